This design comes from an exercise in tuning for small area on the open sky130 flow, not from production work.
Where RTL was checked, it was by simulation tests only, not by an equivalence proof against the original.
Runs are listed by start time; runs that overlapped did not see each other's results, and the first one shown may already differ from the original design.
The series may have gaps, and a smaller design here may also do less where the tests do not look.
No functional check of the RTL was part of run 3.
In runs 9 to 11 the design's own scripts or RTL, not TritonCTS, make the clock network.
The clock port is modelled as an ideal driver, which makes a skipped or thinned clock tree look cheaper than it is; a real chip needs a root buffer or a tree.

**design/flow/run.sh**
```bash
#!/bin/bash
# synth_recipe.tcl (not shown) runs the flow's synth.tcl, then flattens the netlist and writes it again
# the make line also repeats each setting of config.mk as NAME=value (left out here)
make -C /OpenROAD-flow-scripts/flow DESIGN_CONFIG=/design/flow/config.mk WORK_HOME=/design/flow/orfs CLKGATE_MAP_FILE= SYNTH_SCRIPT=/design/flow/synth_recipe.tcl finish
```
**design/flow/config.mk**
```make
export PLATFORM = sky130hd
export DESIGN_NAME = top
export DESIGN_NICKNAME = top
export VERILOG_FILES = /design/flow/design.v
export SDC_FILE = /design/flow/constraint.sdc
export NUM_CORES = 4
export LEC_CHECK = 0
export CAP_MARGIN = 20
export CORE_MARGIN = 2
export CORE_UTILIZATION = 40
export SLEW_MARGIN = 20
```
**design/flow/constraint.sdc**
```tcl
create_clock -name core_clock -period 10.0 [get_ports {opb_clk}]
set_input_delay 2.0000 -clock core_clock [delete_from_list [all_inputs] [get_ports {opb_clk}]]
set_output_delay 2.0000 -clock core_clock [all_outputs]
set_load 0.01 [all_outputs]
```
**design/flow/design.v**
```verilog
`timescale 1ns / 1ps
module serialclockdvdr(write,m_ss_bar,reset,clock,m_sclk,address,opb_datain,opb_dataout,read,cs,MOSI_2);
input reset,clock,write,read,cs;
input [15:0] address;
input [31:0]opb_datain;
output [31:0] opb_dataout;
reg[0:7] spcr;
reg[0:7] temp;
reg[0:7] temp1;
reg [31:0]opb_dataout;
output m_sclk,m_ss_bar,MOSI_2;
reg m_sclk,m_ss_bar,MOSI_2;
integer count1,count2,count3,count4;
reg[15:0] n_clk_cycles,clk_hightime,clk_lowtime;
parameter idle=3'b000,delay=3'b001,sclk1=3'b010,sclk0=3'b011,sclkhigh=3'b100;
reg [2:0]nst;
integer cntr_tx ;
always @(posedge clock or posedge reset)
  begin 
	if (reset ==1)
	 begin
	  n_clk_cycles<=16'b0000000000000000;
	  clk_hightime<=16'b0000000000000000;
	  clk_lowtime<=16'b0000000000000000;
	  spcr<=8'b00000000;
	  temp1<=8'b00000000;
	 end
	 else if(write==1 && cs ==1)
     begin
	   if(address == 16'b0000000000000000)
	      begin
			n_clk_cycles<=opb_datain[15:0];
		   end
		else if(address ==16'b0000000000010000)
		temp1<=opb_datain[7:0];
		else if(address ==16'b0000000000000100)
         clk_hightime<=opb_datain[15:0];
      else if(address ==16'b0000000000001000)
	       clk_lowtime<=opb_datain[15:0];
		else if(address ==16'b0000000000001100)
	       begin
			 spcr<=opb_datain[7:0];
			 end
	  end
  end
always @(posedge clock or posedge reset)
 begin
 if (reset ==1)
	 begin
	  opb_dataout<=32'h00000000;
	 end
  else if(read==1 && cs==1)
   begin
    if(address==16'b0000000000000000)
	  opb_dataout<=n_clk_cycles;
    else if(address==16'b0000000000000100)
	  opb_dataout<=clk_hightime;
    else if(address==16'b0000000000001000)
	  opb_dataout<=clk_lowtime;
    else if (address==16'b000000000001100)
	  opb_dataout<=spcr;
	end
end
wire sclk_rise = (m_sclk==0) && ((nst==sclk1 && count2<=n_clk_cycles && count3<=clk_hightime) || nst==sclkhigh);
always @(posedge clock or posedge reset)
 begin
	if (reset==1)
	begin
	MOSI_2<=0;
	cntr_tx<=0;
	end
	else if (sclk_rise)
	begin
	if (cntr_tx<7)
	begin
   MOSI_2<=temp1[cntr_tx];  
	cntr_tx <= cntr_tx +1;
	end
	else 
	begin
	MOSI_2<=temp1[cntr_tx];  
	cntr_tx <= 0;
	end
	end
end  
always @(posedge clock or posedge reset)
 begin
 if(reset==1 )
                 begin 
	               m_ss_bar<=1;count1<=0;count2<=0;count3<=0;count4<=0;
	                nst<=idle;
					    m_sclk<=0;
					  end
  else 
  case(nst)
         idle:begin
			       if (write==1 &&  spcr==8'b01001010)
                 begin
                  m_ss_bar<=0;
                  nst<=delay;
                 end	
					  end
			delay:begin 
			       if(count1<=1)
                 begin
					   count1<=count1+1;
						nst<=delay;
					  end
					 else
                 begin 
						count1<=0;
                  nst<=sclk1;
                 end
               end
 			sclk1: begin
			          if(count2<=n_clk_cycles)
                    begin
                     if(count3<=clk_hightime)
                      begin
                       m_sclk<=1;
							  count3<=count3+1;
							  nst<=sclk1;
                      end
                     else
                      begin
                       count2<=count2+1;
							  count3<=0;
                       nst<=sclk0;
                      end
							end
						 else
						  begin
                     nst<=sclkhigh;
                    end
                  end
       sclk0:begin
                if(count2<=n_clk_cycles)
                 begin
                  if(count4<=clk_lowtime)
                   begin
                    count4<=count4+1;						 
						  m_sclk<=0;
                    nst<=sclk0;
                   end
                  else
                   begin 
						 count2<=count2+1;
						  count4<=0;						
                    nst<=sclk1;
                   end
                 	end
						else
                   begin
                    nst<=sclkhigh;
						 end
					end
     sclkhigh:begin
	          count2<=0;
				 m_sclk<=1;
				 m_ss_bar<=1;
				 nst<=idle;
				 end
	 default:begin
				nst<=idle;
            end	
	endcase
	end
endmodule
`timescale 1ns / 1ps
module slavebusint(opb_dbus,reset,opb_abus,opb_select,opb_rnw,o_sl_dbus,o_sl_xferack,o_sl_fullack,rd,wr,cs,opb_clk,opb_addrs,data_in,data_out);
    input [31:0] opb_dbus;
    input [15:0]opb_abus;
	 input [31:0]data_out;
	 input opb_clk,reset;
	 input opb_select;
    input opb_rnw;
    output [31:0] o_sl_dbus,data_in;
    output o_sl_xferack;
    output o_sl_fullack;
    output rd;
    output wr;
    output cs;
    output[15:0]  opb_addrs;
    reg o_sl_xferack,o_sl_fullack,rd,wr,cs;
	 reg[15:0] opb_addrs;
	 reg [31:0] o_sl_dbus,data_in;
    reg[2:0] nst;
	 integer readcount;
	 parameter idle=3'b000,write=3'b001,read=3'b010,readwait=3'b011,done=3'b100;
	 always @(posedge opb_clk or posedge reset )
	  begin 
	  if (reset==1)
				 begin
				  rd<=0;
				  wr<=0;
				  o_sl_xferack<=1'b0;
				  o_sl_fullack<=1'b0;
				  cs<=0;
				  opb_addrs<=16'h0000;
				  data_in<=32'h00000000;
				  o_sl_dbus<=32'h00000000;
				  nst<=idle;
				  readcount<=0;
				  end
			else
		case(nst)
		idle:begin				 
				 begin
				 if(opb_select==1) 
              begin
               cs<=1;
               opb_addrs<=opb_abus;	
               if(opb_rnw==0)
                 begin
					  wr<=1;
					  nst<=write;
					  end 
					else
                 nst<=read;
               end 					  
	          else
              begin
				  wr<=0;
				  rd<=0;
				  o_sl_xferack<=1'b0;
              o_sl_fullack<=1'b0;
				  nst<=idle;
              end                
	          end				 
				end 				  
       write:begin
		       wr<=1;
				 data_in<=opb_dbus;
				 o_sl_xferack<=1;
				 o_sl_fullack<=1;
				 nst<=done;
				 end
		 readwait:begin
		           if (readcount<2)
		            begin
                   readcount<=readcount+1;
                   nst<=readwait;
                  end
                 else
                  begin 					  
                   readcount<=0;
					   nst<=idle;
                  end					 
                end   
		 read:begin
		       rd<=1;
				 o_sl_dbus<=data_out;
				 o_sl_xferack<=1;
				 o_sl_fullack<=1;
				 nst<=readwait;
				end 
		 done:begin
		       cs<=0;
				 wr<=0;
				 rd<=0;
				 o_sl_xferack<=1;
				 nst<=idle;
				end
       default:
		         nst<=idle;
	endcase
 end	
endmodule
`timescale 1ns / 1ps
module top(m_ss_bar,reset,m_sclk,MOSI_2,opb_abus,opb_dbus,opb_select,opb_rnw,opb_clk,opb_dataout); 
	 input [31:0] opb_dbus;
    input [15:0]opb_abus;
	 input opb_clk,reset;
	 input opb_select;
    input opb_rnw;
	 wire read,cs,rd,wr;
	 wire [31:0]data_in;
	 wire [15:0]opb_addrs;
	 output [31:0] opb_dataout;
	 output m_sclk,m_ss_bar,MOSI_2;
	 wire m_sclk,m_ss_bar,MOSI_2;
	 wire [15:0]address;
	 wire [31:0] opb_datain;
	 wire [31:0] data_in_opb,data_out_m;
    wire [31:0] o_sl_dbus;
    wire o_sl_xferack;
    wire o_sl_fullack;
serialclockdvdr m1 (
    .write(wr), 
    .m_ss_bar(m_ss_bar), 
    .reset(reset), 
    .clock(opb_clk), 
    .m_sclk(m_sclk), 
    .address(address), 
    .opb_datain(data_in), 
    .opb_dataout(data_out_m), 
    .read(rd), 
    .cs(cs), 
    .MOSI_2(MOSI_2)
    );
slavebusint m3(
    .opb_dbus(opb_dbus), 
    .reset(reset), 
    .opb_abus(opb_abus), 
    .opb_select(opb_select), 
    .opb_rnw(opb_rnw), 
    .rd(rd),
    .wr(wr), 
    .cs(cs), 
    .opb_clk(opb_clk), 
    .opb_addrs(address),  
    .data_in(data_in), 
    .data_out(data_in_opb),
	 .o_sl_dbus (o_sl_dbus),
    .o_sl_xferack (o_sl_xferack),
    .o_sl_fullack (o_sl_fullack)
	 );
assign data_in_opb = data_out_m;
assign opb_dataout = o_sl_dbus;
endmodule
```
==> results of run 1 <==
per-stage QoR:
stage                     cell area [um2]  hold slack [ns]
final                               19100            0.475
after global routing                19100            0.512
after CTS                           19000            0.481
after detailed placement            17800            0.468
after global placement              17800            0.458
after floorplan                     16800            0.444
worst register-to-register path, cell delays in order, from the launching register on:
cell and delay (ns):
sky130_fd_sc_hd__dfrtp_1 0.37, sky130_fd_sc_hd__nor4_1 0.33, sky130_fd_sc_hd__nand4_1 0.39, sky130_fd_sc_hd__or3_1 0.53, sky130_fd_sc_hd__o31ai_4 0.52, sky130_fd_sc_hd__a41oi_4 0.49
sky130_fd_sc_hd__or2_1 0.65, sky130_fd_sc_hd__o41ai_2 0.40
registers in the layout (all words and copies together), names as in the netlist, 3 cells and up:
name             cells
m1.clk_hightime     16
m1.count1           32
m3.o_sl_dbus        16
m3.nst               3
m1.n_clk_cycles     16
m1.opb_dataout      16
m1.count4           32
m1.temp1             8
m3.data_in          16
m1.clk_lowtime      16
m1.count2           32
m3.readcount        32
m3.opb_addrs        16
m1.count3           32
m1.cntr_tx          32
m1.nst               3
m1.spcr              8
logic make-up (layout without fill, tap and decap cells):
group | Yosys count | after routing | synth area share [%]
XOR/XNOR | 49 | 49 | 2.56
adder cells (fa/ha/maj) | 58 | 58 | 4.33
AO/OA/AOI/OAI | 316 | 316 | 12.1
buffers and inverters | 157 | 214 | 4.03
AND/OR/NAND/NOR | 616 | 616 | 19.5
flip-flops | 332 | 332 | 49.6
multiplexers | 117 | 117 | 7.86
other | 1 | 16 | 0.0224
layout make-up:
class	count	area, um2	share of cell area (%)
Clock buffer	53	1120	5.86
Multi-Input combinational cell	1172	7860	41.2
Timing Repair Buffer	73	716	3.75
Clock inverter	12	120	0.630
Sequential cell	332	8310	43.5
Inverter	76	289	1.51
Tap cell	532	666	3.49
worst min-delay path by stage:
stage                          to  slack, ns  depth (start not counted)
6_report       m1.opb_dataout[11]       0.47                          2
2_1_floorplan   m1.opb_dataout[0]       0.44                          2
3_5_place_dp   m1.opb_dataout[11]       0.47                          2
5_1_grt             m1.count2[21]       0.51                          1
3_3_place_gp   m1.opb_dataout[13]       0.46                          2
4_1_cts        m1.opb_dataout[11]       0.48                          2
metal layers:
metal	track usage (%)	up-vias	part of all wire, %
met4	5.91	0	2.7
met5	0	-	0
met2	28.0	156	45
met1	25.6	6098	49
met3	3.07	69	3.3
li1	-	5989	-
cell usage after synthesis, types with 3 or more instances:
| library cell | n | share of area [%] |
|---|---|---|
| sky130_fd_sc_hd__dfrtp_1 | 331 | 49 |
| sky130_fd_sc_hd__o21ai_0 | 137 | 4.1 |
| sky130_fd_sc_hd__nand2_1 | 127 | 2.8 |
| sky130_fd_sc_hd__nor2_1 | 127 | 2.8 |
| sky130_fd_sc_hd__mux2_2 | 97 | 6.5 |
| sky130_fd_sc_hd__inv_1 | 76 | 1.7 |
| sky130_fd_sc_hd__nand3_1 | 60 | 1.8 |
| sky130_fd_sc_hd__ha_1 | 58 | 4.3 |
| sky130_fd_sc_hd__a21oi_1 | 56 | 1.7 |
| sky130_fd_sc_hd__clkbuf_1 | 51 | 1.1 |
| sky130_fd_sc_hd__nor4_1 | 48 | 1.8 |
| sky130_fd_sc_hd__and2_1 | 46 | 1.7 |
| sky130_fd_sc_hd__o31ai_1 | 44 | 2.0 |
| sky130_fd_sc_hd__nand4_1 | 41 | 1.5 |
| sky130_fd_sc_hd__and3_1 | 36 | 1.3 |
| sky130_fd_sc_hd__xor2_1 | 29 | 1.5 |
| sky130_fd_sc_hd__nor2b_1 | 21 | 0.78 |
| sky130_fd_sc_hd__nand2b_1 | 20 | 0.75 |
| sky130_fd_sc_hd__or4_1 | 20 | 0.90 |
| sky130_fd_sc_hd__xnor2_1 | 20 | 1.0 |
| sky130_fd_sc_hd__mux2i_1 | 18 | 1.1 |
| sky130_fd_sc_hd__buf_4 | 17 | 0.76 |
| sky130_fd_sc_hd__nor3_1 | 17 | 0.51 |
| sky130_fd_sc_hd__and4_1 | 13 | 0.68 |
| sky130_fd_sc_hd__a31oi_1 | 10 | 0.37 |
| sky130_fd_sc_hd__and2b_1 | 10 | 0.45 |
| sky130_fd_sc_hd__a222oi_1 | 8 | 0.48 |
| sky130_fd_sc_hd__o21a_1 | 8 | 0.36 |
| sky130_fd_sc_hd__or3_1 | 8 | 0.30 |
| sky130_fd_sc_hd__a21o_1 | 5 | 0.22 |
| sky130_fd_sc_hd__a41oi_1 | 5 | 0.26 |
| sky130_fd_sc_hd__buf_1 | 5 | 0.11 |
| sky130_fd_sc_hd__buf_2 | 5 | 0.15 |
| sky130_fd_sc_hd__o211ai_1 | 5 | 0.22 |
| sky130_fd_sc_hd__a211oi_1 | 3 | 0.13 |
| sky130_fd_sc_hd__a2bb2oi_1 | 3 | 0.16 |
| sky130_fd_sc_hd__o22a_1 | 3 | 0.16 |
| sky130_fd_sc_hd__o22ai_1 | 3 | 0.11 |
| sky130_fd_sc_hd__o31a_1 | 3 | 0.16 |
| sky130_fd_sc_hd__o41ai_2 | 3 | 0.29 |
==> flow_metrics.tcl, run 1 <==
set metrics [dict create \
    cts-htree-levels 2 \
    worst-endpoint-required_ns 10.44 \
    drt_first_pass_iters 5 \
    numClockSinks 332 \
    timing.critical_path.slowest_cell_delay_ns 0.64 \
    chip_height_um 209 \
    postRouteWirelength_um 38500 \
    outcome "complete, no violations" \
    critical_path_arrival_ns 4.23 \
    critical_path_depth 7 \
    cts.repair.resized 0 \
    synth_seq_cells 332 \
    synth_async_sr_flop_share_pct 100 \
    chipWidth_um 209 \
    crit_end "m1.cntr_tx[9]" \
    flow.area_growth_from_synthesis_pct 13.9 \
    finalWeightedCongestion 0.781 \
    slowest_stage "sky130_fd_sc_hd__or2_1" \
    synth-seq-area-share_pct 49.6 \
    cts_tree "done" \
    worst_r2r_startpoint "m1.count2[27]" \
    number_of_antenna_violations_at_the_first_check_in_global_routing 1 \
    synthesis.yosys.warnings 2 \
    crit_reg_reg_endpoint "m1.cntr_tx[9]" \
    fin_util_pct 46.4 \
    design.die.area_um2 43500 \
    post_synth_inst_count 1646 \
    drt-initial-drc-count 791 \
    worstPathMaxFanout 26 \
    numCtsBuffers 38 \
    crit_path_end_kind "flop" \
    layout.cells.most_common "sky130_fd_sc_hd__dfrtp_1" \
    post-route-period-util_pct 37.9 \
    routed_wire_length_per_instance_um 17.1 \
    ioPinCount 87 \
    grt_pass1_vias 12200 \
    ff2ff_setup_slack_ns 6.21 \
    clk_root_buffer_cell "sky130_fd_sc_hd__clkbuf_16" \
    post_route_drc 0 \
    maximum_count_of_clock_buffers_along_a_single_path 3 \
    placement.io_buffers 54 \
    finalSetupViolations 0 \
    worstSetupStartpoint "m1.count2[27]" \
    rsz0062_at_grt "false" \
    cp_num_buf_inv 0 \
    placed_cells_incl_taps 2184 \
    grt_pass1_wl_um 64400 \
    path_clk_slew_ns 0.06 \
    ant_nets 0 \
    hp_start "m1.opb_dataout[11]" \
    layout-drive-gt1-share_pct 12.1 \
    globalRouteOverflowTotal 0 \
    tns_ns 0 \
    dr_total_vias 12300 \
    worst_slack_ns 6.21 \
    antenna-diode-count 0 \
    synth_flop_cell "sky130_fd_sc_hd__dfrtp_1" \
    initial_utilization_pct 40.8 \
    fillerInstances 3842 \
    drv_cap 0 \
    crit_chain "nor4_1 > nand4_1 > or3_1 > o31ai_4 > a41oi_4 > or2_1 > o41ai_2" \
    grt_max_degree 184 \
    final_cell_count_no_fill 2250 \
    cts.repair_timing.setup_buffer_count 0 \
    drt-vias-per-instance 5.47 \
    maxSlewViolCount 0 \
    tightest_pin_transition_ns 1.02 \
    hold_viol 0 \
    synth.cell_area_um2 16800 \
    slew-limit-headroom_pct 32.1 \
    synth_edf_count 0 \
    fin_nets 1803 \
    pre_cts_ws_ns 5.37 \
    clock-skew-final_ns 0.0170 \
    grt.total_usage_pct 18.0 \
    maximum_clock_frequency_ghz 0.264 \
    fp.coreArea_um2 41100 \
    ctsHoldBuffers 0 \
    critPathTopFamily "simple AND/OR/NAND/NOR gates" \
    yosys.cell_types.count 79 \
    dp.final_hpwl_um 26200 \
    reg2regPathDepth 7 \
    layout.cells.most_common_list "sky130_fd_sc_hd__dfrtp_1, sky130_fd_sc_hd__o21ai_0, sky130_fd_sc_hd__nor2_1, sky130_fd_sc_hd__nand2_1, sky130_fd_sc_hd__mux2_2" \
    timing.final.crit_period_ns 3.79 \
    rows 74 \
    timing.hold.worst.class "flop to flop" \
    critical_path_class "flop to flop" \
    timing.critical_path.from_type "flop" \
    synth_area_per_cell_um2 10.2 \
    worst_skew_pair.late_latency_ns 0.55 \
]
Power of run 1 is not shown: the default activity estimate is doubtful for this run.
==> inputs of run 2 (changes only) <==
==> design/flow/design.v (replaced) <==
module serialclockdvdr(clock, reset, write, read, asel, opb_datain, opb_dataout,
                       m_ss_bar, m_sclk, MOSI_2);
  input         clock, reset;
  input         write, read;
  input  [2:0]  asel;
  input  [15:0] opb_datain;
  output [15:0] opb_dataout;
  output        m_ss_bar, m_sclk, MOSI_2;
  reg [15:0] n_clk_cycles, clk_hightime, clk_lowtime;
  reg [7:0]  spcr, txbyte;
  reg [15:0] opb_dataout;
  reg        m_sclk, MOSI_2;
  reg [2:0]  cntr_tx;
  reg [2:0]  st;
  reg [15:0] count2;
  reg [16:0] count3, count4;
  localparam IDLE = 3'd0, D0 = 3'd1, D1 = 3'd2, D2 = 3'd3,
             S1 = 3'd4, S0 = 3'd5, SH = 3'd6, OVF = 3'd7;
  assign m_ss_bar = (st == IDLE);
  always @(posedge clock or posedge reset) begin
    if (reset) begin
      n_clk_cycles <= 16'h0000;
      clk_hightime <= 16'h0000;
      clk_lowtime <= 16'h0000;
      spcr <= 8'h00;
      txbyte <= 8'h00;
    end else if (write) begin
      case (asel)
        3'd0: n_clk_cycles <= opb_datain;
        3'd1: clk_hightime <= opb_datain;
        3'd2: clk_lowtime <= opb_datain;
        3'd3: spcr <= opb_datain[7:0];
        3'd4: txbyte <= opb_datain[7:0];
        default: ;
      endcase
    end
  end
  always @(posedge clock or posedge reset) begin
    if (reset)
      opb_dataout <= 16'h0000;
    else if (read && !asel[2]) begin
      case (asel[1:0])
        2'd0: opb_dataout <= n_clk_cycles;
        2'd1: opb_dataout <= clk_hightime;
        2'd2: opb_dataout <= clk_lowtime;
        default: opb_dataout <= {8'h00, spcr};
      endcase
    end
  end
  wire c2_le = count2 <= n_clk_cycles;
  wire c3_le = count3 <= {1'b0, clk_hightime};
  wire c4_le = count4 <= {1'b0, clk_lowtime};
  wire sclk_rise = !m_sclk && ((st == S1 && c2_le && c3_le) || st == SH);
  always @(posedge clock or posedge reset) begin
    if (reset) begin
      MOSI_2 <= 1'b0;
      cntr_tx <= 3'd0;
    end else if (sclk_rise) begin
      MOSI_2 <= txbyte[3'd7 - cntr_tx];
      cntr_tx <= cntr_tx + 3'd1;
    end
  end
  always @(posedge clock or posedge reset) begin
    if (reset) begin
      st <= IDLE;
      m_sclk <= 1'b0;
      count2 <= 16'h0000;
      count3 <= 17'h00000;
      count4 <= 17'h00000;
    end else begin
      case (st)
        IDLE: if (write && spcr == 8'h4a) st <= D0;
        D0: st <= D1;
        D1: st <= D2;
        D2: st <= S1;
        S1: begin
          if (c2_le) begin
            if (c3_le) begin
              m_sclk <= 1'b1;
              count3 <= count3 + 17'd1;
            end else begin
              count2 <= count2 + 16'd1;
              count3 <= 17'h00000;
              st <= (count2 == 16'hffff) ? OVF : S0;
            end
          end else
            st <= SH;
        end
        S0: begin
          if (c2_le) begin
            if (c4_le) begin
              m_sclk <= 1'b0;
              count4 <= count4 + 17'd1;
            end else begin
              count2 <= count2 + 16'd1;
              count4 <= 17'h00000;
              st <= (count2 == 16'hffff) ? OVF : S1;
            end
          end else
            st <= SH;
        end
        SH: begin
          count2 <= 16'h0000;
          m_sclk <= 1'b1;
          st <= IDLE;
        end
        default: st <= SH;
      endcase
    end
  end
endmodule
module slavebusint(opb_clk, reset, opb_select, opb_rnw, opb_abus, opb_dbus,
                   rd, wr, asel, data_in, data_out, o_sl_dbus);
  input         opb_clk, reset;
  input         opb_select, opb_rnw;
  input  [15:0] opb_abus;
  input  [31:0] opb_dbus;
  input  [15:0] data_out;
  output        rd, wr;
  output [2:0]  asel;
  output [15:0] data_in;
  output [15:0] o_sl_dbus;
  reg        rd;
  reg [2:0]  asel;
  reg [15:0] data_in;
  reg [15:0] o_sl_dbus;
  reg [2:0]  st;
  localparam IDLE = 3'd0, WRITE = 3'd1, DONE = 3'd2, READ = 3'd4,
             RW0 = 3'd5, RW1 = 3'd6, RW2 = 3'd7;
  assign wr = (st == WRITE) || (st == DONE);
  wire avalid = (opb_abus[15:5] == 11'd0) && (opb_abus[1:0] == 2'd0) &&
                !(opb_abus[4] && (opb_abus[3] || opb_abus[2]));
  always @(posedge opb_clk or posedge reset) begin
    if (reset) begin
      rd <= 1'b0;
      asel <= 3'd0;
      data_in <= 16'h0000;
      o_sl_dbus <= 16'h0000;
      st <= IDLE;
    end else begin
      case (st)
        IDLE: begin
          if (opb_select) begin
            asel <= avalid ? opb_abus[4:2] : 3'd7;
            st <= opb_rnw ? READ : WRITE;
          end else
            rd <= 1'b0;
        end
        WRITE: begin
          data_in <= opb_dbus[15:0];
          st <= DONE;
        end
        DONE: begin
          rd <= 1'b0;
          st <= IDLE;
        end
        READ: begin
          rd <= 1'b1;
          o_sl_dbus <= data_out;
          st <= RW0;
        end
        RW0: st <= RW1;
        RW1: st <= RW2;
        RW2: st <= IDLE;
        default: st <= IDLE;
      endcase
    end
  end
endmodule
module top(m_ss_bar,reset,m_sclk,MOSI_2,opb_abus,opb_dbus,opb_select,opb_rnw,opb_clk,opb_dataout);
  input  [31:0] opb_dbus;
  input  [15:0] opb_abus;
  input         opb_clk, reset;
  input         opb_select;
  input         opb_rnw;
  output [31:0] opb_dataout;
  output        m_sclk, m_ss_bar, MOSI_2;
  wire        rd, wr;
  wire [2:0]  asel;
  wire [15:0] wdata;
  wire [15:0] rback;
  wire [15:0] dout;
  slavebusint m3 (
    .opb_clk(opb_clk), .reset(reset),
    .opb_select(opb_select), .opb_rnw(opb_rnw), .opb_abus(opb_abus), .opb_dbus(opb_dbus),
    .rd(rd), .wr(wr), .asel(asel), .data_in(wdata), .data_out(rback), .o_sl_dbus(dout));
  serialclockdvdr m1 (
    .clock(opb_clk), .reset(reset),
    .write(wr), .read(rd), .asel(asel), .opb_datain(wdata), .opb_dataout(rback),
    .m_ss_bar(m_ss_bar), .m_sclk(m_sclk), .MOSI_2(MOSI_2));
  assign opb_dataout = {16'h0000, dout};
endmodule
==> flow_metrics.tcl, run 2 <==
set metrics [dict create \
    synth_seq_cells 177 \
    postPlaceCellArea_um2 10300 \
    tightest_pin_transition_ns 0.989 \
    clk_root_buffer_cell "sky130_fd_sc_hd__clkbuf_16" \
    chipWidth_um 158 \
    clock-skew-final_ns 0.0115 \
    ctsHoldBuffers 0 \
    worst-endpoint-required_ns 8.00 \
    timing.final.crit_period_ns 3.99 \
    fin_nets 1108 \
    post-synth-top-count-cell "sky130_fd_sc_hd__dfrtp_1" \
    number_of_antenna_violations_at_the_first_check_in_global_routing 0 \
    worstPathMaxFanout 26 \
    synth_flop_cell "sky130_fd_sc_hd__dfrtp_1" \
    rows 56 \
    timing.hold.worst.class "flop to flop" \
    stdcell_area_um2 11000 \
    grt_max_degree 107 \
    flow.area_growth_from_synthesis_pct 15.7 \
    tns_ns 0 \
    layout.cells.most_common_list "sky130_fd_sc_hd__dfrtp_1, sky130_fd_sc_hd__nand2_1, sky130_fd_sc_hd__o21ai_0" \
    timing.critical_path.from_type "flop" \
    fp.coreArea_um2 23400 \
    placed_cells_incl_taps 1303 \
    slowest_stage "sky130_fd_sc_hd__dfrtp_1" \
    maximum_count_of_clock_buffers_along_a_single_path 2 \
    drt-vias-per-instance 5.35 \
    rsz0062_at_grt "false" \
    design.die.area_um2 25000 \
    post_synth_inst_count 956 \
    layout.cells.most_common "sky130_fd_sc_hd__dfrtp_1" \
    hold_viol 0 \
    post_synth_main_area_contributors "sky130_fd_sc_hd__dfrtp_1, sky130_fd_sc_hd__mux2_2, sky130_fd_sc_hd__ha_1, sky130_fd_sc_hd__o21ai_0, sky130_fd_sc_hd__nand2_1" \
    post_route_drc 0 \
    critical_path_class "flop to output pin" \
    netlist.area_leader.share_pct 46.7 \
    synth_area_per_cell_um2 9.93 \
    synth_edf_count 0 \
    grt.total_usage_pct 19.5 \
    ant_nets 0 \
    routed_wire_length_per_instance_um 17.2 \
    maximum_clock_frequency_ghz 0.251 \
    dr_total_vias 7144 \
    cts-htree-levels 4 \
    ff2ff_setup_slack_ns 6.54 \
    ioPinCount 87 \
    critical_path_arrival_ns 1.99 \
    biggestRegsByFlops "m1.count3 (17), m1.count4 (17)" \
    worst_skew_pair.late_latency_ns 0.44 \
    timing.critical_path.slowest_cell_delay_ns 0.69 \
    drt_first_pass_iters 4 \
    maxSlewViolCount 0 \
    crit_chain "nor3_1 > clkdlybuf4s50_1" \
    synth.largest_area_cell "sky130_fd_sc_hd__dfrtp_1" \
    final_cell_count_no_fill 1336 \
    initial_utilization_pct 40.6 \
    post-route-period-util_pct 39.9 \
    synthesis.yosys.warnings 2 \
    path_clk_slew_ns 0.08 \
    antenna-diode-count 0 \
    cts.repair_timing.setup_buffer_count 0 \
    postRouteWirelength_um 23000 \
    final.hold.worst_slack_ns 0.491 \
    placement.io_buffers 54 \
    numCtsBuffers 17 \
    grt_pass1_wl_um 37100 \
    outcome "complete, no violations" \
    finalSetupViolations 0 \
    yosys.cell_types.count 64 \
    dp.final_hpwl_um 16500 \
    numClockSinks 177 \
    layout-drive-gt1-share_pct 13.4 \
    synth-seq-area-share_pct 46.7 \
    synth.cell_area_um2 9490 \
    cts_tree "done" \
    grt_pass1_vias 6825 \
    cts.repair.resized 0 \
    chip_height_um 158 \
    synth_commonest_cells "sky130_fd_sc_hd__dfrtp_1, sky130_fd_sc_hd__nand2_1, sky130_fd_sc_hd__o21ai_0, sky130_fd_sc_hd__nor2_1, sky130_fd_sc_hd__mux2_2" \
    finalWeightedCongestion 0.822 \
    synth_async_sr_flop_share_pct 100 \
    crit_path_end_kind "output pin" \
    globalRouteOverflowTotal 0 \
    drt-initial-drc-count 463 \
    slew-limit-headroom_pct 33.9 \
    drv_cap 0 \
]
run 2: metrics by stage:
stage	setup WS (ns)	utilization, %
5_1_grt	5.86	46.9
6_report	6.01	46.9
2_1_floorplan	3.20	-
3_3_place_gp	5.74	44.1
4_1_cts	5.96	46.8
3_5_place_dp	5.76	44.1
run 2: path summary, 6_finish.rpt:
path	startpoint	endpoint	depth (start not counted)
worst max-delay path	flop	m_ss_bar	2
worst min-delay path	m1.cntr_tx[2]	m1.cntr_tx[2]	1
worst max register to register	m1.count2[13]	m1.count3[11]	8
worst min register to register	m1.cntr_tx[2]	m1.cntr_tx[2]	1
max in group asynchronous	reset	m1.count4[2]	4
min in group asynchronous	reset	m1.count2[7]	2
run 2: layout make-up:
cell class	instances	area, um2
Tap cell	319	399
Multi-Input combinational cell	682	4640
Clock buffer	17	425
Inverter	60	230
Clock inverter	15	209
Sequential cell	177	4430
Timing Repair Buffer	66	651
Fill cell	2228	12400
run 2: metal layers:
metal / part of all wire (%) / up-vias / track usage [%]
met4: 0.76 / 0 / 5.36
li1: - / 3490 / -
met2: 47 / 137 / 30.5
met1: 48 / 3506 / 27.5
met5: 0 / - / 0
met3: 4.1 / 11 / 3.75
run 2: cell families after synthesis:
family | synth area share [%]
buf+inv | 5.17
simple gates | 16.4
xor+xnor | 0.185
flops | 46.7
fa+ha+maj | 6.85
compound gates | 14.0
mux | 10.7
other cells | 0.0395
run 2: critical path, delay by kind of cell (launching register included):
| family | cells | cell delay, ns |
|---|---|---|
| flip-flops | 1 | 0.69 |
| AND/OR/NAND/NOR | 1 | 0.29 |
| buffers and inverters | 1 | 0.57 |
Power of run 2 is not shown: the default activity estimate is doubtful for this run.
==> inputs of run 3 (changes only) <==
--- a/design/flow/design.v
+++ b/design/flow/design.v
@@ -8,3 +8,4 @@
   output        m_ss_bar, m_sclk, MOSI_2;
-  reg [15:0] n_clk_cycles, clk_hightime, clk_lowtime;
+  localparam W = 16;    
+  reg [W-1:0] n_clk_cycles, clk_hightime, clk_lowtime;
   reg [7:0]  spcr, txbyte;
@@ -14,4 +15,5 @@
   reg [2:0]  st;
-  reg [15:0] count2;
-  reg [16:0] count3, count4;
+  reg [W-1:1] c2hi;
+  wire [W-1:0] count2 = {c2hi, st == S0};
+  reg [W:0]   count3, count4;
   localparam IDLE = 3'd0, D0 = 3'd1, D1 = 3'd2, D2 = 3'd3,
@@ -21,5 +23,5 @@
     if (reset) begin
-      n_clk_cycles <= 16'h0000;
-      clk_hightime <= 16'h0000;
-      clk_lowtime <= 16'h0000;
+      n_clk_cycles <= 0;
+      clk_hightime <= 0;
+      clk_lowtime <= 0;
       spcr <= 8'h00;
@@ -28,5 +30,5 @@
       case (asel)
-        3'd0: n_clk_cycles <= opb_datain;
-        3'd1: clk_hightime <= opb_datain;
-        3'd2: clk_lowtime <= opb_datain;
+        3'd0: n_clk_cycles <= opb_datain[W-1:0];
+        3'd1: clk_hightime <= opb_datain[W-1:0];
+        3'd2: clk_lowtime <= opb_datain[W-1:0];
         3'd3: spcr <= opb_datain[7:0];
@@ -66,5 +68,5 @@
       m_sclk <= 1'b0;
-      count2 <= 16'h0000;
-      count3 <= 17'h00000;
-      count4 <= 17'h00000;
+      c2hi <= 0;
+      count3 <= 0;
+      count4 <= 0;
     end else begin
@@ -79,7 +81,6 @@
               m_sclk <= 1'b1;
-              count3 <= count3 + 17'd1;
+              count3 <= count3 + 1'b1;
             end else begin
-              count2 <= count2 + 16'd1;
-              count3 <= 17'h00000;
-              st <= (count2 == 16'hffff) ? OVF : S0;
+              count3 <= 0;
+              st <= S0;
             end
@@ -92,7 +93,7 @@
               m_sclk <= 1'b0;
-              count4 <= count4 + 17'd1;
+              count4 <= count4 + 1'b1;
             end else begin
-              count2 <= count2 + 16'd1;
-              count4 <= 17'h00000;
-              st <= (count2 == 16'hffff) ? OVF : S1;
+              c2hi <= c2hi + 1'b1;
+              count4 <= 0;
+              st <= (&c2hi) ? OVF : S1;
             end
@@ -102,3 +103,3 @@
         SH: begin
-          count2 <= 16'h0000;
+          c2hi <= 0;
           m_sclk <= 1'b1;
--- a/design/flow/config.mk
+++ b/design/flow/config.mk
@@ -10,2 +10,3 @@
 export CORE_UTILIZATION = 40
+export CTS_BUF_LIST = sky130_fd_sc_hd__clkbuf_8
 export SLEW_MARGIN = 20
==> flow_metrics.tcl, run 3 <==
set metrics [dict create \
    outcome "complete, no violations" \
    dr_total_vias 6496 \
    design.die.area_um2 24500 \
    maximum_count_of_clock_buffers_along_a_single_path 2 \
    stdcell_area_um2 10500 \
    ioPinCount 87 \
    slowest_stage "sky130_fd_sc_hd__clkdlybuf4s50_1" \
    netlist.area_leader.share_pct 47.4 \
    drt_first_pass_iters 4 \
    synth.cell_area_um2 9290 \
    synth_flop_cell "sky130_fd_sc_hd__dfrtp_1" \
    synth-seq-area-share_pct 47.4 \
    timing.critical_path.slowest_cell_delay_ns 0.65 \
    cts-htree-levels 4 \
    placed_cells_incl_taps 1174 \
    postPlaceCellArea_um2 10000 \
    synth_edf_count 0 \
    grt_pass1_wl_um 34200 \
    synth_seq_cells 176 \
    drt-vias-per-instance 5.39 \
    grt_max_degree 65 \
    crit_chain "nor3_1 > clkdlybuf4s50_1" \
    chipWidth_um 156 \
    post-synth-top-count-cell "sky130_fd_sc_hd__dfrtp_1" \
    crit_path_end_kind "output pin" \
    critical_path_arrival_ns 2.18 \
    synthesis.yosys.warnings 2 \
    fillerInstances 2076 \
    grt_pass1_vias 6340 \
    rows 55 \
    layout.cells.most_common "sky130_fd_sc_hd__dfrtp_1" \
    grt.total_usage_pct 18.1 \
    synth_area_per_cell_um2 10.8 \
    biggestRegsByFlops "m1.count3 (17), m1.count4 (17)" \
    worstPathMaxFanout 11 \
    ctsHoldBuffers 0 \
    worst_skew_pair.late_latency_ns 0.48 \
    drv_cap 0 \
    tightest_pin_transition_ns 0.938 \
    critical_path_class "flop to output pin" \
    drt-initial-drc-count 334 \
    antenna-diode-count 0 \
    worst-endpoint-required_ns 8.00 \
    finalWeightedCongestion 0.801 \
    flow.area_growth_from_synthesis_pct 12.6 \
    numCtsBuffers 17 \
    number_of_antenna_violations_at_the_first_check_in_global_routing 0 \
    synth.largest_area_cell "sky130_fd_sc_hd__dfrtp_1" \
    yosys.cell_types.count 58 \
    clock-skew-final_ns 0.0216 \
    rsz0062_at_grt "false" \
    ant_nets 0 \
    numClockSinks 176 \
    post_synth_inst_count 862 \
    timing.final.crit_period_ns 4.18 \
    timing.hold.worst.class "flop to flop" \
    postRouteWirelength_um 21000 \
    tns_ns 0 \
    layout.cells.most_common_list "sky130_fd_sc_hd__dfrtp_1, sky130_fd_sc_hd__mux2_2, sky130_fd_sc_hd__inv_1, sky130_fd_sc_hd__nor2_1, sky130_fd_sc_hd__o21ai_0" \
    chip_height_um 156 \
    post_synth_main_area_contributors "sky130_fd_sc_hd__dfrtp_1, sky130_fd_sc_hd__mux2_2, sky130_fd_sc_hd__ha_1, sky130_fd_sc_hd__o21ai_0, sky130_fd_sc_hd__a21oi_1" \
    path_clk_slew_ns 0.10 \
    synth_async_sr_flop_share_pct 100 \
    hold_viol 0 \
    fin_util_pct 46.0 \
    initial_utilization_pct 40.9 \
    routed_wire_length_per_instance_um 17.4 \
    layout-drive-gt1-share_pct 17.7 \
    globalRouteOverflowTotal 0 \
    timing.critical_path.from_type "flop" \
    synth_commonest_cells "sky130_fd_sc_hd__dfrtp_1, sky130_fd_sc_hd__mux2_2, sky130_fd_sc_hd__inv_1, sky130_fd_sc_hd__nor2_1, sky130_fd_sc_hd__o21ai_0" \
    slew-limit-headroom_pct 37.3 \
    clk_root_buffer_cell "sky130_fd_sc_hd__clkbuf_8" \
    post_route_drc 0 \
    dp.final_hpwl_um 15400 \
    fin_nets 1012 \
    maximum_clock_frequency_ghz 0.239 \
    cts_tree "done" \
    final_cell_count_no_fill 1206 \
    maxSlewViolCount 0 \
    cts.repair_timing.setup_buffer_count 0 \
    ff2ff_setup_slack_ns 6.66 \
    placement.io_buffers 54 \
    post-route-period-util_pct 41.8 \
    cts.repair.resized 0 \
    fp.coreArea_um2 22700 \
    finalSetupViolations 0 \
]
run 3: cell types whose count changed in the layout (fill, tap and decap cells not counted), sizes merged, moves of 5 or more:
| cell | delta |
|---|---|
| nor4 | -11 |
| buf | -6 |
| o21a | +5 |
| nor2b | -7 |
| nand3b | +5 |
| mux2 | +46 |
| a21o | -6 |
| nor3 | -11 |
| o31ai | +5 |
| nand2b | -9 |
| o21ai | -34 |
| a31oi | -5 |
| nand2 | -58 |
run 3: worst paths after layout:
path / from / endpoint / cells past startpoint
max reg2reg: flop / m1.count4[14] / 8
min in group asynchronous: reset / m1.c2hi[11] / 2
max in group asynchronous: reset / m3.data_in[6] / 4
min: m1.cntr_tx[2] / m1.cntr_tx[2] / 1
max: m1.st[0] / m_ss_bar / 2
min reg2reg: m1.cntr_tx[2] / m1.cntr_tx[2] / 1
run 3: worst max-delay path, delay by kind of cell (launching register included):
kind                   cells  cell delay, ns
buffers and inverters      1            0.65
AND/OR/NAND/NOR            1            0.55
flip-flops                 1            0.51
run 3: layout make-up:
class	count	area [um2]	share of cell area [%]
clock buffers	17	234	2.24
clock inverters	15	186	1.78
inverters	60	230	2.20
multi-input cells	593	4460	42.6
flip-flops and latches	176	4410	42.1
well taps	285	357	3.41
repair buffers	60	586	5.60
run 3: metal layers:
layer,track usage (%),wire (um)
met2,28.9,10100
met4,4.41,218
met1,25.4,9960
met3,3.49,698
met5,0,0
run 3: per-stage QoR:
step	hold WS (ns)	worst slack (ns)
floorplan	0.455	3.23
CTS	0.495	5.80
global placement	0.477	5.51
finish	0.487	5.82
global route	0.521	5.72
detailed placement	0.471	5.54
run 3: kinds of logic after synthesis:
logic type	after synthesis	synth area share, %
AND/OR/NAND/NOR	228	12.3
flip-flops	176	47.4
AO/OA/AOI/OAI	167	11.3
multiplexers	127	16.5
buffers and inverters	108	5.16
adder cells (fa/ha/maj)	52	7.01
XOR/XNOR	3	0.283
other	1	0.0404
Power of run 3 is not shown: the default activity estimate is doubtful for this run.
==> inputs of run 4 (changes only) <==
--- a/design/flow/design.v
+++ b/design/flow/design.v
@@ -51,5 +51,15 @@
   end
-  wire c2_le = count2 <= n_clk_cycles;
-  wire c3_le = count3 <= {1'b0, clk_hightime};
-  wire c4_le = count4 <= {1'b0, clk_lowtime};
+  function automatic le(input [W-1:0] a, input [W-1:0] b);
+    integer i;
+    reg c;
+    begin
+      c = 1'b1;
+      for (i = 0; i < W; i = i + 1)
+        c = (~a[i] & b[i]) | (~a[i] & c) | (b[i] & c);
+      le = c;
+    end
+  endfunction
+  wire c2_le = le(count2, n_clk_cycles);
+  wire c3_le = !count3[W] && le(count3[W-1:0], clk_hightime);
+  wire c4_le = !count4[W] && le(count4[W-1:0], clk_lowtime);
   wire sclk_rise = !m_sclk && ((st == S1 && c2_le && c3_le) || st == SH);
@@ -64,2 +74,31 @@
   end
+  function automatic [W:0] incr(input [W:0] a, input cin);
+    integer i;
+    reg c;
+    begin
+      c = cin;
+      for (i = 0; i <= W; i = i + 1) begin
+        incr[i] = a[i] ^ c;
+        c = a[i] & c;
+      end
+    end
+  endfunction
+  wire in_s1 = (st == S1);
+  wire in_s0 = (st == S0);
+  wire en3 = in_s1 && c2_le;
+  wire en4 = in_s0 && c2_le;
+  wire [W:0] count3_inc = incr(count3, en3 && c3_le);
+  wire [W:0] count4_inc = incr(count4, en4 && c4_le);
+  wire [W:0] c2hi_inc = incr({2'b00, c2hi}, en4 && !c4_le);
+  always @(posedge clock or posedge reset) begin
+    if (reset) begin
+      count3 <= 0;
+      count4 <= 0;
+      c2hi <= 0;
+    end else begin
+      count3 <= (en3 && !c3_le) ? {(W+1){1'b0}} : count3_inc;
+      count4 <= (en4 && !c4_le) ? {(W+1){1'b0}} : count4_inc;
+      c2hi <= (st == SH) ? {(W-1){1'b0}} : c2hi_inc[W-2:0];
+    end
+  end
   always @(posedge clock or posedge reset) begin
@@ -68,5 +107,2 @@
       m_sclk <= 1'b0;
-      c2hi <= 0;
-      count3 <= 0;
-      count4 <= 0;
     end else begin
@@ -79,9 +115,4 @@
           if (c2_le) begin
-            if (c3_le) begin
-              m_sclk <= 1'b1;
-              count3 <= count3 + 1'b1;
-            end else begin
-              count3 <= 0;
-              st <= S0;
-            end
+            if (c3_le) m_sclk <= 1'b1;
+            else st <= S0;
           end else
@@ -91,10 +122,4 @@
           if (c2_le) begin
-            if (c4_le) begin
-              m_sclk <= 1'b0;
-              count4 <= count4 + 1'b1;
-            end else begin
-              c2hi <= c2hi + 1'b1;
-              count4 <= 0;
-              st <= (&c2hi) ? OVF : S1;
-            end
+            if (c4_le) m_sclk <= 1'b0;
+            else st <= (&c2hi) ? OVF : S1;
           end else
@@ -103,3 +128,2 @@
         SH: begin
-          c2hi <= 0;
           m_sclk <= 1'b1;
==> design/flow/flow/run.sh (new file) <==
#!/bin/bash
# Own layout flow: the standard ORFS flow (standard.sh) with three changes that only
# affect how the layout is built:
#  - synthesis runs synth_recipe.tcl unchanged except that ABC maps the logic with an
#    area-oriented script (area.abc) instead of ORFS's speed script; registers are mapped
#    by the same dfflibmap step, so their names and cells are the standard ones;
#  - every input and output port still gets a buffer, but a 1x one (buf_1);
#  - the clock tree uses clkbuf_8 and no dummy loads.
# Each tool's output goes to its own log in this folder (and ORFS's logs under orfs/logs).
set -euo pipefail
W=$(pwd)
sed "s#synth_recipe\.tcl#flow/synth_area.tcl#" standard.sh > run_standard.sh
export MY_ABC_SCRIPT="$W/flow/area.abc"
bash run_standard.sh \
  "BUFFER_PORTS_ARGS=-buffer_cell sky130_fd_sc_hd__buf_1" \
  "CTS_ARGS=-sink_clustering_enable -repair_clock_nets -buf_list sky130_fd_sc_hd__clkbuf_8 -dont_use_dummy_load" \
  finish > "$W/flow_make.log" 2>&1
for f in orfs/logs/*/*/*/*.log; do cp "$f" "$W/log_$(basename "$f")"; done
==> design/flow/flow/area.abc (new file) <==
strash
dc2
dch -f
amap
topo
==> design/flow/flow/synth_area.tcl (new file) <==
# synth_recipe.tcl with one change: ABC's script is $::env(MY_ABC_SCRIPT).
proc synth {args} { yosys synth -nofsm -noshare {*}$args }
proc abc {args} {
  set i [lsearch -exact $args -script]
  if {$i >= 0} { lset args [expr {$i + 1}] $::env(MY_ABC_SCRIPT) }
  yosys abc {*}$args
}
source $::env(SCRIPTS_DIR)/synth.tcl
# left out here: clear keep_hierarchy, flatten, clean up, hide names made inside functions, write 1_2_yosys.v
==> design/flow/standard.sh (new file) <==
#!/bin/bash
# synth_recipe.tcl (not shown) runs the flow's synth.tcl, then flattens the netlist and writes it again
# the make line also repeats each setting of config.mk as NAME=value (left out here)
make -C /OpenROAD-flow-scripts/flow DESIGN_CONFIG=/design/flow/config.mk WORK_HOME=/design/flow/orfs CLKGATE_MAP_FILE= SYNTH_SCRIPT=/design/flow/synth_recipe.tcl "${@:-finish}"
removed: design/flow/run.sh
==> flow_metrics.tcl, run 4 <==
set metrics [dict create \
    placement.io_buffers 54 \
    slew-limit-headroom_pct 31.2 \
    hold_viol 0 \
    finalSetupViolations 0 \
    worst-endpoint-required_ns 10.31 \
    timing.critical_path.slowest_cell_delay_ns 0.52 \
    number_of_antenna_violations_at_the_first_check_in_global_routing 0 \
    post_synth_main_area_contributors "sky130_fd_sc_hd__dfrtp_1, sky130_fd_sc_hd__ha_1, sky130_fd_sc_hd__o22ai_1, sky130_fd_sc_hd__clkinv_1, sky130_fd_sc_hd__nor2b_1" \
    clock-skew-final_ns 0.0176 \
    layout-drive-gt1-share_pct 3.57 \
    biggestRegsByFlops "m1.count3 (17), m1.count4 (17)" \
    maximum_clock_frequency_ghz 0.149 \
    critical_path_arrival_ns 7.03 \
    tightest_pin_transition_ns 1.03 \
    critical_path_class "flop to flop" \
    synth_top_family_by_area "compound AO/OA/AOI/OAI gates" \
    drt_first_pass_iters 7 \
    dr_total_vias 5770 \
    cts.repair.resized 0 \
    netlist.area_leader.share_pct 56.0 \
    tns_ns 0 \
    initial_utilization_pct 40.6 \
    worst_skew_pair.late_latency_ns 0.46 \
    numClockSinks 176 \
    timing.final.crit_period_ns 6.72 \
    synth-seq-area-share_pct 56.0 \
    post-synth-top-count-cell "sky130_fd_sc_hd__dfrtp_1" \
    synth-compound-area-share_pct 18.2 \
    yosys.area_share.adder_pct 7.48 \
    synth_flop_cell "sky130_fd_sc_hd__dfrtp_1" \
    outcome "complete, no violations" \
    synthesis.yosys.warnings 2 \
    fp.coreArea_um2 19400 \
    ioPinCount 87 \
    post-route-period-util_pct 67.2 \
    routed_wire_length_per_instance_um 15.4 \
    clk_root_buffer_cell "sky130_fd_sc_hd__clkbuf_8" \
    dp.final_hpwl_um 12100 \
    crit_path_end_kind "flop" \
    ctsHoldBuffers 0 \
    postRouteWirelength_um 17000 \
    cts-htree-levels 4 \
    post_route_drc 0 \
    chip_height_um 144 \
    grt.total_usage_pct 17.4 \
    rows 51 \
    synth_commonest_cells "sky130_fd_sc_hd__dfrtp_1, sky130_fd_sc_hd__clkinv_1, sky130_fd_sc_hd__o22ai_1, sky130_fd_sc_hd__nor2_1, sky130_fd_sc_hd__o21ai_0" \
    layout.cells.most_common "sky130_fd_sc_hd__dfrtp_1" \
    flow.area_growth_from_synthesis_pct 10.0 \
    most_common_cell_type_on_the_critical_path "sky130_fd_sc_hd__ha_1" \
    multiplexer_fraction_of_the_synthesized_cell_area_pct 0 \
    cts_tree "done" \
    synth_area_per_cell_um2 10.3 \
    layout.cells.most_common_list "sky130_fd_sc_hd__dfrtp_1, sky130_fd_sc_hd__clkinv_1, sky130_fd_sc_hd__o22ai_1" \
    timing.hold.worst.class "flop to flop" \
    path_clk_slew_ns 0.08 \
    drt-vias-per-instance 5.22 \
    synth_edf_count 0 \
    cp_num_buf_inv 2 \
    synth_simple_gate_area_share_pct 11.1 \
    maxSlewViolCount 0 \
    synth_seq_cells 176 \
    globalRouteOverflowTotal 0 \
    maximum_count_of_clock_buffers_along_a_single_path 2 \
    cts.repair_timing.setup_buffer_count 0 \
    synth.largest_area_cell "sky130_fd_sc_hd__dfrtp_1" \
    design.die.area_um2 20800 \
    worstPathMaxFanout 7 \
    antenna-diode-count 0 \
    rsz0062_at_grt "false" \
    post_synth_inst_count 762 \
    slowest_stage "sky130_fd_sc_hd__nor3b_1" \
    drv_cap 0 \
    synth_async_sr_flop_share_pct 100 \
    chipWidth_um 144 \
    critPathTopFamily "adder cells" \
    numCtsBuffers 17 \
    ant_nets 0 \
    timing.critical_path.from_type "flop" \
    synthXorXnorAreaFrac_pct 0 \
    synth.cell_area_um2 7870 \
    fin_nets 941 \
    finalWeightedCongestion 0.805 \
    grt_max_degree 108 \
    yosys.cell_types.count 34 \
    grt_pass1_vias 5388 \
    drt-initial-drc-count 466 \
    grt_pass1_wl_um 28000 \
]
-- run 4: cell type report --
| class | count | area, um2 |
|---|---|---|
| fill | 1910 | 10700 |
| sequential | 176 | 4400 |
| multi-input combinational | 466 | 2970 |
| inverter | 119 | 452 |
| tap | 265 | 332 |
| timing repair buffer | 62 | 263 |
| clock buffer | 17 | 234 |
-- run 4: worst reg2reg max path, delay by kind of cell, from the launching register on --
kind,cells,cell delay [ns]
adder cells (fa/ha/maj),16,3.27
AND/OR/NAND/NOR,9,1.52
AO/OA/AOI/OAI,10,1.06
flip-flops,1,0.46
buffers and inverters,2,0.27
-- run 4: per-layer routing --
layer  part of all wire, %  global-route usage [%]  vias to the layer above
met2                    45                    26.4                      124
met1                    49                    25.4                     2790
met5                     0                       0                        -
met3                   3.9                    3.28                       19
li1                      -                       -                     2837
met4                   1.5                    5.16                        0
-- run 4: final timing paths --
kind	from	endpoint	slack (ns)	cells past startpoint
worst min register to register	m1.count4[16]	m1.count4[16]	0.48	1
max in group asynchronous	reset	m1.clk_hightime[2]	6.79	3
worst max-delay path	flop	m1.count3[15]	3.28	37
min in group asynchronous	reset	m3.o_sl_dbus[6]	1.77	2
worst max register to register	flop	m1.count3[15]	3.28	37
worst min-delay path	m1.count4[16]	m1.count4[16]	0.48	1
-- run 4: cell families (layout without fill, tap and decap cells) --
| kind of cell | Yosys count | in the layout |
|---|---|---|
| adder cells (fa/ha/maj) | 47 | 47 |
| AND/OR/NAND/NOR | 188 | 188 |
| AO/OA/AOI/OAI | 215 | 215 |
| flip-flops | 176 | 176 |
| other | 1 | 16 |
| buffers and inverters | 135 | 198 |
-- run 4: metrics by stage --
| step | worst slack [ns] | cells | area [um2] | utilization (%) | hold WS, ns |
|---|---|---|---|---|---|
| finish | 3.28 | 1105 | 8650 | 44.6 | 0.482 |
| global route | 2.61 | 1105 | 8650 | 44.6 | 0.508 |
| CTS | 3.20 | 1105 | 8640 | 44.6 | 0.487 |
| detailed placement | 3.23 | 1088 | 8410 | 43.4 | 0.471 |
| global placement | 3.32 | 1088 | 8410 | 43.4 | 0.463 |
| floorplan | 4.08 | 777 | 7920 | - | 0.448 |
Power of run 4 is not shown: the default activity estimate is doubtful for this run.
==> inputs of run 5 (changes only) <==
==> design/flow/run.sh (new file) <==
#!/bin/bash
# synth_recipe.tcl (not shown) runs the flow's synth.tcl, then flattens the netlist and writes it again
# the make line also repeats each setting of config.mk as NAME=value (left out here)
make -C /OpenROAD-flow-scripts/flow DESIGN_CONFIG=/design/flow/config.mk WORK_HOME=/design/flow/orfs CLKGATE_MAP_FILE= SYNTH_SCRIPT=/design/flow/synth_recipe.tcl finish
removed: design/flow/flow/run.sh
removed: design/flow/flow/area.abc
removed: design/flow/flow/synth_area.tcl
removed: design/flow/standard.sh
==> flow_metrics.tcl, run 5 <==
set metrics [dict create \
    outcome "complete, no violations" \
    chip_height_um 151 \
    placement.io_buffers 54 \
    drt_first_pass_iters 4 \
    synth-seq-area-share_pct 51.3 \
    rows 53 \
    number_of_antenna_violations_at_the_first_check_in_global_routing 0 \
    drt-vias-per-instance 5.21 \
    routed_wire_length_per_instance_um 17.0 \
    cts.repair_timing.setup_buffer_count 0 \
    clk_root_buffer_cell "sky130_fd_sc_hd__clkbuf_8" \
    initial_utilization_pct 40.8 \
    finalWeightedCongestion 0.839 \
    postRouteWirelength_um 17900 \
    fin_util_pct 46.4 \
    biggestRegsByFlops "m1.count3 (17), m1.count4 (17)" \
    stdcell_area_um2 9750 \
    timing.critical_path.from_type "flop" \
    post-synth-top-count-cell "sky130_fd_sc_hd__dfrtp_1" \
    timing.hold.worst.class "flop to flop" \
    flow.area_growth_from_synthesis_pct 13.6 \
    grt_use_met1_pct 22.7 \
    dp.final_hpwl_um 13300 \
    maxSlewViolCount 0 \
    chipWidth_um 151 \
    crit_end "m1.count3[15]" \
    layout.cells.most_common_list "sky130_fd_sc_hd__dfrtp_1, sky130_fd_sc_hd__mux2_2, sky130_fd_sc_hd__clkdlybuf4s50_1" \
    ant_nets 0 \
    timing.final.crit_period_ns 5.64 \
    synth_seq_cells 176 \
    fp.coreArea_um2 21000 \
    drt-initial-drc-count 285 \
    critical_path_arrival_ns 5.95 \
    rsz0062_at_grt "false" \
    synth.cell_area_um2 8590 \
    placed_cells_incl_taps 1020 \
    yosys.cell_types.count 62 \
    synthesis.yosys.warnings 2 \
    grt.total_usage_pct 17.0 \
    dr_total_vias 5481 \
    numClockSinks 176 \
    netlist.area_leader.share_pct 51.3 \
    tns_ns 0 \
    synth_edf_count 0 \
    globalRouteOverflowTotal 0 \
    synth_area_per_cell_um2 12.1 \
    synth_flop_cell "sky130_fd_sc_hd__dfrtp_1" \
    hold_viol 0 \
    crit_reg_reg_endpoint "m1.count3[15]" \
    worst_r2r_startpoint "m1.st[1]" \
    synth_commonest_cells "sky130_fd_sc_hd__dfrtp_1, sky130_fd_sc_hd__mux2_2, sky130_fd_sc_hd__ha_1, sky130_fd_sc_hd__inv_1, sky130_fd_sc_hd__and2_1" \
    cts-htree-levels 4 \
    grt_max_degree 115 \
    slew-limit-headroom_pct 26.4 \
    post_synth_inst_count 712 \
    synth.largest_area_cell "sky130_fd_sc_hd__dfrtp_1" \
    clock-skew-final_ns 0.0137 \
    antenna-diode-count 0 \
    tightest_pin_transition_ns 1.10 \
    globalRouteMet3Util_pct 3.12 \
    critical_path_class "flop to flop" \
    finalSetupViolations 0 \
    grt_pass1_wl_um 29200 \
    groute.layer.met2.usage_pct 27.5 \
    ff2ff_setup_slack_ns 4.36 \
    post_route_drc 0 \
    design.die.area_um2 22700 \
    crit_path_end_kind "flop" \
    ioPinCount 87 \
    worst_skew_pair.late_latency_ns 0.47 \
    cts_tree "done" \
    synth_async_sr_flop_share_pct 100 \
    layout-drive-gt1-share_pct 20.3 \
    maximum_clock_frequency_ghz 0.177 \
    layout.cells.most_common "sky130_fd_sc_hd__dfrtp_1" \
    maximum_count_of_clock_buffers_along_a_single_path 2 \
    worstSetupStartpoint "m1.st[1]" \
    drv_cap 0 \
    grt_most_used_layer "met2" \
    worst-endpoint-required_ns 10.31 \
    fin_nets 863 \
    reg2regPathDepth 24 \
    cts.repair.resized 0 \
    post-route-period-util_pct 56.4 \
    grt_pass1_vias 5620 \
    worstPathMaxFanout 10 \
    numCtsBuffers 17 \
    postPlaceCellArea_um2 9330 \
    path_clk_slew_ns 0.10 \
    final_cell_count_no_fill 1052 \
    ctsHoldBuffers 0 \
    post_synth_main_area_contributors "sky130_fd_sc_hd__dfrtp_1, sky130_fd_sc_hd__mux2_2, sky130_fd_sc_hd__ha_1, sky130_fd_sc_hd__mux4_2, sky130_fd_sc_hd__and2_1" \
]
==> run 5: cell types whose count changed after synthesis, sizes merged, moves of 19 or more <==
cell    before  now
clkinv     119    0
inv          0   46
a222oi      19    0
mux2         0   97
nor2        66   26
o21ai       49   30
o22ai       72    9
and2         0   34
==> run 5: worst min-delay path by stage <==
stage	to	slack [ns]	cells after the start	from
after floorplan	m1.opb_dataout[10]	0.44	2	m1.opb_dataout[10]
after global placement	m1.opb_dataout[9]	0.46	2	m1.opb_dataout[9]
final	m1.opb_dataout[11]	0.49	2	m1.opb_dataout[11]
after global routing	m1.opb_dataout[8]	0.52	2	m1.opb_dataout[8]
after detailed placement	m1.opb_dataout[14]	0.48	2	m1.opb_dataout[14]
after CTS	m1.opb_dataout[14]	0.50	2	m1.opb_dataout[14]
==> run 5: kinds of logic (layout without fill, tap and decap cells) <==
family                   after synthesis  in the layout  share of synthesized area [%]
flip-flops                           176            176                           51.3
AND/OR/NAND/NOR                      176            176                           11.6
multiplexers                         115            115                           16.3
AO/OA/AOI/OAI                         96             96                           7.51
buffers and inverters                 86            136                           4.72
adder cells (fa/ha/maj)               56             56                           7.91
XOR/XNOR                               6              6                          0.612
other                                  1             16                         0.0437
==> run 5: layout make-up <==
type / count / area (um2)
Clock buffer: 17 / 234
Multi-Input combinational cell: 465 / 3830
Inverter: 46 / 180
Sequential cell: 176 / 4400
Clock inverter: 15 / 185
Timing Repair Buffer: 58 / 571
Tap cell: 275 / 344
Fill cell: 1892 / 11300
==> run 5: worst max-delay path, cell delays in order, from the launching register on <==
cell	delay, ns
sky130_fd_sc_hd__dfrtp_1	0.53
sky130_fd_sc_hd__nand3b_1	0.27
sky130_fd_sc_hd__a211oi_1	0.25
sky130_fd_sc_hd__nor3_1	0.08
sky130_fd_sc_hd__o21ai_0	0.36
sky130_fd_sc_hd__a31oi_4	0.19
sky130_fd_sc_hd__nand2_2	0.15
sky130_fd_sc_hd__nor3_1	0.12
sky130_fd_sc_hd__ha_1	0.25
sky130_fd_sc_hd__ha_1	0.20
sky130_fd_sc_hd__ha_1	0.19
sky130_fd_sc_hd__ha_1	0.20
sky130_fd_sc_hd__ha_1	0.20
sky130_fd_sc_hd__ha_1	0.21
sky130_fd_sc_hd__ha_1	0.21
sky130_fd_sc_hd__ha_1	0.20
sky130_fd_sc_hd__ha_1	0.20
sky130_fd_sc_hd__ha_1	0.20
sky130_fd_sc_hd__ha_1	0.22
sky130_fd_sc_hd__ha_1	0.20
sky130_fd_sc_hd__ha_1	0.21
sky130_fd_sc_hd__ha_1	0.21
sky130_fd_sc_hd__ha_1	0.21
sky130_fd_sc_hd__ha_1	0.28
sky130_fd_sc_hd__nor2b_1	0.13
==> run 5: per-stage QoR <==
step                      hold WS, ns  setup slack (ns)
after detailed placement        0.476              4.32
after floorplan                 0.444              3.23
after global routing            0.523              4.06
after CTS                       0.498              4.29
final                           0.489              4.36
after global placement          0.459              4.41
==> run 5: metal layers <==
metal	share of wire [%]	vias to the layer above
li1	-	2583
met1	46	2755
met2	48	117
met3	4.5	26
met4	2.1	0
met5	0	-
Power of run 5 is not shown: the default activity estimate is doubtful for this run.
==> inputs of run 6 (changes only) <==
--- a/design/flow/design.v
+++ b/design/flow/design.v
@@ -14,3 +14,6 @@
   reg [2:0]  cntr_tx;
-  reg [2:0]  st;
+  reg        st2, st1, st0;
+  wire [2:0] st = {st2, st1, st0};
+  reg [2:0]  st_nx;
+  reg        sclk_nx;
   reg [W-1:1] c2hi;
@@ -18,4 +21,4 @@
   reg [W:0]   count3, count4;
-  localparam IDLE = 3'd0, D0 = 3'd1, D1 = 3'd2, D2 = 3'd3,
-             S1 = 3'd4, S0 = 3'd5, SH = 3'd6, OVF = 3'd7;
+  localparam IDLE = 3'd0, D0 = 3'd1, D1 = 3'd3, D2 = 3'd7,
+             S1 = 3'd6, S0 = 3'd4, SH = 3'd2, OVF = 3'd5;
   assign m_ss_bar = (st == IDLE);
@@ -103,32 +106,42 @@
   end
-  always @(posedge clock or posedge reset) begin
-    if (reset) begin
-      st <= IDLE;
+  always @* begin
+    st_nx = st;
+    sclk_nx = m_sclk;
+    case (st)
+      IDLE: if (write && spcr == 8'h4a) st_nx = D0;
+      D0: st_nx = D1;
+      D1: st_nx = D2;
+      D2: st_nx = S1;
+      S1: begin
+        if (c2_le) begin
+          if (c3_le) sclk_nx = 1'b1;
+          else st_nx = S0;
+        end else
+          st_nx = SH;
+      end
+      S0: begin
+        if (c2_le) begin
+          if (c4_le) sclk_nx = 1'b0;
+          else st_nx = (&c2hi) ? OVF : S1;
+        end else
+          st_nx = SH;
+      end
+      SH: begin
+        sclk_nx = 1'b1;
+        st_nx = IDLE;
+      end
+      default: st_nx = SH;
+    endcase
+  end
+  always @(posedge clock or posedge reset) begin
+    if (reset) begin
+      st2 <= 1'b0;
+      st1 <= 1'b0;
+      st0 <= 1'b0;
       m_sclk <= 1'b0;
     end else begin
-      case (st)
-        IDLE: if (write && spcr == 8'h4a) st <= D0;
-        D0: st <= D1;
-        D1: st <= D2;
-        D2: st <= S1;
-        S1: begin
-          if (c2_le) begin
-            if (c3_le) m_sclk <= 1'b1;
-            else st <= S0;
-          end else
-            st <= SH;
-        end
-        S0: begin
-          if (c2_le) begin
-            if (c4_le) m_sclk <= 1'b0;
-            else st <= (&c2hi) ? OVF : S1;
-          end else
-            st <= SH;
-        end
-        SH: begin
-          m_sclk <= 1'b1;
-          st <= IDLE;
-        end
-        default: st <= SH;
-      endcase
+      st2 <= st_nx[2];
+      st1 <= st_nx[1];
+      st0 <= st_nx[0];
+      m_sclk <= sclk_nx;
     end
==> design/flow/flow/run.sh (new file) <==
#!/bin/bash
# Own layout flow: the standard ORFS flow (standard.sh) with three changes that only
# affect how the layout is built:
#  - synthesis runs synth_recipe.tcl unchanged except that ABC maps the logic with an
#    area-oriented script (area.abc) instead of ORFS's speed script; registers are mapped
#    by the same dfflibmap step, so their names and cells are the standard ones;
#    ORFS's half/full-adder extraction is also skipped so that ABC maps adders too;
#  - every input and output port still gets a buffer, but a 1x one (buf_1);
#  - the clock tree uses clkbuf_8 and no dummy loads.
# Each tool's output goes to its own log in this folder (and ORFS's logs under orfs/logs).
set -euo pipefail
W=$(pwd)
sed "s#synth_recipe\.tcl#flow/synth_area.tcl#" standard.sh > run_standard.sh
export MY_ABC_SCRIPT="$W/flow/area.abc"
bash run_standard.sh \
  ADDER_MAP_FILE= \
  "BUFFER_PORTS_ARGS=-buffer_cell sky130_fd_sc_hd__buf_1" \
  "CTS_ARGS=-sink_clustering_enable -repair_clock_nets -buf_list sky130_fd_sc_hd__clkbuf_8 -dont_use_dummy_load" \
  finish > "$W/flow_make.log" 2>&1
for f in orfs/logs/*/*/*/*.log; do cp "$f" "$W/log_$(basename "$f")"; done
==> design/flow/flow/area.abc (new file) <==
strash
dc2
dch -f
amap -m
topo
==> design/flow/flow/synth_area.tcl (new file) <==
# synth_recipe.tcl with one change: ABC's script is $::env(MY_ABC_SCRIPT).
proc synth {args} { yosys synth -nofsm -noshare {*}$args }
proc abc {args} {
  set i [lsearch -exact $args -script]
  if {$i >= 0} { lset args [expr {$i + 1}] $::env(MY_ABC_SCRIPT) }
  yosys abc {*}$args
}
source $::env(SCRIPTS_DIR)/synth.tcl
# left out here: clear keep_hierarchy, flatten, clean up, hide names made inside functions, write 1_2_yosys.v
==> design/flow/standard.sh (new file) <==
#!/bin/bash
# synth_recipe.tcl (not shown) runs the flow's synth.tcl, then flattens the netlist and writes it again
# the make line also repeats each setting of config.mk as NAME=value (left out here)
make -C /OpenROAD-flow-scripts/flow DESIGN_CONFIG=/design/flow/config.mk WORK_HOME=/design/flow/orfs CLKGATE_MAP_FILE= SYNTH_SCRIPT=/design/flow/synth_recipe.tcl "${@:-finish}"
removed: design/flow/run.sh
==> flow_metrics.tcl, run 6 <==
set metrics [dict create \
    synth-seq-area-share_pct 57.8 \
    crit_path_end_kind "flop" \
    synth_commonest_cells "sky130_fd_sc_hd__dfrtp_1, sky130_fd_sc_hd__clkinv_1, sky130_fd_sc_hd__nor2_1, sky130_fd_sc_hd__nand2_1, sky130_fd_sc_hd__o21ai_0" \
    drv_cap 0 \
    ctsHoldBuffers 0 \
    slowest_stage "sky130_fd_sc_hd__nor3_1" \
    grt.total_usage_pct 18.3 \
    synth_top_family_by_area "compound AO/OA/AOI/OAI gates" \
    post-route-period-util_pct 56.4 \
    maxSlewViolCount 0 \
    post_synth_main_area_contributors "sky130_fd_sc_hd__dfrtp_1, sky130_fd_sc_hd__clkinv_1, sky130_fd_sc_hd__o21ai_0, sky130_fd_sc_hd__nor2_1, sky130_fd_sc_hd__o22ai_1" \
    worstPathMaxFanout 5 \
    post_synth_inst_count 809 \
    critical_path_arrival_ns 5.94 \
    placement.io_buffers 54 \
    grt_pass1_wl_um 28700 \
    yosys.cell_types.count 34 \
    layout.cells.most_common_list "sky130_fd_sc_hd__dfrtp_1, sky130_fd_sc_hd__clkinv_1, sky130_fd_sc_hd__nor2_1" \
    tightest_pin_transition_ns 1.08 \
    grt_pass1_vias 5502 \
    synth_seq_cells 176 \
    drt_first_pass_iters 5 \
    synth.cell_area_um2 7620 \
    cts_tree "done" \
    critical_path_class "flop to flop" \
    fp.coreArea_um2 18700 \
    routed_wire_length_per_instance_um 15.3 \
    worst_r2r_startpoint "m1.n_clk_cycles[2]" \
    design.die.area_um2 20200 \
    layout.cells.most_common "sky130_fd_sc_hd__dfrtp_1" \
    reg2regPathDepth 32 \
    numCtsBuffers 17 \
    drt-vias-per-instance 5.29 \
    hold_viol 0 \
    globalRouteOverflowTotal 0 \
    synth_simple_gate_area_share_pct 13.9 \
    crit_reg_reg_endpoint "m1.count3[15]" \
    postRouteWirelength_um 17100 \
    chip_height_um 142 \
    ff2ff_setup_slack_ns 4.36 \
    antenna-diode-count 0 \
    post-synth-top-count-cell "sky130_fd_sc_hd__dfrtp_1" \
    tns_ns 0 \
    synthXorXnorAreaFrac_pct 0 \
    timing.critical_path.slowest_cell_delay_ns 0.50 \
    synth_flop_cell "sky130_fd_sc_hd__dfrtp_1" \
    synth_area_per_cell_um2 9.41 \
    numClockSinks 176 \
    rows 50 \
    netlist.area_leader.share_pct 57.8 \
    fin_util_pct 44.6 \
    synth_edf_count 0 \
    dp.final_hpwl_um 12300 \
    rsz0062_at_grt "false" \
    ant_nets 0 \
    most_common_cell_type_on_the_critical_path "sky130_fd_sc_hd__nand2_1" \
    finalWeightedCongestion 0.822 \
    dr_total_vias 5929 \
    synthesis.yosys.warnings 2 \
    cts-htree-levels 4 \
    yosys.area_share.adder_pct 0 \
    slew-limit-headroom_pct 27.9 \
    flow.area_growth_from_synthesis_pct 9.59 \
    layout-drive-gt1-share_pct 3.05 \
    drt-initial-drc-count 488 \
    outcome "complete, no violations" \
    path_clk_slew_ns 0.07 \
    worst_skew_pair.late_latency_ns 0.46 \
    clk_root_buffer_cell "sky130_fd_sc_hd__clkbuf_8" \
    worstSetupStartpoint "m1.n_clk_cycles[2]" \
    timing.critical_path.from_type "flop" \
    finalSetupViolations 0 \
    fin_nets 940 \
    synth.largest_area_cell "sky130_fd_sc_hd__dfrtp_1" \
    worst-endpoint-required_ns 10.30 \
    final.hold.worst_slack_ns 0.474 \
    chipWidth_um 142 \
    cts.repair.resized 0 \
    synth_async_sr_flop_share_pct 100 \
    grt_max_degree 99 \
    timing.hold.worst.class "flop to flop" \
    ioPinCount 87 \
    multiplexer_fraction_of_the_synthesized_cell_area_pct 0 \
    cts.repair_timing.setup_buffer_count 0 \
    maximum_count_of_clock_buffers_along_a_single_path 2 \
    synth-compound-area-share_pct 20.4 \
    crit_end "m1.count3[15]" \
    post_route_drc 0 \
    timing.final.crit_period_ns 5.64 \
    number_of_antenna_violations_at_the_first_check_in_global_routing 0 \
    initial_utilization_pct 40.7 \
    clock-skew-final_ns 0.0197 \
    maximum_clock_frequency_ghz 0.177 \
    biggestRegsByFlops "m1.count3 (17), m1.count4 (17)" \
]
run 6: worst max-delay path: cells and delay by family, from the launching register on:
kind / cells / cell delay, ns
compound gates: 12 / 1.72
buf+inv: 2 / 0.27
flops: 1 / 0.39
simple gates: 18 / 3.10
run 6: final cells by class:
type	count	area, um2
fillers	1840	10400
flip-flops and latches	176	4400
inverters	127	482
repair buffers	61	259
multi-input cells	505	2680
clock buffers	17	234
well taps	234	293
run 6: through the flow:
stage | setup WS (ns) | cells | instance area [um2]
2_1_floorplan | 4.84 | 824 | 7670
3_3_place_gp | 4.38 | 1103 | 8110
3_5_place_dp | 4.28 | 1103 | 8110
4_1_cts | 4.26 | 1120 | 8340
5_1_grt | 3.45 | 1120 | 8350
6_report | 4.36 | 1120 | 8350
run 6: per-layer routing:
metal	global-route usage (%)	wire [um]	vias to the layer above
li1	-	-	2989
met1	26.6	8490	2803
met2	27.9	7680	118
met3	3.70	685	19
met4	5.26	259	0
met5	0	0	-
run 6: logic make-up (layout without fill, tap and decap cells):
kind of cell,count (synthesis),count (layout)
compound gates,238,238
simple gates,251,251
other cells,1,16
buf+inv,143,205
flops,176,176
run 6: worst min path at each step:
stage	slack [ns]	cells after the start	from	to
floorplan	0.45	2	m1.txbyte[3]	m1.txbyte[3]
global placement	0.46	2	m3.o_sl_dbus[5]	m3.o_sl_dbus[5]
detailed placement	0.47	2	m3.o_sl_dbus[7]	m3.o_sl_dbus[7]
CTS	0.48	2	m3.o_sl_dbus[1]	m3.o_sl_dbus[1]
global route	0.50	2	m3.o_sl_dbus[6]	m3.o_sl_dbus[6]
finish	0.47	2	m3.o_sl_dbus[1]	m3.o_sl_dbus[1]
Power of run 6 is not shown: the default activity estimate is doubtful for this run.
==> inputs of run 7 (changes only) <==
--- a/design/flow/flow/run.sh
+++ b/design/flow/flow/run.sh
@@ -15,3 +15,3 @@
 bash run_standard.sh \
-  ADDER_MAP_FILE= \
+  ADDER_MAP_FILE= SKIP_REPAIR_TIE_FANOUT=1 \
   "BUFFER_PORTS_ARGS=-buffer_cell sky130_fd_sc_hd__buf_1" \
--- a/design/flow/config.mk
+++ b/design/flow/config.mk
@@ -9,3 +9,3 @@
 export CORE_MARGIN = 2
-export CORE_UTILIZATION = 40
+export CORE_UTILIZATION = 70
 export CTS_BUF_LIST = sky130_fd_sc_hd__clkbuf_8
==> flow_metrics.tcl, run 7 <==
set metrics [dict create \
    maxUsedRoutingLayer "met4" \
    maxSlewViolCount 0 \
    maximum_count_of_clock_buffers_along_a_single_path 2 \
    flow.area_growth_from_synthesis_pct 7.13 \
    layout.cells.most_common_list "sky130_fd_sc_hd__dfrtp_1, sky130_fd_sc_hd__clkinv_1, sky130_fd_sc_hd__nor2_1" \
    path_clk_slew_ns 0.09 \
    slew-limit-headroom_pct 31.9 \
    critPathTopFamily "simple AND/OR/NAND/NOR gates" \
    timing.critical_path.slowest_cell_delay_ns 0.55 \
    worst_r2r_startpoint "m1.st2" \
    drt-initial-drc-count 611 \
    worstSetupStartpoint "m1.st2" \
    grt.total_usage_pct 32.1 \
    fp.coreArea_um2 10700 \
    cts.repair_timing.setup_buffer_count 0 \
    pre_cts_ws_ns 4.28 \
    fillerInstances 802 \
    post_route_drc 0 \
    synth_seq_cells 176 \
    synth_area_per_cell_um2 9.41 \
    worst_slack_ns 4.17 \
    outcome "complete, no violations" \
    ff2ff_setup_slack_ns 4.17 \
    clock-skew-final_ns 0.0281 \
    slowest_stage "sky130_fd_sc_hd__nor3_1" \
    dp.final_hpwl_um 12400 \
    biggestRegsByFlops "m1.count3 (17), m1.count4 (17)" \
    met3_length_um 1370 \
    post_synth_inst_count 809 \
    number_of_antenna_violations_at_the_first_check_in_global_routing 0 \
    synth_commonest_cells "sky130_fd_sc_hd__dfrtp_1, sky130_fd_sc_hd__clkinv_1, sky130_fd_sc_hd__nor2_1, sky130_fd_sc_hd__nand2_1, sky130_fd_sc_hd__o21ai_0" \
    crit_path_end_kind "flop" \
    post_synth_main_area_contributors "sky130_fd_sc_hd__dfrtp_1, sky130_fd_sc_hd__clkinv_1, sky130_fd_sc_hd__o21ai_0, sky130_fd_sc_hd__nor2_1, sky130_fd_sc_hd__o22ai_1" \
    drt_first_pass_iters 6 \
    rows 38 \
    grt_pass1_vias 5789 \
    chipWidth_um 108 \
    clk_root_buffer_cell "sky130_fd_sc_hd__clkbuf_8" \
    most_common_cell_type_on_the_critical_path "sky130_fd_sc_hd__nand2_1" \
    rsz0062_at_grt "false" \
    total_length_of_routed_met2_wires_um 8510 \
    netlist.area_leader.share_pct 57.8 \
    ioPinCount 87 \
    critical_path_class "flop to flop" \
    register_area_um2 4400 \
    synthXorXnorAreaFrac_pct 0 \
    post-synth-top-count-cell "sky130_fd_sc_hd__dfrtp_1" \
    timing.hold.worst.class "flop to flop" \
    cp_num_buf_inv 2 \
    worst-endpoint-required_ns 10.32 \
    dr_total_vias 6279 \
    worst_skew_pair.late_latency_ns 0.46 \
    synth-compound-area-share_pct 20.4 \
    critical_path_arrival_ns 6.15 \
    synth_simple_gate_area_share_pct 13.9 \
    antenna-diode-count 0 \
    drt-vias-per-instance 6.22 \
    cts-htree-levels 4 \
    post-route-period-util_pct 58.3 \
    grt_max_degree 101 \
    reg2regPathDepth 33 \
    synth-seq-area-share_pct 57.8 \
    routed_wire_length_per_instance_um 17.5 \
    final_cell_count_no_fill 1009 \
    crit_reg_reg_endpoint "m1.count3[15]" \
    cts_tree "done" \
    synthesis.yosys.warnings 2 \
    critical_path_depth 33 \
    globalRouteOverflowTotal 0 \
    placement.io_buffers 54 \
    multi_input_comb_area_um2 2620 \
    chip_height_um 108 \
    numCtsBuffers 17 \
    postRouteWirelength_um 17700 \
    stdcell_area_um2 8160 \
    design.die.area_um2 11700 \
    met1Wirelength_um 7550 \
    worstPathMaxFanout 5 \
    drv_cap 0 \
    layout-drive-gt1-share_pct 3.11 \
    hold_viol 0 \
    ctsHoldBuffers 0 \
    yosys.area_share.adder_pct 0 \
    tightest_pin_transition_ns 1.02 \
    synth.largest_area_cell "sky130_fd_sc_hd__dfrtp_1" \
    layout.cells.most_common "sky130_fd_sc_hd__dfrtp_1" \
    yosys.cell_types.count 34 \
    grt_pass1_wl_um 28400 \
    timing.critical_path.from_type "flop" \
    multiplexer_fraction_of_the_synthesized_cell_area_pct 0 \
    hold_path_depth 2 \
    crit_end "m1.count3[15]" \
    synth_top_family_by_area "compound AO/OA/AOI/OAI gates" \
    cts.repair.resized 0 \
    tns_ns 0 \
    synth_flop_cell "sky130_fd_sc_hd__dfrtp_1" \
    numClockSinks 176 \
    synth_edf_count 0 \
    fin_nets 923 \
    synth.cell_area_um2 7620 \
    synth_async_sr_flop_share_pct 100 \
    ant_nets 0 \
    initial_utilization_pct 70.9 \
    timing.final.crit_period_ns 5.83 \
    finalWeightedCongestion 0.880 \
    placed_cells_incl_taps 992 \
    finalSetupViolations 0 \
    maximum_clock_frequency_ghz 0.172 \
    postPlaceCellArea_um2 7920 \
]
==> run 7: cells by family (layout without fill, tap and decap cells) <==
family	after synthesis	in the layout
simple gates	251	251
buf+inv	143	203
flops	176	176
compound gates	238	238
other cells	1	1
==> run 7: worst min path at each step <==
stage                          start               end  slack (ns)
floorplan               m1.txbyte[3]      m1.txbyte[3]        0.45
global placement    m3.o_sl_dbus[11]  m3.o_sl_dbus[11]        0.46
detailed placement   m3.o_sl_dbus[8]   m3.o_sl_dbus[8]        0.47
CTS                  m3.o_sl_dbus[8]   m3.o_sl_dbus[8]        0.49
global route            m1.txbyte[1]      m1.txbyte[1]        0.53
finish               m3.o_sl_dbus[8]   m3.o_sl_dbus[8]        0.48
==> run 7: per-layer routing <==
layer,global-route usage [%],vias up
li1,-,2971
met1,44.3,3016
met2,50.5,266
met3,8.56,26
met4,9.80,0
met5,0,-
==> run 7: stage by stage <==
| step | util, % | hold slack [ns] |
|---|---|---|
| 2_1_floorplan | - | 0.450 |
| 3_3_place_gp | 73.7 | 0.459 |
| 3_5_place_dp | 73.7 | 0.471 |
| 4_1_cts | 75.9 | 0.489 |
| 5_1_grt | 75.9 | 0.527 |
| 6_report | 75.9 | 0.481 |
==> run 7: cell type report <==
type                       instances  area share [%]
inverter                         127            5.90
sequential                       176            54.0
clock buffer                      17            2.87
timing repair buffer              59            2.94
tap                              140            2.15
multi-input combinational        490            32.2
==> run 7: worst reg2reg max path, delay by kind of cell (launching register included) <==
kind            cells  cell delay [ns]
compound gates     12             1.67
simple gates       19             3.33
buf+inv             2             0.24
flops               1             0.44
Power of run 7 is not shown: the default activity estimate is doubtful for this run.
==> inputs of run 8 (changes only) <==
--- a/design/flow/flow/run.sh
+++ b/design/flow/flow/run.sh
@@ -17,3 +17,3 @@
   "BUFFER_PORTS_ARGS=-buffer_cell sky130_fd_sc_hd__buf_1" \
-  "CTS_ARGS=-sink_clustering_enable -repair_clock_nets -buf_list sky130_fd_sc_hd__clkbuf_8 -dont_use_dummy_load" \
+  "CTS_ARGS=-sink_clustering_enable -repair_clock_nets -buf_list {sky130_fd_sc_hd__clkbuf_4 sky130_fd_sc_hd__clkbuf_8} -dont_use_dummy_load" \
   finish > "$W/flow_make.log" 2>&1
==> flow_metrics.tcl, run 8 <==
set metrics [dict create \
    outcome "complete, no violations" \
    critical_path_class "flop to flop" \
    finalWeightedCongestion 0.880 \
    drt-initial-drc-count 611 \
    grt_max_degree 101 \
    hold_viol 0 \
    chipWidth_um 108 \
    layout.cells.most_common "sky130_fd_sc_hd__dfrtp_1" \
    clock-skew-final_ns 0.0281 \
    biggestRegsByFlops "m1.count3 (17), m1.count4 (17)" \
    postRouteWirelength_um 17700 \
    design.die.area_um2 11700 \
    stdcell_area_um2 8160 \
    synth_commonest_cells "sky130_fd_sc_hd__dfrtp_1, sky130_fd_sc_hd__clkinv_1, sky130_fd_sc_hd__nor2_1, sky130_fd_sc_hd__nand2_1, sky130_fd_sc_hd__o21ai_0" \
    slowest_stage "sky130_fd_sc_hd__nor3_1" \
    hold_path_depth 2 \
    finalSetupViolations 0 \
    cts.repair.resized 0 \
    drt_first_pass_iters 6 \
    synth.cell_area_um2 7620 \
    globalRouteOverflowTotal 0 \
    chip_height_um 108 \
    flow.area_growth_from_synthesis_pct 7.13 \
    worstSetupStartpoint "m1.st2" \
    layout-drive-gt1-share_pct 3.11 \
    cp_num_buf_inv 2 \
    most_common_cell_type_on_the_critical_path "sky130_fd_sc_hd__nand2_1" \
    post-route-period-util_pct 58.3 \
    dp.final_hpwl_um 12400 \
    worstPathMaxFanout 5 \
    fp.coreArea_um2 10700 \
    yosys.cell_types.count 34 \
    initial_utilization_pct 70.9 \
    maximum_count_of_clock_buffers_along_a_single_path 2 \
    cts_tree "done" \
    slew-limit-headroom_pct 31.9 \
    synth-seq-area-share_pct 57.8 \
    ant_nets 0 \
    grt.total_usage_pct 32.1 \
    critPathTopFamily "simple AND/OR/NAND/NOR gates" \
    clk_root_buffer_cell "sky130_fd_sc_hd__clkbuf_8" \
    path_clk_slew_ns 0.09 \
    grt_pass1_wl_um 28400 \
    grt_pass1_vias 5789 \
    layout.cells.most_common_list "sky130_fd_sc_hd__dfrtp_1, sky130_fd_sc_hd__clkinv_1, sky130_fd_sc_hd__nor2_1" \
    placement.io_buffers 54 \
    crit_reg_reg_endpoint "m1.count3[15]" \
    worst_skew_pair.late_latency_ns 0.46 \
    dr_total_vias 6279 \
    drv_cap 0 \
    worst_r2r_startpoint "m1.st2" \
    drt-vias-per-instance 6.22 \
    fillerInstances 802 \
    routed_wire_length_per_instance_um 17.5 \
    number_of_antenna_violations_at_the_first_check_in_global_routing 0 \
    synthesis.yosys.warnings 2 \
    synth_edf_count 0 \
    critical_path_arrival_ns 6.15 \
    cts.repair_timing.setup_buffer_count 0 \
    fin_nets 923 \
    tns_ns 0 \
    hp_start "m3.o_sl_dbus[8]" \
    worst-endpoint-required_ns 10.32 \
    timing.final.crit_period_ns 5.83 \
    postPlaceCellArea_um2 7920 \
    maximum_clock_frequency_ghz 0.172 \
    rows 38 \
    synth_async_sr_flop_share_pct 100 \
    synth.largest_area_cell "sky130_fd_sc_hd__dfrtp_1" \
    ioPinCount 87 \
    timing.critical_path.slowest_cell_delay_ns 0.55 \
    post_route_drc 0 \
    synth_area_per_cell_um2 9.41 \
    worst_hold_endpoint "m3.o_sl_dbus[8]" \
    synth_flop_cell "sky130_fd_sc_hd__dfrtp_1" \
    rsz0062_at_grt "false" \
    synth_seq_cells 176 \
    timing.critical_path.from_type "flop" \
    netlist.area_leader.share_pct 57.8 \
    reg2regPathDepth 33 \
    ctsHoldBuffers 0 \
    numClockSinks 176 \
    numCtsBuffers 17 \
    post-synth-top-count-cell "sky130_fd_sc_hd__dfrtp_1" \
    crit_path_end_kind "flop" \
    ff2ff_setup_slack_ns 4.17 \
    tightest_pin_transition_ns 1.02 \
    post_synth_main_area_contributors "sky130_fd_sc_hd__dfrtp_1, sky130_fd_sc_hd__clkinv_1, sky130_fd_sc_hd__o21ai_0, sky130_fd_sc_hd__nor2_1, sky130_fd_sc_hd__o22ai_1" \
    maxSlewViolCount 0 \
    antenna-diode-count 0 \
    timing.hold.worst.class "flop to flop" \
    post_synth_inst_count 809 \
    cts-htree-levels 4 \
]
[run 8: cell counts in the layout (fill, tap and decap cells not counted)]
No cell type changed its count.
[run 8: how the worst max path moves through the flow]
stage / endpoint / slack [ns] / depth (start not counted)
floorplan: m1.MOSI_2 / 4.84 / 1
global placement: m1.c2hi[14] / 4.49 / 31
detailed placement: m1.c2hi[15] / 4.28 / 31
CTS: m1.c2hi[15] / 4.25 / 31
global route: m1.count3[16] / 3.51 / 34
finish: m1.count3[15] / 4.17 / 33
[run 8: metal layers]
metal | part of all wire (%) | global-route usage (%)
met4 | 1.5 | 9.80
met5 | 0 | 0
met2 | 48 | 50.5
met3 | 7.7 | 8.56
met1 | 43 | 44.3
[run 8: cell families (layout without fill, tap and decap cells)]
family	Yosys count	in the layout	share of synthesized area (%)
buffers and inverters	143	203	7.84
AO/OA/AOI/OAI	238	238	20.4
other	1	1	0.0492
flip-flops	176	176	57.8
AND/OR/NAND/NOR	251	251	13.9
[run 8: worst min-delay path, stage by stage (launching register included)]
cell                      delay, ns
sky130_fd_sc_hd__dfrtp_1       0.34
sky130_fd_sc_hd__nand2_1       0.05
sky130_fd_sc_hd__o21ai_0       0.06
[run 8: final cells by class]
| class | count | area (um2) | share of cell area [%] |
|---|---|---|---|
| Timing Repair Buffer | 59 | 240 | 2.94 |
| Clock buffer | 17 | 234 | 2.87 |
| Inverter | 127 | 482 | 5.90 |
| Multi-Input combinational cell | 490 | 2620 | 32.2 |
| Sequential cell | 176 | 4400 | 54.0 |
| Tap cell | 140 | 175 | 2.15 |
[run 8: through the flow]
| stage | instances | hold slack (ns) | setup WS [ns] | utilization (%) |
|---|---|---|---|---|
| after floorplan | 809 | 0.450 | 4.84 | - |
| after CTS | 1009 | 0.489 | 4.25 | 75.9 |
| after global routing | 1009 | 0.527 | 3.51 | 75.9 |
| after global placement | 992 | 0.459 | 4.49 | 73.7 |
| final | 1009 | 0.481 | 4.17 | 75.9 |
| after detailed placement | 992 | 0.471 | 4.28 | 73.7 |
Power of run 8 is not shown: the default activity estimate is doubtful for this run.
==> inputs of run 9 (changes only) <==
==> design/flow/flow/run.sh (replaced) <==
#!/bin/bash
# Own layout flow: the standard ORFS flow (standard.sh) with changes that only
# affect how the layout is built:
#  - synthesis runs synth_recipe.tcl unchanged except that ABC maps the logic with an
#    area-oriented script (area.abc) instead of ORFS's speed script, and ORFS's
#    half/full-adder extraction is skipped so that ABC maps the adders too; registers
#    are mapped by the same dfflibmap step, so their names and cells are the standard ones;
#  - every input and output port still gets a buffer, but a 1x one (buf_1);
#  - constant outputs share one tie cell (SKIP_REPAIR_TIE_FANOUT);
#  - the clock tree is built by manual_cts.tcl (a PRE_CTS hook that replaces TritonCTS):
#    two root buffers and ten leaf buffers, each leaf driving the flip-flops of one
#    region; all flip-flops sit at the same depth, so the clock reaches them together.
# Each tool's output goes to its own log in this folder (and ORFS's logs under orfs/logs).
set -euo pipefail
W=$(pwd)
sed "s#synth_recipe\.tcl#flow/synth_area.tcl#" standard.sh > run_standard.sh
export MY_ABC_SCRIPT="$W/flow/area.abc"
bash run_standard.sh \
  ADDER_MAP_FILE= SKIP_REPAIR_TIE_FANOUT=1 \
  "BUFFER_PORTS_ARGS=-buffer_cell sky130_fd_sc_hd__buf_1" \
  "PRE_CTS_TCL=$W/flow/manual_cts.tcl" \
  finish > "$W/flow_make.log" 2>&1
for f in orfs/logs/*/*/*/*.log; do cp "$f" "$W/log_$(basename "$f")"; done
==> design/flow/flow/manual_cts.tcl (new file) <==
# Clock tree built here in place of TritonCTS (cts.tcl calls clock_tree_synthesis):
# the flip-flops are split into 5 x 2 groups of equal size
# (by x, then by y), each driven by one leaf buffer placed at the group's centre; the
# leaves are driven by 2 root buffers, which the clock port drives.
proc mcts_split {items index parts} {
  set s [lsort -integer -index $index $items]
  set n [llength $s]
  set out {}
  for {set k 0} {$k < $parts} {incr k} {
    set a [expr {($k * $n) / $parts}]
    set b [expr {(($k + 1) * $n) / $parts - 1}]
    lappend out [lrange $s $a $b]
  }
  return $out
}

proc mcts_buffer {block master name in_net items} {
  set sx 0; set sy 0
  foreach s $items { incr sx [lindex $s 1]; incr sy [lindex $s 2] }
  set cx [expr {$sx / [llength $items]}]
  set cy [expr {$sy / [llength $items]}]
  set inst [odb::dbInst_create $block $master $name]
  set net [odb::dbNet_create $block "${name}_net"]
  $net setSigType CLOCK
  foreach s $items {
    set it [lindex $s 0]
    $it disconnect
    $it connect $net
  }
  [$inst findITerm A] connect $in_net
  [$inst findITerm X] connect $net
  $inst setLocation $cx $cy
  $inst setPlacementStatus PLACED
  puts "manual cts: $name ([$master getName]) at ($cx, $cy) drives [llength $items] pins"
  return [list [$inst findITerm A] $cx $cy]
}

proc clock_tree_synthesis {args} {
  set cols 5
  set rows 2
  set roots 2
  set db [ord::get_db]
  set block [ord::get_db_block]
  set leaf [$db findMaster sky130_fd_sc_hd__clkbuf_8]
  set root [$db findMaster sky130_fd_sc_hd__clkbuf_4]
  set clk [$block findNet opb_clk]
  set sinks {}
  foreach it [$clk getITerms] {
    set bb [[$it getInst] getBBox]
    lappend sinks [list $it [expr {([$bb xMin] + [$bb xMax]) / 2}] [expr {([$bb yMin] + [$bb yMax]) / 2}]]
  }
  set leaves {}
  set i 0
  foreach col [mcts_split $sinks 1 $cols] {
    foreach g [mcts_split $col 2 $rows] {
      lappend leaves [mcts_buffer $block $leaf "clkbuf_leaf_$i" $clk $g]
      incr i
    }
  }
  if {$roots > 0} {
    set i 0
    foreach g [mcts_split $leaves 1 $roots] {
      mcts_buffer $block $root "clkbuf_root_$i" $clk $g
      incr i
    }
  }
  set_propagated_clock [all_clocks]
}
--- a/design/flow/config.mk
+++ b/design/flow/config.mk
@@ -10,3 +10,2 @@
 export CORE_UTILIZATION = 70
-export CTS_BUF_LIST = sky130_fd_sc_hd__clkbuf_8
 export SLEW_MARGIN = 20
==> flow_metrics.tcl, run 9 <==
set metrics [dict create \
    synth.cell_area_um2 7620 \
    synthesis.yosys.warnings 2 \
    design.die.area_um2 11700 \
    drt-initial-drc-count 644 \
    layout-drive-gt1-share_pct 2.55 \
    rows 38 \
    synth_async_sr_flop_share_pct 100 \
    synth_commonest_cells "sky130_fd_sc_hd__dfrtp_1, sky130_fd_sc_hd__clkinv_1, sky130_fd_sc_hd__nor2_1, sky130_fd_sc_hd__nand2_1, sky130_fd_sc_hd__o21ai_0" \
    critical_path_class "flop to flop" \
    hold_path_depth 2 \
    finalWeightedCongestion 0.880 \
    biggestRegsByFlops "m1.count3 (17), m1.count4 (17)" \
    synth_area_per_cell_um2 9.41 \
    grt.total_usage_pct 30.6 \
    most_common_cell_type_on_the_critical_path "sky130_fd_sc_hd__nand2_1" \
    drt-vias-per-instance 6.18 \
    ctsHoldBuffers 0 \
    ioPinCount 87 \
    flow.area_growth_from_synthesis_pct 6.06 \
    outcome "complete, no violations" \
    synth-seq-area-share_pct 57.8 \
    number_of_antenna_violations_at_the_first_check_in_global_routing 1 \
    cts.repair.resized 0 \
    timing.critical_path.from_type "flop" \
    grt_pass1_wl_um 28400 \
    post-route-period-util_pct 58.5 \
    postRouteWirelength_um 17500 \
    clock-skew-final_ns 0.0155 \
    post_route_drc 0 \
    placement.io_buffers 54 \
    fp.coreArea_um2 10700 \
    initial_utilization_pct 70.9 \
    maxSlewViolCount 0 \
    synth_edf_count 0 \
    layout.cells.most_common "sky130_fd_sc_hd__dfrtp_1" \
    worst_skew_pair.late_latency_ns 0.41 \
    globalRouteOverflowTotal 0 \
    grt_max_degree 101 \
    worst_slack_ns 4.15 \
    chipWidth_um 108 \
    slew-limit-headroom_pct 32.0 \
    routed_wire_length_per_instance_um 17.4 \
    timing.hold.worst.class "flop to flop" \
    netlist.area_leader.share_pct 57.8 \
    worstPathMaxFanout 5 \
    ant_nets 0 \
    antenna-diode-count 0 \
    timing.critical_path.slowest_cell_delay_ns 0.57 \
    finalSetupViolations 0 \
    slowest_stage "sky130_fd_sc_hd__nor3_1" \
    synth.largest_area_cell "sky130_fd_sc_hd__dfrtp_1" \
    synth_seq_cells 176 \
    layout.cells.most_common_list "sky130_fd_sc_hd__dfrtp_1, sky130_fd_sc_hd__clkinv_1, sky130_fd_sc_hd__nor2_1" \
    cts.repair_timing.setup_buffer_count 0 \
    yosys.cell_types.count 34 \
    post-synth-top-count-cell "sky130_fd_sc_hd__dfrtp_1" \
    tns_ns 0 \
    rsz0062_at_grt "false" \
    maximum_clock_frequency_ghz 0.171 \
    path_clk_slew_ns 0.10 \
    dr_total_vias 6203 \
    grt_pass1_vias 5814 \
    synth_flop_cell "sky130_fd_sc_hd__dfrtp_1" \
    critical_path_arrival_ns 6.11 \
    fin_util_pct 75.2 \
    fin_nets 918 \
    drv_cap 0 \
    post_synth_main_area_contributors "sky130_fd_sc_hd__dfrtp_1, sky130_fd_sc_hd__clkinv_1, sky130_fd_sc_hd__o21ai_0, sky130_fd_sc_hd__nor2_1, sky130_fd_sc_hd__o22ai_1" \
    final.hold.worst_slack_ns 0.487 \
    hold_viol 0 \
    post_synth_inst_count 809 \
    pre_cts_ws_ns 4.28 \
    drt_first_pass_iters 7 \
    tightest_pin_transition_ns 1.02 \
    chip_height_um 108 \
    reg2regPathDepth 32 \
    crit_path_end_kind "flop" \
    worst-endpoint-required_ns 10.26 \
    dp.final_hpwl_um 12400 \
    timing.final.crit_period_ns 5.85 \
]
[run 9: cells by family after synthesis]
family / count (synthesis) / share of synthesized area [%]
other: 1 / 0.0492
AO/OA/AOI/OAI: 238 / 20.4
buffers and inverters: 143 / 7.84
AND/OR/NAND/NOR: 251 / 13.9
flip-flops: 176 / 57.8
[run 9: area by class of cell]
type	instances	area (um2)
Buffer	12	153
Fill cell	814	2670
Inverter	127	482
Multi-Input combinational cell	490	2620
Sequential cell	176	4400
Tap cell	140	175
Timing Repair Buffer	59	240
[run 9: critical path, delay by kind of cell (launching register included)]
kind	cells	cell delay, ns
AO/OA/AOI/OAI	12	1.79
AND/OR/NAND/NOR	18	3.27
buffers and inverters	2	0.27
flip-flops	1	0.38
[run 9: worst paths after layout]
check	from	to	slack, ns
setup / recovery	m1.n_clk_cycles[2]	m1.count3[15]	4.15
hold / removal	m3.o_sl_dbus[8]	m3.o_sl_dbus[8]	0.49
max in group asynchronous	reset	m3.o_sl_dbus[14]	6.77
setup reg to reg	m1.n_clk_cycles[2]	m1.count3[15]	4.15
hold reg to reg	m3.o_sl_dbus[8]	m3.o_sl_dbus[8]	0.49
min in group asynchronous	reset	m1.MOSI_2	1.76
[run 9: through the flow]
stage,cell area [um2],std cells
finish,8080,1004
global placement,7920,992
global route,8080,1004
floorplan,7620,809
detailed placement,7920,992
CTS,8070,1004
[run 9: per-layer routing]
layer | wire length, um | vias to the layer above | track usage, % | part of all wire (%)
met3 | 1210 | 24 | 4.46 | 6.9
met2 | 8440 | 225 | 50.7 | 48
met5 | 0 | - | 0 | 0
met4 | 229 | 0 | 5.40 | 1.3
li1 | - | 2958 | - | -
met1 | 7620 | 2996 | 44.3 | 44
Power of run 9 is not shown: the default activity estimate is doubtful for this run.
==> inputs of run 10 (changes only) <==
==> design/flow/flow/area.abc (replaced) <==
strash
dc2
dch -f
amap -m -Q 0.1
topo
==> flow_metrics.tcl, run 10 <==
set metrics [dict create \
    timing.final.crit_period_ns 5.49 \
    yosys.cell_types.count 38 \
    routed_wire_length_per_instance_um 18.4 \
    initial_utilization_pct 72.7 \
    number_of_antenna_violations_at_the_first_check_in_global_routing 0 \
    worst_skew_pair.late_latency_ns 0.40 \
    ioPinCount 87 \
    critical_path_class "flop to flop" \
    rows 37 \
    path_clk_slew_ns 0.11 \
    grt_pass1_wl_um 28400 \
    most_common_cell_type_on_the_critical_path "sky130_fd_sc_hd__nand2_1" \
    cts.repair.resized 0 \
    dp.final_hpwl_um 12300 \
    post_synth_inst_count 735 \
    drv_cap 0 \
    post_route_drc 0 \
    postRouteWirelength_um 17100 \
    post_synth_main_area_contributors "sky130_fd_sc_hd__dfrtp_1, sky130_fd_sc_hd__clkinv_1, sky130_fd_sc_hd__a22o_1, sky130_fd_sc_hd__o22ai_1, sky130_fd_sc_hd__nor2_1" \
    maxSlewViolCount 0 \
    synth.cell_area_um2 7570 \
    drt-vias-per-instance 6.48 \
    finalSetupViolations 0 \
    ctsHoldBuffers 0 \
    tightest_pin_transition_ns 1.06 \
    dr_total_vias 6019 \
    drt_first_pass_iters 6 \
    timing.critical_path.slowest_cell_delay_ns 0.44 \
    post-synth-top-count-cell "sky130_fd_sc_hd__dfrtp_1" \
    rsz0062_at_grt "false" \
    globalRouteOverflowTotal 0 \
    multi_input_comb_area_um2 2630 \
    layout.cells.most_common "sky130_fd_sc_hd__dfrtp_1" \
    synth_flop_cell "sky130_fd_sc_hd__dfrtp_1" \
    placement.io_buffers 54 \
    antenna-diode-count 0 \
    synth_commonest_cells "sky130_fd_sc_hd__dfrtp_1, sky130_fd_sc_hd__clkinv_1, sky130_fd_sc_hd__nor2_1, sky130_fd_sc_hd__o22ai_1, sky130_fd_sc_hd__a22o_1" \
    worst-endpoint-required_ns 10.25 \
    ant_nets 0 \
    synth-seq-area-share_pct 58.2 \
    chip_height_um 108 \
    fin_nets 847 \
    cts.repair_timing.setup_buffer_count 0 \
    synth.largest_area_cell "sky130_fd_sc_hd__dfrtp_1" \
    timing.hold.worst.class "flop to flop" \
    layout-drive-gt1-share_pct 2.77 \
    timing.critical_path.from_type "flop" \
    outcome "complete, no violations" \
    stdcell_area_um2 8050 \
    grt_pass1_vias 5759 \
    crit_path_end_kind "flop" \
    biggestRegsByFlops "m1.count3 (17), m1.count4 (17)" \
    drt-initial-drc-count 575 \
    synth_area_per_cell_um2 10.3 \
    maximum_clock_frequency_ghz 0.182 \
    layout.cells.most_common_list "sky130_fd_sc_hd__dfrtp_1, sky130_fd_sc_hd__clkinv_1, sky130_fd_sc_hd__nor2_1" \
    synth_async_sr_flop_share_pct 100 \
    register_area_um2 4400 \
    synth_seq_cells 176 \
    flow.area_growth_from_synthesis_pct 6.24 \
    synthesis.yosys.warnings 2 \
    slew-limit-headroom_pct 29.3 \
    synth_edf_count 0 \
    hold_viol 0 \
    critical_path_arrival_ns 5.73 \
    grt.total_usage_pct 30.7 \
    slowest_stage "sky130_fd_sc_hd__dfrtp_1" \
    netlist.area_leader.share_pct 58.2 \
    worstPathMaxFanout 6 \
    grt_max_degree 97 \
    finalWeightedCongestion 0.899 \
    clock-skew-final_ns 0.0194 \
    chipWidth_um 108 \
    fillerInstances 738 \
    postPlaceCellArea_um2 7890 \
    design.die.area_um2 11700 \
    fp.coreArea_um2 10400 \
    fin_util_pct 77.2 \
    tns_ns 0 \
    post-route-period-util_pct 54.9 \
]
## run 10: cell type report
type | instances | share of cell area, %
multi-input cells | 430 | 32.7
inverters | 113 | 5.33
flip-flops and latches | 176 | 54.7
plain buffers | 12 | 1.90
repair buffers | 62 | 3.27
well taps | 136 | 2.11
## run 10: metal layers
metal | global-route usage, % | wire length, um | up-vias
li1 | - | - | 2828
met1 | 45.0 | 7400 | 2929
met2 | 51.2 | 8000 | 233
met3 | 4.34 | 1460 | 29
met4 | 4.21 | 261 | 0
met5 | 0 | 0 | -
## run 10: worst paths after layout
path	from	endpoint	slack (ns)	depth (start not counted)
worst max-delay path	m1.st2	m1.count3[15]	4.51	32
worst min-delay path	m3.o_sl_dbus[6]	m3.o_sl_dbus[6]	0.50	1
worst max register to register	m1.st2	m1.count3[15]	4.51	32
worst min register to register	m3.o_sl_dbus[6]	m3.o_sl_dbus[6]	0.50	1
max in group asynchronous	reset	m1.count3[2]	6.68	3
min in group asynchronous	reset	m1.cntr_tx[1]	1.77	2
## run 10: kinds of logic (layout without fill, tap and decap cells)
logic type	count (synthesis)	count (layout)	share of synthesized area [%]
AOI/OAI and AO/OA	239	239	23.6
buffers and inverters	129	187	7.19
DFF	176	176	58.2
other	1	1	0.0495
and+or+nand+nor	190	190	11.0
## run 10: through the flow
| step | hold WS, ns | cells | setup slack (ns) |
|---|---|---|---|
| finish | 0.500 | 929 | 4.51 |
| global route | 0.526 | 929 | 3.64 |
| CTS | 0.503 | 929 | 4.54 |
| detailed placement | 0.480 | 917 | 4.58 |
| global placement | 0.463 | 917 | 4.75 |
| floorplan | 0.450 | 735 | 4.84 |
## run 10: worst max-delay path, delay by kind of cell, from the launching register on
| kind | cells | cell delay [ns] |
|---|---|---|
| flip-flops | 1 | 0.44 |
| AO/OA/AOI/OAI | 12 | 1.64 |
| buffers and inverters | 3 | 0.45 |
| AND/OR/NAND/NOR | 17 | 2.81 |
Power of run 10 is not shown: the default activity estimate is doubtful for this run.
==> inputs of run 11 (changes only) <==
--- a/design/flow/config.mk
+++ b/design/flow/config.mk
@@ -9,3 +9,3 @@
 export CORE_MARGIN = 2
-export CORE_UTILIZATION = 70
+export CORE_UTILIZATION = 85
 export SLEW_MARGIN = 20
==> flow_metrics.tcl, run 11 <==
set metrics [dict create \
    outcome "complete, no violations" \
    ioPinCount 87 \
    postRouteWirelength_um 19800 \
    grt_max_degree 115 \
    post-route-period-util_pct 59.9 \
    grt.total_usage_pct 41.9 \
    chipWidth_um 98.4 \
    path_clk_slew_ns 0.11 \
    layout.cells.most_common "sky130_fd_sc_hd__dfrtp_1" \
    flow.area_growth_from_synthesis_pct 5.85 \
    hold_path_depth 2 \
    stdcell_area_um2 8020 \
    fp.coreArea_um2 8680 \
    met3_length_um 2230 \
    hold_viol 0 \
    synth_edf_count 0 \
    synth-compound-area-share_pct 23.6 \
    yosys.cell_types.count 38 \
    slew-limit-headroom_pct 32.6 \
    worst-endpoint-required_ns 10.27 \
    maxUsedRoutingLayer "met4" \
    layout-drive-gt1-share_pct 3.03 \
    timing.hold.worst.class "flop to flop" \
    finalWeightedCongestion 0.961 \
    synth.cell_area_um2 7570 \
    rows 34 \
    synth_flop_cell "sky130_fd_sc_hd__dfrtp_1" \
    worst_skew_pair.late_latency_ns 0.40 \
    chip_height_um 98.4 \
    cts.repair_timing.setup_buffer_count 0 \
    synth_simple_gate_area_share_pct 11.0 \
    synthesis.yosys.warnings 2 \
    routed_wire_length_per_instance_um 22.0 \
    synth_top_family_by_area "compound AO/OA/AOI/OAI gates" \
    post-synth-top-count-cell "sky130_fd_sc_hd__dfrtp_1" \
    multi_input_comb_area_um2 2630 \
    slowest_stage "sky130_fd_sc_hd__dfrtp_1" \
    biggestRegsByFlops "m1.count3 (17), m1.count4 (17)" \
    synth_area_per_cell_um2 10.3 \
    worstPathMaxFanout 6 \
    synth_commonest_cells "sky130_fd_sc_hd__dfrtp_1, sky130_fd_sc_hd__clkinv_1, sky130_fd_sc_hd__nor2_1, sky130_fd_sc_hd__o22ai_1, sky130_fd_sc_hd__a22o_1" \
    yosys.area_share.adder_pct 0 \
    netlist.area_leader.share_pct 58.2 \
    clock-skew-final_ns 0.00991 \
    ant_nets 0 \
    drt-vias-per-instance 7.34 \
    drt_first_pass_iters 10 \
    layout.cells.most_common_list "sky130_fd_sc_hd__dfrtp_1, sky130_fd_sc_hd__clkinv_1, sky130_fd_sc_hd__nor2_1" \
    most_common_cell_type_on_the_critical_path "sky130_fd_sc_hd__nand2_1" \
    synth-seq-area-share_pct 58.2 \
    cts.repair.resized 0 \
    tns_ns 0 \
    post_route_drc 0 \
    maximum_clock_frequency_ghz 0.167 \
    initial_utilization_pct 87.3 \
    grt_pass1_vias 6562 \
    synth_seq_cells 176 \
    timing.critical_path.from_type "flop" \
    maxSlewViolCount 0 \
    critical_path_arrival_ns 6.26 \
    dr_total_vias 6615 \
    multiplexer_fraction_of_the_synthesized_cell_area_pct 0 \
    total_length_of_routed_met2_wires_um 9770 \
    placement.io_buffers 54 \
    met1Wirelength_um 6920 \
    timing.final.crit_period_ns 5.99 \
    tightest_pin_transition_ns 1.01 \
    register_area_um2 4400 \
    critical_path_class "flop to flop" \
    fin_nets 847 \
    post_synth_inst_count 735 \
    rsz0062_at_grt "false" \
    post_synth_main_area_contributors "sky130_fd_sc_hd__dfrtp_1, sky130_fd_sc_hd__clkinv_1, sky130_fd_sc_hd__a22o_1, sky130_fd_sc_hd__o22ai_1, sky130_fd_sc_hd__nor2_1" \
    globalRouteOverflowTotal 0 \
    synth_async_sr_flop_share_pct 100 \
    synth.largest_area_cell "sky130_fd_sc_hd__dfrtp_1" \
    synthXorXnorAreaFrac_pct 0 \
    reg2regPathDepth 32 \
    postPlaceCellArea_um2 7860 \
    design.die.area_um2 9680 \
    fillerInstances 328 \
    timing.critical_path.slowest_cell_delay_ns 0.45 \
    drt-initial-drc-count 1021 \
    number_of_antenna_violations_at_the_first_check_in_global_routing 0 \
    crit_path_end_kind "flop" \
    dp.final_hpwl_um 13700 \
    finalSetupViolations 0 \
    antenna-diode-count 0 \
    ctsHoldBuffers 0 \
    drv_cap 0 \
    grt_pass1_wl_um 32500 \
]
[run 11: cell counts after synthesis]
No cell type changed its count.
[run 11: kinds of logic after synthesis]
kind of cell,after synthesis
flip-flops,176
buffers and inverters,129
AND/OR/NAND/NOR,190
AO/OA/AOI/OAI,239
other,1
[run 11: critical path: cells and delay by family (launching register included)]
| kind | cells | cell delay [ns] |
|---|---|---|
| compound gates | 12 | 1.75 |
| buf+inv | 3 | 0.46 |
| flops | 1 | 0.45 |
| simple gates | 17 | 3.16 |
[run 11: worst paths after layout]
kind | end | slack (ns) | from
max | m1.count3[15] | 4.01 | m1.st2
min reg2reg | m1.opb_dataout[14] | 0.50 | m1.opb_dataout[14]
max in group asynchronous | m1.clk_hightime[12] | 6.87 | reset
min | m1.opb_dataout[14] | 0.50 | m1.opb_dataout[14]
min in group asynchronous | m1.count4[2] | 1.81 | reset
max reg2reg | m1.count3[15] | 4.01 | m1.st2
[run 11: final cells by class]
class / instances / area share (%)
sequential: 176 / 54.9
tap: 108 / 1.69
buffer: 12 / 1.90
multi-input combinational: 430 / 32.8
timing repair buffer: 62 / 3.28
inverter: 113 / 5.35
[run 11: metal layers]
| layer | global-route usage (%) | up-vias |
|---|---|---|
| met3 | 7.30 | 125 |
| met5 | 0 | - |
| met4 | 15.0 | 0 |
| li1 | - | 2834 |
| met2 | 70.3 | 540 |
| met1 | 56.3 | 3116 |
[run 11: metrics by stage]
step           instances  setup slack (ns)  hold slack (ns)  utilization, %
6_report             901              4.01            0.500            92.4
3_3_place_gp         889              4.81            0.464            90.5
4_1_cts              901              4.20            0.504            92.3
3_5_place_dp         889              4.31            0.477            90.5
5_1_grt              901              3.41            0.522            92.4
2_1_floorplan        735              4.84            0.450               -
Power of run 11 is not shown: the default activity estimate is doubtful for this run.

static timing again, ports no longer ideal:
The flow's constraints put no driver on any port. The routed layouts listed below were extracted and timed again, unchanged, in two steps.
Step 1 assumes that a clkbuf_16 drives the clock port and a buf_2 every other input.
Step 2 times the ports against the registers' clock, not the clock port: input delays grow and output delays shrink by t, the midpoint of the rising clock arrivals with the driver on.
Three values: no drivers, after step 1, after step 2; two values: the first two.
| run | t, ns | setup slack, ns | worst slew at a driven data input, ns |
|---|---|---|---|
| run 1 | 0.593 | 6.214 / 6.214 / 5.928 | 0.07 |
| run 2 | 0.480 | 6.009 / 5.964 / 6.002 | 0.04 |
| run 3 | 0.506 | 5.818 / 5.778 / 5.718 | 0.04 |
| run 4 | 0.491 | 3.282 / 3.282 / 3.282 | 0.03 |
| run 5 | 0.503 | 4.359 / 4.359 / 4.359 | 0.04 |
| run 6 | 0.483 | 4.355 / 4.355 / 4.355 | 0.04 |
| run 7 | 0.485 | 4.172 / 4.172 / 4.172 | 0.04 |
| run 8 | 0.485 | 4.172 / 4.172 / 4.172 | 0.04 |
| run 9 | 0.445 | 4.146 / 4.146 / 4.146 | 0.04 |
| run 10 | 0.432 | 4.515 / 4.514 / 4.514 | 0.04 |
| run 11 | 0.444 | 4.009 / 4.009 / 4.009 | 0.04 |
After both steps every run listed still meets setup and hold. The setup slack of run 1, which loses most, moves by 0.000 ns with the drivers and by -0.286 ns with both steps. The worst setup slack also covers recovery checks on asynchronous resets.
